Context: an optimization exercise on an open-source flow, tuned for small area. The choices shown serve that exercise and are no tape-out recipe.
Function was checked by simulation only, so behaviour that the tests miss may differ from the original.
The runs stand in the order in which they began. Some may have run side by side, so a run need not build on the results above it, and the first need not be the original design.
Some runs may be left out. An edit can pass the tests and still lose a function that they never use.
The clock cells of runs 6 to 11 come from the design's own scripts or RTL, not from TritonCTS.
The flow treats the clock pin as an ideal source. Dropping or thinning the clock tree relies on that and would not hold on a real chip.

<file path="design/flow/config.mk">
export PLATFORM = sky130hd
export DESIGN_NAME = lab4
export DESIGN_NICKNAME = lab4
export VERILOG_FILES = /design/flow/design.v
export SDC_FILE = /design/flow/constraint.sdc
export NUM_CORES = 4
export LEC_CHECK = 0
export CAP_MARGIN = 20
export CORE_MARGIN = 2
export CORE_UTILIZATION = 40
export PLACE_DENSITY = 0.6
export SLEW_MARGIN = 20
</file>
<file path="design/flow/constraint.sdc">
create_clock -name core_clock -period 10.0 [get_ports {clk}]
set_input_delay 2.0000 -clock core_clock [delete_from_list [all_inputs] [get_ports {clk}]]
set_output_delay 2.0000 -clock core_clock [all_outputs]
set_load 0.01 [all_outputs]
</file>
<file path="design/flow/design.v">
`timescale 1ns / 1ps
module uart(
    input clk,  
    input rst,  
    input rx,  
    output tx,  
    input transmit,  
    input [7:0] tx_byte,  
    output received,  
    output [7:0] rx_byte,  
    output is_receiving,  
    output is_transmitting,  
    output recv_error  
    );
parameter CLOCK_DIVIDE = 651;  
parameter RX_IDLE = 0;
parameter RX_CHECK_START = 1;
parameter RX_READ_BITS = 2;
parameter RX_CHECK_STOP = 3;
parameter RX_DELAY_RESTART = 4;
parameter RX_ERROR = 5;
parameter RX_RECEIVED = 6;
parameter TX_IDLE = 0;
parameter TX_SENDING = 1;
parameter TX_DELAY_RESTART = 2;
reg [10:0] rx_clk_divider;
reg [10:0] tx_clk_divider;
reg [2:0] recv_state;
reg [5:0] rx_countdown;
reg [3:0] rx_bits_remaining;
reg [7:0] rx_data;
reg tx_out;
reg [1:0] tx_state;
reg [5:0] tx_countdown;
reg [3:0] tx_bits_remaining;
reg [7:0] tx_data;
assign received = (recv_state == RX_RECEIVED);
assign recv_error = (recv_state == RX_ERROR);
assign is_receiving = (recv_state != RX_IDLE);
assign rx_byte = rx_data;
assign tx = tx_out;
assign is_transmitting = tx_state != TX_IDLE;
reg [10:0] rx_clk_divider_n;
reg [10:0] tx_clk_divider_n;
reg [2:0] recv_state_n;
reg [5:0] rx_countdown_n;
reg [3:0] rx_bits_remaining_n;
reg [7:0] rx_data_n;
reg tx_out_n;
reg [1:0] tx_state_n;
reg [5:0] tx_countdown_n;
reg [3:0] tx_bits_remaining_n;
reg [7:0] tx_data_n;
always @(posedge clk) begin
  rx_clk_divider_n = rx_clk_divider;
  tx_clk_divider_n = tx_clk_divider;
  recv_state_n = recv_state;
  rx_countdown_n = rx_countdown;
  rx_bits_remaining_n = rx_bits_remaining;
  rx_data_n = rx_data;
  tx_out_n = tx_out;
  tx_state_n = tx_state;
  tx_countdown_n = tx_countdown;
  tx_bits_remaining_n = tx_bits_remaining;
  tx_data_n = tx_data;
  if (rst) begin
    recv_state_n = RX_IDLE;
    tx_state_n = TX_IDLE;
    rx_clk_divider_n = CLOCK_DIVIDE;
    tx_clk_divider_n = CLOCK_DIVIDE;
    rx_countdown_n = 0;
    tx_countdown_n = 0;
    rx_bits_remaining_n = 0;
    tx_bits_remaining_n = 0;
    rx_data_n = 0;
    tx_data_n = 0;
    tx_out_n = 1;
  end else begin
  rx_clk_divider_n = rx_clk_divider_n - 1;
  if (!rx_clk_divider_n) begin
    rx_clk_divider_n = CLOCK_DIVIDE;
    rx_countdown_n = rx_countdown_n - 1;
  end
  tx_clk_divider_n = tx_clk_divider_n - 1;
  if (!tx_clk_divider_n) begin
    tx_clk_divider_n = CLOCK_DIVIDE;
    tx_countdown_n = tx_countdown_n - 1;
  end
  case (recv_state_n)
    RX_IDLE: begin
      if (!rx) begin
        rx_clk_divider_n = CLOCK_DIVIDE;
        rx_countdown_n = 8;
        recv_state_n = RX_CHECK_START;
      end
    end
    RX_CHECK_START: begin
      if (!rx_countdown_n) begin
        if (!rx) begin
          rx_countdown_n = 16;
          rx_bits_remaining_n = 8;
          recv_state_n = RX_READ_BITS;
        end else begin
          recv_state_n = RX_ERROR;
        end
      end
    end
    RX_READ_BITS: begin
      if (!rx_countdown_n) begin
        rx_data_n = {rx, rx_data_n[7:1]};
        rx_countdown_n = 16;
        rx_bits_remaining_n = rx_bits_remaining_n - 1;
        recv_state_n = rx_bits_remaining_n ? RX_READ_BITS : RX_CHECK_STOP;
      end
    end
    RX_CHECK_STOP: begin
      if (!rx_countdown_n) begin
        recv_state_n = rx ? RX_RECEIVED : RX_ERROR;
      end
    end
    RX_DELAY_RESTART: begin
      recv_state_n = rx_countdown_n ? RX_DELAY_RESTART : RX_IDLE;
    end
    RX_ERROR: begin
      rx_countdown_n = 32;
      recv_state_n = RX_DELAY_RESTART;
    end
    RX_RECEIVED: begin
      recv_state_n = RX_IDLE;
    end
    default: recv_state_n = RX_IDLE;
  endcase
  case (tx_state_n)
    TX_IDLE: begin
      if (transmit) begin
        tx_data_n = tx_byte;
        tx_clk_divider_n = CLOCK_DIVIDE;
        tx_countdown_n = 16;
        tx_out_n = 0;
        tx_bits_remaining_n = 8;
        tx_state_n = TX_SENDING;
      end
    end
    TX_SENDING: begin
      if (!tx_countdown_n) begin
        if (tx_bits_remaining_n) begin
          tx_bits_remaining_n = tx_bits_remaining_n - 1;
          tx_out_n = tx_data_n[0];
          tx_data_n = {1'b0, tx_data_n[7:1]};
          tx_countdown_n = 16;
          tx_state_n = TX_SENDING;
        end else begin
          tx_out_n = 1;
          tx_countdown_n = 32;
          tx_state_n = TX_DELAY_RESTART;
        end
      end
    end
    TX_DELAY_RESTART: begin
      tx_state_n = tx_countdown_n ? TX_DELAY_RESTART : TX_IDLE;
    end
    default: tx_state_n = TX_IDLE;
  endcase
  end
  rx_clk_divider <= rx_clk_divider_n;
  tx_clk_divider <= tx_clk_divider_n;
  recv_state <= recv_state_n;
  rx_countdown <= rx_countdown_n;
  rx_bits_remaining <= rx_bits_remaining_n;
  rx_data <= rx_data_n;
  tx_out <= tx_out_n;
  tx_state <= tx_state_n;
  tx_countdown <= tx_countdown_n;
  tx_bits_remaining <= tx_bits_remaining_n;
  tx_data <= tx_data_n;
end
endmodule
`timescale 1ns / 1ps
module lab4(
  input  clk,
  input  reset_n,
  input  [3:0] usr_btn,
  output [3:0] usr_led,
  input  uart_rx,
  output uart_tx
);
localparam [1:0] S_MAIN_INIT = 0, S_MAIN_PROMPT = 1,
                 S_MAIN_WAIT_KEY = 2, S_MAIN_HELLO = 3;
localparam [1:0] S_UART_IDLE = 0, S_UART_WAIT = 1,
                 S_UART_SEND = 2, S_UART_INCR = 3;
wire print_enable, print_done;
reg [4:0] send_counter;
reg [1:0] P, P_next;
reg [1:0] Q, Q_next;
reg [23:0] init_counter;
wire transmit;
wire received;
wire [7:0] rx_byte;
reg  [7:0] rx_temp;
wire [7:0] tx_byte;
wire is_receiving;
wire enter_pressed;
wire is_transmitting;
wire recv_error;
uart uart(
  .clk(clk),
  .rst(~reset_n),
  .rx(uart_rx),
  .tx(uart_tx),
  .transmit(transmit),
  .tx_byte(tx_byte),
  .received(received),
  .rx_byte(rx_byte),
  .is_receiving(is_receiving),
  .is_transmitting(is_transmitting),
  .recv_error(recv_error)
);
localparam MEM_SIZE = 32;
localparam PROMPT_STR = 0;
localparam HELLO_STR = 16;
reg [7:0] rom_byte;
always @(*) begin
  case (send_counter)
    5'd0:  rom_byte = 8'h0D;
    5'd1:  rom_byte = 8'h0A;
    5'd2:  rom_byte = "P";
    5'd3:  rom_byte = "r";
    5'd4:  rom_byte = "e";
    5'd5:  rom_byte = "s";
    5'd6:  rom_byte = "s";
    5'd7:  rom_byte = " ";
    5'd8:  rom_byte = "E";
    5'd9:  rom_byte = "n";
    5'd10: rom_byte = "t";
    5'd11: rom_byte = "e";
    5'd12: rom_byte = "r";
    5'd13: rom_byte = ":";
    5'd14: rom_byte = " ";
    5'd15: rom_byte = 8'h00;
    5'd16: rom_byte = "H";
    5'd17: rom_byte = "e";
    5'd18: rom_byte = "l";
    5'd19: rom_byte = "l";
    5'd20: rom_byte = "o";
    5'd21: rom_byte = ",";
    5'd22: rom_byte = " ";
    5'd23: rom_byte = "W";
    5'd24: rom_byte = "o";
    5'd25: rom_byte = "r";
    5'd26: rom_byte = "l";
    5'd27: rom_byte = "d";
    5'd28: rom_byte = "!";
    5'd29: rom_byte = 8'h0D;
    5'd30: rom_byte = 8'h0A;
    default: rom_byte = 8'h00;
  endcase
end
assign usr_led = usr_btn;
assign enter_pressed = (rx_temp == 8'h0D);
assign tx_byte = rom_byte;
always @(posedge clk) begin
  if (~reset_n) P <= S_MAIN_INIT;
  else P <= P_next;
end
always @(*) begin  
  case (P)
    S_MAIN_INIT:  
	   if (init_counter < 1000) P_next = S_MAIN_INIT;
		else P_next = S_MAIN_PROMPT;
    S_MAIN_PROMPT:  
      if (print_done) P_next = S_MAIN_WAIT_KEY;
      else P_next = S_MAIN_PROMPT;
    S_MAIN_WAIT_KEY:  
      if (enter_pressed) P_next = S_MAIN_HELLO;
      else P_next = S_MAIN_WAIT_KEY;
    S_MAIN_HELLO:  
      if (print_done) P_next = S_MAIN_INIT;
      else P_next = S_MAIN_HELLO;
  endcase
end
assign print_enable = (P != S_MAIN_PROMPT && P_next == S_MAIN_PROMPT) ||
                  (P == S_MAIN_WAIT_KEY && P_next == S_MAIN_HELLO);
assign print_done = (tx_byte == 8'h0);
always @(posedge clk) begin
  if (~reset_n) init_counter <= 0;
  else if (P == S_MAIN_INIT) init_counter <= init_counter + 1;
  else init_counter <= 0;
end
always @(posedge clk) begin
  if (~reset_n) Q <= S_UART_IDLE;
  else Q <= Q_next;
end
always @(*) begin  
  case (Q)
    S_UART_IDLE:  
      if (print_enable) Q_next = S_UART_WAIT;
      else Q_next = S_UART_IDLE;
    S_UART_WAIT:  
      if (is_transmitting == 1) Q_next = S_UART_SEND;
      else Q_next = S_UART_WAIT;
    S_UART_SEND:  
      if (is_transmitting == 0) Q_next = S_UART_INCR;  
      else Q_next = S_UART_SEND;
    S_UART_INCR:
      if (tx_byte == 8'h0) Q_next = S_UART_IDLE;  
      else Q_next = S_UART_WAIT;
  endcase
end
assign transmit = (Q_next == S_UART_WAIT || print_enable);
always @(posedge clk) begin
  if (~reset_n) send_counter <= PROMPT_STR;
  else case (P_next)
    S_MAIN_INIT: send_counter <= PROMPT_STR;
    S_MAIN_WAIT_KEY: send_counter <= HELLO_STR;
    default: send_counter <= send_counter + (Q_next == S_UART_INCR);
  endcase
end
always @(posedge clk) begin
  if (~reset_n) rx_temp <= 8'h0;
  else rx_temp <= (received)? rx_byte : 8'h0;
end
endmodule
</file>
<file path="design/flow/run.sh">
#!/bin/bash
# synth_recipe.tcl (not shown) runs the flow's synth.tcl, then flattens the netlist and writes it again
# the make line also repeats each setting of config.mk as NAME=value (left out here)
make -C /OpenROAD-flow-scripts/flow DESIGN_CONFIG=/design/flow/config.mk WORK_HOME=/design/flow/orfs CLKGATE_MAP_FILE= SYNTH_SCRIPT=/design/flow/synth_recipe.tcl finish
</file>
==> summary.txt, run 1 <==
Floorplan
  – Die Y: 124 µm
  – Core Area: 0.0140 mm²
  – Die width: 124 µm
  – Rows: 43
  – Top Ports: 12
  – Initial Util: 0.411
  – Die area: 0.0154 mm²

Drt
  – Avg WL per Cell: 13.5 µm
  – Via-per-instance ratio: 5.47
  – Routed WL: 11.6 mm
  – Post-route antenna net violation count: 0
  – 1st-pass router iterations: 5
  – Vias: 4,716
  – # DRC: 0
  – Drt initial violations: 288

Worst setup path
  – CP endpoint kind: register
  – Worst R2R Setup Slack: 6420 ps
  – CP dominant cell by count: nor2_1
  – RR Startpoint: uart.tx_clk_divider[0]
  – WP data arrival: 4800 ps
  – CP startpoint kind: primary input
  – Required @ worst endpoint: 10,250 ps
  – CP max stage delay: 470 ps
  – Delay-heaviest family, CP: compound AO/OA/AOI/OAI gates
  – Worst reg2reg endpoint: uart.tx_data[5]
  – Slowest CP cell: clkdlybuf4s50_1
  – Crit-path cells: clkdlybuf4s50_1 -> buf_4 -> o2111ai_1 -> nor2_1 -> inv_1 -> ha_1 -> o21ai_0 -> nor2_1 -> a221oi_1 -> nor3_1 -> a21o_1
  – Critical path type: primary input to register
  – Worst r2r path cells: 9
  – WP buf/inv: 3
  – Max FO, Critical Path: 28

Final layout
  – Final #Nets: 703
  – Area Growth Syn to Fin: 7.74%
  – Fraction of layout cells with a size suffix above 1: 0.0630
  – # fillers: 1,411
  – Diode count: 0
  – Register Area: 0.00222 mm²
  – Non-filler cells, final: 862
  – Area of the multi-input gates: 0.00325 mm²

Logic synthesis
  – Top_reg_cell synth: dfxtp_1
  – Async SR Flop Fraction: 0
  – Share of the synthesized area in the top cell type: 0.386
  – YS warnings: 2
  – Commonest cells post-synth: 111 x dfxtp_1, 95 x nor2_1, 56 x nand2_1
  – Cells after synthesis: 690
  – Post-Syn Area: 0.00575 mm²
  – Most common cell in the netlist: dfxtp_1
  – Syn_nets: 716
  – Post-synth EDFFs: 0
  – Seq/Total Area, Yosys: 0.386
  – Post-Syn Area per Cell: 8.34 µm²
  – Top post-synthesis cells by area: dfxtp_1 39%, nor2_1 6.2%, xnor2_1 4.6%
  – Count of unique library cells instantiated by Yosys: 73
  – Largest area contributor in the netlist: dfxtp_1
  – Yosys reg bits: 111

Timing
  – Fin crit share: 0.455
  – Post-Route Setup TNS: 0 ps
  – Rel. slew slack: 0.353
  – Max frequency: 220 MHz
  – Fin crit period: 4550 ps
  – Worst-margin pin slew: 968 ps
  – Final setup fails: 0
  – Slew Limit Fails: 0
  – RSZ-0062 raised after global routing: no
  – Skew final: 10.5 ps
  – Final hold vios: 0

CTS
  – Worst-skew pair later-pin latency: 350 ps
  – Total CTS buffers: 9
  – Hold buffer count at CTS: 0
  – Post-CTS Setup Inserts: 0
  – TritonCTS clock tree: built
  – Num Clock Sinks: 111
  – Quantity of gates resized following cts: 0
  – Clock Tree Buf Depth: 2
  – Clk pin slew, worst setup/hold paths: 70 ps
  – CTS root buf: clkbuf_16
  – H-tree level count: 3

GRT
  – Largest net degree at the start of global routing: 29
  – First-pass GRT wire length: 19.9 mm
  – GRT Max-Usage Layer: met2
  – GR Util met3: 0.0302
  – Initial antenna violation count: 0
  – GR Util met2: 0.263
  – Total grt overflow: 0
  – Met1 Usage GRT: 0.213
  – Total Routing Usage GR: 0.161
  – Vias in the first global route: 4,302

Placed design
  – GP Congestion: 0.900
  – Detailed placement HPWL: 8.29 mm
  – Dpl cells: 846
  – Port Buffers: 3

Hold path
  – Worst Hold Class: register to register
  – HP Start: uart.tx_clk_divider[0]
  – End of the worst hold path: uart.tx_clk_divider[0]
  – Hold path cells: 1

Job
  – Max_cap viols: 0

Run status
  – Outcome: no timing/DRC/antenna violations
-- layout by cell type (no fill, tap or decap), types with 7 or more instances in the layout --
| cell type | instances |
|---|---|
| dfxtp_1 | 111 |
| nor2_1 | 95 |
| nand2_1 | 56 |
| inv_1 | 36 |
| a21oi_1 | 35 |
| o21ai_0 | 30 |
| xnor2_1 | 30 |
| nor3_1 | 27 |
| xor2_1 | 19 |
| ha_1 | 19 |
| nand3_1 | 18 |
| nor4_1 | 13 |
| mux2i_1 | 13 |
| and2_1 | 12 |
| or3_1 | 11 |
| and3_1 | 9 |
| clkbuf_16 | 9 |
| nand4_1 | 8 |
| nand2b_1 | 7 |
| a211oi_1 | 7 |
| o221a_2 | 7 |
-- registers in the layout, summed over array words and instances, names as in the netlist --
register,count
P,2
Q,2
init_counter,24
rx_temp,8
send_counter,5
tx_byte,7
uart.recv_state,3
uart.rx_bits_remaining,4
uart.rx_clk_divider,11
uart.rx_countdown,6
uart.rx_data,8
uart.tx_bits_remaining,4
uart.tx_clk_divider,11
uart.tx_countdown,6
uart.tx_data,7
uart.tx_out,1
uart.tx_state,2
-- routing by layer --
metal	share of wire	vias to the layer above
met2	0.47	68
met5	0	-
met1	0.49	2226
met3	0.026	10
met4	0.012	0
li1	-	2412
-- final cells by class --
| type | instances | share of cell area |
|---|---|---|
| Timing Repair Buffer | 7 | 0.00969 |
| Tap cell | 180 | 0.0363 |
| Clock buffer | 9 | 0.0363 |
| Inverter | 37 | 0.0224 |
| Sequential cell | 111 | 0.358 |
| Multi-Input combinational cell | 511 | 0.524 |
| Clock inverter | 7 | 0.0125 |
-- worst max path at each step --
stage | from | endpoint | cells after the start
3_3_place_gp | reset_n | tx_byte[4] | 11
3_5_place_dp | reset_n | tx_byte[4] | 11
5_1_grt | reset_n | tx_byte[4] | 11
2_1_floorplan | usr_btn[0] | usr_led[0] | 1
4_1_cts | reset_n | tx_byte[4] | 11
6_report | reset_n | tx_byte[4] | 11
-- logic make-up after synthesis --
logic type | count (synthesis) | share of synthesized area
and+or+nand+nor | 290 | 0.252
AOI/OAI and AO/OA | 136 | 0.165
DFF | 111 | 0.386
buffers and inverters | 68 | 0.0500
xor gates and xnor gates | 49 | 0.0746
adders and majority gates | 19 | 0.0413
muxes | 17 | 0.0309
-- stage by stage --
stage | utilization | hold slack [ps] | setup slack [ps] | area, µm²
finish | 0.443 | 462 | 5450 | 6200
floorplan | - | 410 | 5880 | 5750
global placement | 0.421 | 433 | 5230 | 5890
CTS | 0.443 | 469 | 5530 | 6200
detailed placement | 0.421 | 453 | 5150 | 5900
global route | 0.443 | 496 | 5200 | 6200
Power of run 1 is not shown: the default activity estimate is doubtful for this run.
==> run 2, diff against run 1 <==
==> design/flow/design.v (replaced) <==
`timescale 1ns / 1ps
module uart(
  input  clk,
  input  reset_n,
  input  rx,
  output enter
);
localparam integer DIV  = 651;
localparam integer BIT  = 16 * DIV;
localparam integer HALF = 8 * DIV;
localparam [7:0] KEY = 8'h0D;
reg [13:0] rtm;
reg [3:0]  rc;
reg        match;
wire [2:0] ksel = rc[2:0] - 3'd1;
always @(posedge clk) begin
  if (~reset_n) begin
    rc <= 4'd15;
  end else if (rc[3:1] == 3'b111) begin
    if (~rx) begin
      rc  <= 4'd0;
      rtm <= HALF - 1;
    end else
      rc <= 4'd15;
  end else if (rc == 4'd12) begin
    rc <= 4'd14;
  end else if (rc == 4'd13) begin
    rc <= 4'd15;
  end else if (rtm == 14'd0) begin
    rtm <= BIT - 1;
    if (rc == 4'd0) begin
      rc    <= rx ? 4'd10 : 4'd1;
      match <= 1'b1;
    end else if (rc <= 4'd8) begin
      rc    <= rc + 4'd1;
      match <= match & (rx == KEY[ksel]);
    end else if (rc == 4'd9) begin
      rc <= rx ? (match ? 4'd12 : 4'd13) : 4'd10;
    end else if (rc == 4'd10) begin
      rc <= 4'd11;
    end else begin
      rc <= 4'd15;
    end
  end else begin
    rtm <= rtm - 14'd1;
  end
end
assign enter = (rc == 4'd14);
endmodule
`timescale 1ns / 1ps
module lab4(
  input  clk,
  input  reset_n,
  input  [3:0] usr_btn,
  output [3:0] usr_led,
  input  uart_rx,
  output uart_tx
);
localparam integer DIV   = 651;        
localparam integer INITD = 1000;       
localparam integer BIT   = 16 * DIV;   
assign usr_led = usr_btn;
wire enter;
uart uart(
  .clk(clk),
  .reset_n(reset_n),
  .rx(uart_rx),
  .enter(enter)
);
reg [13:0] ttm;
reg [3:0]  slot;
reg [3:0]  bidx;
reg        str;    
wire tev = (ttm == 14'd0);
always @(posedge clk) begin
  if (~reset_n) begin
    slot <= 4'd11;
    bidx <= 4'd0;
    str  <= 1'b0;
    ttm  <= INITD;
  end else if (slot == 4'd12) begin
    if (enter) begin
      slot <= 4'd0;
      ttm  <= BIT - 1;
    end
  end else if (tev) begin
    if (slot == 4'd10) begin
      if (bidx == 4'd14) begin
        bidx <= 4'd0;
        str  <= ~str;
        slot <= str ? 4'd11 : 4'd12;
        ttm  <= INITD;
      end else begin
        bidx <= bidx + 4'd1;
        slot <= 4'd0;
        ttm  <= BIT - 1;
      end
    end else begin
      slot <= (slot == 4'd11) ? 4'd0 : slot + 4'd1;
      ttm  <= (slot == 4'd9) ? BIT + 1 : BIT - 1;
    end
  end else begin
    ttm <= ttm - 14'd1;
  end
end
reg [7:0] rom_byte;
always @(*) begin
  case ({str, bidx})
    5'd0:  rom_byte = 8'h0D;
    5'd1:  rom_byte = 8'h0A;
    5'd2:  rom_byte = "P";
    5'd3:  rom_byte = "r";
    5'd4:  rom_byte = "e";
    5'd5:  rom_byte = "s";
    5'd6:  rom_byte = "s";
    5'd7:  rom_byte = " ";
    5'd8:  rom_byte = "E";
    5'd9:  rom_byte = "n";
    5'd10: rom_byte = "t";
    5'd11: rom_byte = "e";
    5'd12: rom_byte = "r";
    5'd13: rom_byte = ":";
    5'd14: rom_byte = " ";
    5'd16: rom_byte = "H";
    5'd17: rom_byte = "e";
    5'd18: rom_byte = "l";
    5'd19: rom_byte = "l";
    5'd20: rom_byte = "o";
    5'd21: rom_byte = ",";
    5'd22: rom_byte = " ";
    5'd23: rom_byte = "W";
    5'd24: rom_byte = "o";
    5'd25: rom_byte = "r";
    5'd26: rom_byte = "l";
    5'd27: rom_byte = "d";
    5'd28: rom_byte = "!";
    5'd29: rom_byte = 8'h0D;
    5'd30: rom_byte = 8'h0A;
    default: rom_byte = 8'h00;
  endcase
end
wire [2:0] bsel = slot[2:0] - 3'd1;
assign uart_tx = (slot == 4'd0) ? 1'b0 :
                 (slot <= 4'd8) ? rom_byte[bsel] : 1'b1;
endmodule
==> run 2 against run 1 <==
  * Routed wire length is 39% lower
  * Synthesized cell count decreased by 42%
  * Still clean
  * Critical path type is now register to output port
  * First-iteration DRC count down 50%
  * Final area decreased by 47%
  * Clock skew is 4.2 ps lower
==> summary.txt, run 2 <==
Timing
  – Final hold vios: 0
  – Worst-margin pin slew: 760 ps
  – RSZ-0062 raised after global routing: no
  – Rel. slew slack: 0.487
  – Fin crit period: 5070 ps
  – Post-Route Setup TNS: 0 ps
  – Slew Limit Fails: 0
  – Skew final: 6.27 ps
  – Final setup fails: 0
  – Max frequency: 197 MHz
  – Fin crit share: 0.507

Drt
  – # DRC: 0
  – Via-per-instance ratio: 5.70
  – Drt initial violations: 143
  – 1st-pass router iterations: 4
  – Routed WL: 7.14 mm
  – Vias: 2,772
  – Avg WL per Cell: 14.7 µm
  – Post-route antenna net violation count: 0

Logic synthesis
  – Most common cell in the netlist: nand2_1
  – Share of the synthesized area in the top cell type: 0.172
  – Post-Syn Area: 0.00314 mm²
  – Async SR Flop Fraction: 0
  – Post-Syn Area per Cell: 7.90 µm²
  – Commonest cells post-synth: 41 x nand2_1, 36 x nor2_1, 32 x o21ai_0
  – Post-synth EDFFs: 15
  – Top post-synthesis cells by area: dfxtp_1 17%, edfxtp_1 14%, ha_1 8.0%
  – Syn_nets: 425
  – YS warnings: 2
  – Seq/Total Area, Yosys: 0.315
  – Top_reg_cell synth: dfxtp_1
  – Cells after synthesis: 398
  – Largest area contributor in the netlist: dfxtp_1
  – Yosys reg bits: 42
  – Count of unique library cells instantiated by Yosys: 58

GRT
  – First-pass GRT wire length: 12.1 mm
  – Vias in the first global route: 2,489
  – Largest net degree at the start of global routing: 27
  – Total grt overflow: 0
  – Total Routing Usage GR: 0.173
  – Initial antenna violation count: 0

Floorplan
  – Top Ports: 12
  – Die width: 92.7 µm
  – Core Area: 0.00769 mm²
  – Die area: 0.00859 mm²
  – Rows: 32
  – Die Y: 92.7 µm
  – Initial Util: 0.409

Hold path
  – Worst Hold Class: register to register

CTS
  – Worst-skew pair later-pin latency: 290 ps
  – Num Clock Sinks: 42
  – Clk pin slew, worst setup/hold paths: 80 ps
  – Clock Tree Buf Depth: 2
  – Total CTS buffers: 5
  – Hold buffer count at CTS: 0
  – TritonCTS clock tree: built
  – H-tree level count: 2
  – Quantity of gates resized following cts: 0
  – CTS root buf: clkbuf_8
  – Post-CTS Setup Inserts: 0

Final layout
  – Most frequent cells in the layout: 41 x nand2_1, 36 x nor2_1, 32 x o21ai_0
  – Biggest registers after layout: ttm (14), uart.rtm (14)
  – Commonest non-fill, non-tap cell in the layout: nand2_1
  – Diode count: 0
  – Area Growth Syn to Fin: 4.85%
  – Fraction of layout cells with a size suffix above 1: 0.0469
  – Final #Nets: 410

Worst setup path
  – CP max stage delay: 570 ps
  – Delay-heaviest family, CP: buffers and inverters
  – Slowest CP cell: dfxtp_1
  – WP data arrival: 3070 ps
  – Required @ worst endpoint: 8000 ps
  – CP startpoint kind: register
  – Critical path type: register to output port
  – Crit-path cells: inv_1 -> ha_1 -> nor2b_1 -> or4_1 -> a21oi_1 -> o22ai_1 -> a221oi_1 -> a211oi_1 -> clkdlybuf4s50_1
  – Max FO, Critical Path: 12
  – CP endpoint kind: output port
  – WP buf/inv: 2
  – Worst R2R Setup Slack: 7170 ps

Placed design
  – Detailed placement HPWL: 5.18 mm
  – Port Buffers: 3
  – GP Congestion: 0.862

Run status
  – Outcome: no timing/DRC/antenna violations

Job
  – Max_cap viols: 0
run 2: kinds of logic (layout without fill, tap and decap cells):
logic type,Yosys count,in the layout,synth area share
simple gates,158,158,0.255
compound gates,118,118,0.244
flops,42,42,0.315
fa+ha+maj,20,20,0.0796
xor+xnor,13,13,0.0362
mux,3,3,0.00995
buf+inv,44,30,0.0605
run 2: worst paths after layout:
path	startpoint	endpoint	cells after the start
worst min-delay path	ttm[9]	ttm[9]	2
worst min register to register	ttm[9]	ttm[9]	2
worst max-delay path	bidx[1]	uart_tx	9
worst max register to register	ttm[0]	bidx[3]	7
run 2: layer usage:
metal  vias to the layer above  wire, µm  track usage
li1                       1422         -            -
met1                      1287      3580        0.240
met2                        57      3250        0.276
met3                         6       252       0.0334
met4                         0        62       0.0453
met5                         -         0            0
run 2: cell type report:
cell class | count | area [µm²]
well taps | 102 | 128
clock inverters | 2 | 37.5
multi-input cells | 312 | 1960
clock buffers | 6 | 72.6
fillers | 785 | 4390
repair buffers | 4 | 37.5
flip-flops and latches | 42 | 991
inverters | 18 | 67.6
run 2: through the flow:
| stage | utilization | instances | hold WS (ps) | setup WS [ps] | instance area (µm²) |
|---|---|---|---|---|---|
| global placement | 0.415 | 478 | 491 | 5290 | 3190 |
| floorplan | - | 398 | 467 | 5880 | 3140 |
| finish | 0.429 | 486 | 505 | 4930 | 3300 |
| global route | 0.429 | 486 | 546 | 4740 | 3300 |
| detailed placement | 0.415 | 478 | 493 | 5270 | 3190 |
| CTS | 0.429 | 486 | 507 | 4940 | 3300 |
run 2: tightest hold or removal path: stages, from the launching register on:
cell	delay (ps)
dfxtp_1	320
o21ai_0	70
nand3_1	70
Power of run 2 is not shown: the default activity estimate is doubtful for this run.
==> run 3, diff against run 2 <==
--- a/design/flow/design.v
+++ b/design/flow/design.v
@@ -6,11 +6,14 @@
   output enter
 );
-localparam integer DIV  = 651;
-localparam integer BIT  = 16 * DIV;
-localparam integer HALF = 8 * DIV;
 localparam [7:0] KEY = 8'h0D;
+localparam [13:0] R_END  = 14'h1337;
+localparam [13:0] R_MASK = 14'h2FEE;
+localparam [13:0] R_HALF = 14'h23EB;    
+localparam [13:0] R_BIT  = 14'h2129;    
 reg [13:0] rtm;
 reg [3:0]  rc;
 reg        match;
+wire rev = ((rtm ^ R_END) & R_MASK) == 14'd0;
+wire [13:0] rstep = {rtm[12:0], rtm[13] ^ rtm[12]};
 wire [2:0] ksel = rc[2:0] - 3'd1;
 always @(posedge clk) begin
@@ -18,15 +21,10 @@
     rc <= 4'd15;
   end else if (rc[3:1] == 3'b111) begin
-    if (~rx) begin
-      rc  <= 4'd0;
-      rtm <= HALF - 1;
-    end else
-      rc <= 4'd15;
+    rc  <= rx ? 4'd15 : 4'd0;
   end else if (rc == 4'd12) begin
     rc <= 4'd14;
   end else if (rc == 4'd13) begin
     rc <= 4'd15;
-  end else if (rtm == 14'd0) begin
-    rtm <= BIT - 1;
+  end else if (rev) begin
     if (rc == 4'd0) begin
       rc    <= rx ? 4'd10 : 4'd1;
@@ -42,7 +40,10 @@
       rc <= 4'd15;
     end
-  end else begin
-    rtm <= rtm - 14'd1;
   end
+end
+always @(posedge clk) begin
+  if (rc[3:1] == 3'b111) rtm <= R_HALF;
+  else if (rev) rtm <= R_BIT;
+  else rtm <= rstep;
 end
 assign enter = (rc == 4'd14);
@@ -57,7 +58,4 @@
   output uart_tx
 );
-localparam integer DIV   = 651;        
-localparam integer INITD = 1000;       
-localparam integer BIT   = 16 * DIV;   
 assign usr_led = usr_btn;
 wire enter;
@@ -68,9 +66,15 @@
   .enter(enter)
 );
+localparam [13:0] T_END  = 14'h05B8;
+localparam [13:0] T_MASK = 14'h36FB;
+localparam [13:0] T_BIT  = 14'h1475;    
+localparam [13:0] T_BIT2 = 14'h351D;    
+localparam [13:0] T_INIT = 14'h3571;    
 reg [13:0] ttm;
 reg [3:0]  slot;
 reg [3:0]  bidx;
 reg        str;    
-wire tev = (ttm == 14'd0);
+wire tev = ((ttm ^ T_END) & T_MASK) == 14'd0;
+wire [13:0] tstep = {ttm[12:0], ttm[13] ^ ttm[12]};
 always @(posedge clk) begin
   if (~reset_n) begin
@@ -78,10 +82,8 @@
     bidx <= 4'd0;
     str  <= 1'b0;
-    ttm  <= INITD;
+    ttm  <= T_INIT;
   end else if (slot == 4'd12) begin
-    if (enter) begin
-      slot <= 4'd0;
-      ttm  <= BIT - 1;
-    end
+    ttm <= T_BIT;
+    if (enter) slot <= 4'd0;
   end else if (tev) begin
     if (slot == 4'd10) begin
@@ -90,16 +92,16 @@
         str  <= ~str;
         slot <= str ? 4'd11 : 4'd12;
-        ttm  <= INITD;
+        ttm  <= T_INIT;
       end else begin
         bidx <= bidx + 4'd1;
         slot <= 4'd0;
-        ttm  <= BIT - 1;
+        ttm  <= T_BIT;
       end
     end else begin
       slot <= (slot == 4'd11) ? 4'd0 : slot + 4'd1;
-      ttm  <= (slot == 4'd9) ? BIT + 1 : BIT - 1;
+      ttm  <= (slot == 4'd9) ? T_BIT2 : T_BIT;
     end
   end else begin
-    ttm <= ttm - 14'd1;
+    ttm <= tstep;
   end
 end
==> run 3 against run 2 <==
  * Still clean
  * Via count is 24% lower
  * Area after synthesis is 15% lower
  * Critical path depth is 1 lower
  * Routed wire length is 26% lower
  * Sequential share of layout area is 0.71 points higher
  * Sequential cell count stayed put
  * Register-to-register slack better by 780 ps
  * Fmax is 2.0% higher
  * Non-clock buffer count is 1 lower
  * Final area is 16% lower
  * Critical path type unchanged
==> summary.txt, run 3 <==
Run status
  – Outcome: no timing/DRC/antenna violations

Timing
  – Fin crit period: 4970 ps
  – Slew Limit Fails: 0
  – Fin crit share: 0.497
  – Max frequency: 201 MHz
  – Rel. slew slack: 0.481
  – Skew final: 9.14 ps
  – Worst-margin pin slew: 778 ps
  – Final setup fails: 0
  – RSZ-0062 raised after global routing: no
  – Final hold vios: 0
  – Post-Route Setup TNS: 0 ps

Worst setup path
  – Critical path type: register to output port
  – CP max stage delay: 830 ps
  – Slowest CP cell: dfxtp_1
  – CP endpoint kind: output port
  – WP data arrival: 2970 ps
  – CP startpoint kind: register
  – Crit-path cells: inv_2 -> ha_1 -> nor2_1 -> a211oi_1 -> a211o_1 -> a32o_1 -> a31oi_1 -> clkdlybuf4s50_1
  – Max FO, Critical Path: 24
  – Delay-heaviest family, CP: flip-flops
  – Required @ worst endpoint: 8000 ps
  – WP buf/inv: 2
  – Worst R2R Setup Slack: 7950 ps

Final layout
  – Register Area: 851 µm²
  – Area Growth Syn to Fin: 3.71%
  – Most frequent cells in the layout: 41 x dfxtp_1, 28 x nand2_1, 19 x nor2_1
  – Commonest non-fill, non-tap cell in the layout: dfxtp_1
  – Area of the multi-input gates: 0.00162 mm²
  – Fraction of layout cells with a size suffix above 1: 0.0828
  – Biggest registers after layout: ttm (14), uart.rtm (14)
  – Util after Layout: 0.433
  – # fillers: 648
  – Diode count: 0
  – Final #Nets: 326

CTS
  – Worst-skew pair later-pin latency: 300 ps
  – Post-CTS Setup Inserts: 0
  – Clock Tree Buf Depth: 2
  – TritonCTS clock tree: built
  – Quantity of gates resized following cts: 0
  – CTS root buf: clkbuf_8
  – Clk pin slew, worst setup/hold paths: 70 ps
  – Hold buffer count at CTS: 0
  – Num Clock Sinks: 42
  – Total CTS buffers: 5
  – H-tree level count: 2

Logic synthesis
  – Post-Syn Area per Cell: 8.52 µm²
  – Seq/Total Area, Yosys: 0.319
  – Commonest cells post-synth: 41 x dfxtp_1, 28 x nand2_1, 19 x nor2_1
  – Async SR Flop Fraction: 0
  – Count of unique library cells instantiated by Yosys: 64
  – Post-synth EDFFs: 1
  – YS warnings: 2
  – Top post-synthesis cells by area: dfxtp_1 31%, ha_1 8.4%, nand2_1 3.9%
  – Share of the synthesized area in the top cell type: 0.308
  – Cells after synthesis: 313
  – Top_reg_cell synth: dfxtp_1
  – Post-Syn Area: 0.00267 mm²
  – Yosys reg bits: 42
  – Syn_nets: 338
  – Most common cell in the netlist: dfxtp_1
  – Largest area contributor in the netlist: dfxtp_1

Drt
  – Vias: 2,110
  – Avg WL per Cell: 13.9 µm
  – Drt initial violations: 122
  – Routed WL: 5.26 mm
  – 1st-pass router iterations: 4
  – # DRC: 0
  – Via-per-instance ratio: 5.57
  – Post-route antenna net violation count: 0

GRT
  – First-pass GRT wire length: 9.21 mm
  – Total grt overflow: 0
  – Initial antenna violation count: 0
  – GR Util met2: 0.223
  – GR Util met3: 0.0404
  – Vias in the first global route: 1,904
  – Met1 Usage GRT: 0.230
  – GRT Max-Usage Layer: met1
  – Largest net degree at the start of global routing: 25
  – Total Routing Usage GR: 0.155

Floorplan
  – Core Area: 0.00639 mm²
  – Top Ports: 12
  – Rows: 29
  – Initial Util: 0.418
  – Die area: 0.00734 mm²
  – Die width: 85.6 µm
  – Die Y: 85.6 µm

Hold path
  – Worst Hold Class: register to register

Job
  – Max_cap viols: 0

Placed design
  – Port Buffers: 3
  – GP Congestion: 0.844
  – Detailed placement HPWL: 3.86 mm
-- run 3: cell types whose count changed after synthesis, sizes merged, moves of 6 or more --
cell    previous run  this run
a21oi             26        18
buf                9        16
clkbuf            17         6
dfxtp             27        41
edfxtp            15         1
nand2             41        28
nor2              36        19
nor4               6         0
o21ai             33        19
-- run 3: stage by stage --
stage / hold WS, ps / area [µm²] / cells / worst slack (ps)
5_1_grt: 428 / 2770 / 379 / 4810
6_report: 417 / 2770 / 379 / 5030
2_1_floorplan: 386 / 2670 / 313 / 5880
3_5_place_dp: 405 / 2660 / 371 / 5370
3_3_place_gp: 394 / 2660 / 371 / 5430
4_1_cts: 419 / 2770 / 379 / 5040
-- run 3: cell type report --
type,instances,share of cell area
Sequential cell,42,0.308
Inverter,17,0.0231
Tap cell,77,0.0348
Clock buffer,6,0.0339
Multi-Input combinational cell,232,0.586
Timing Repair Buffer,3,0.0109
Clock inverter,2,0.00362
-- run 3: worst paths after layout --
kind | end | from | cells after the start
hold reg to reg | ttm[12] | ttm[11] | 1
setup reg to reg | uart.rc[2] | uart.rc[1] | 6
hold / removal | ttm[12] | ttm[11] | 1
setup / recovery | uart_tx | bidx[2] | 8
-- run 3: per-layer routing --
| metal | vias up | wire length, µm |
|---|---|---|
| met3 | 6 | 230 |
| met2 | 47 | 2250 |
| met1 | 973 | 2730 |
| met4 | 0 | 50 |
| li1 | 1084 | - |
| met5 | - | 0 |
-- run 3: kinds of logic after synthesis --
| logic type | Yosys count | synth area share |
|---|---|---|
| simple gates | 124 | 0.279 |
| buf+inv | 39 | 0.0732 |
| mux | 5 | 0.0235 |
| compound gates | 80 | 0.204 |
| flops | 42 | 0.319 |
| xor+xnor | 5 | 0.0164 |
| fa+ha+maj | 18 | 0.0845 |
-- run 3: worst reg2reg max path, cell delays in order, from the launching register on --
cell	delay, ps
dfxtp_1	530
inv_1	110
ha_1	380
o311ai_0	460
and2_1	220
o21ai_0	110
o311ai_0	130
Power of run 3 is not shown: the default activity estimate is doubtful for this run.
==> run 4, diff against run 3 <==
==> design/flow/flow/run.sh (new file) <==
#!/bin/bash
# Own layout flow: the standard flow (standard.sh), with two changes:
#  - synthesis maps the logic with an area-oriented ABC script (area.abc) and
#    without ORFS's adder extraction; everything else in synthesis, and so the
#    registers, their names and cell types, is synth_recipe.tcl unchanged;
#  - clock tree synthesis uses CTS_ARGS below (no dummy loads, big clusters).
# Each tool's output stays in orfs/logs/; make's own output goes to flow.log.
set -euo pipefail
W=$(pwd)
export MY_WORK=$W
export MY_ABC_SCRIPT=$W/flow/area.abc
CTS="-sink_clustering_enable -repair_clock_nets -dont_use_dummy_load"
CTS="$CTS -buf_list ${MY_CTS_BUF:-sky130_fd_sc_hd__clkbuf_8} -sink_clustering_size 60 -sink_clustering_max_diameter 300"
bash standard.sh SYNTH_SCRIPT=$W/flow/synth.tcl ADDER_MAP_FILE= "CTS_ARGS=$CTS" finish > $W/flow.log 2>&1
==> design/flow/flow/area.abc (new file) <==
strash
&get -n
&fraig -x
&put
scorr
dc2
strash
&get -n
&deepsyn -T 60 -S 1
&dch -f
&nf -p -R 1000
&put
==> design/flow/flow/synth.tcl (new file) <==
# synth_recipe.tcl with ORFS's abc call given our own script (area.abc) and no
# delay target; every other step, and the flatten/rename at the end, is
# synth_recipe.tcl's own.
proc abc {args} {
  set i [lsearch -exact $args -script]
  if { $i >= 0 } { set args [lreplace $args $i [expr {$i + 1}] -script $::env(MY_ABC_SCRIPT)] }
  set j [lsearch -exact $args -D]
  if { $j >= 0 } { set args [lreplace $args $j [expr {$j + 1}]] }
  yosys abc {*}$args
}
source $::env(MY_WORK)/synth_recipe.tcl
==> design/flow/standard.sh (new file) <==
#!/bin/bash
# synth_recipe.tcl (not shown) runs the flow's synth.tcl, then flattens the netlist and writes it again
# the make line also repeats each setting of config.mk as NAME=value (left out here)
make -C /OpenROAD-flow-scripts/flow DESIGN_CONFIG=/design/flow/config.mk WORK_HOME=/design/flow/orfs CLKGATE_MAP_FILE= SYNTH_SCRIPT=/design/flow/synth_recipe.tcl "${@:-finish}"
removed: design/flow/run.sh
==> run 4 against run 3 <==
  * Hold slack improved by 2.5 ps
  * Critical endpoint unchanged
  * Fmax decreased by 3.9%
  * Clock skew increased by 10 ps
==> summary.txt, run 4 <==
Floorplan
  – Core Area: 0.00438 mm²
  – Top Ports: 12
  – Die area: 0.00517 mm²
  – Initial Util: 0.421
  – Die width: 71.9 µm
  – Die Y: 71.9 µm
  – Rows: 24

Worst setup path
  – Worst R2R Setup Slack: 7580 ps
  – RR Startpoint: ttm[12]
  – Worst reg2reg endpoint: bidx[2]
  – Required @ worst endpoint: 8000 ps
  – Critical path type: register to output port
  – Max FO, Critical Path: 16
  – WP data arrival: 3170 ps
  – CP startpoint kind: register
  – CP endpoint kind: output port
  – Worst r2r path cells: 8

CTS
  – H-tree level count: 2
  – Hold buffer count at CTS: 0
  – CTS root buf: clkbuf_8
  – Worst-skew pair later-pin latency: 290 ps
  – Total CTS buffers: 5
  – Quantity of gates resized following cts: 0
  – Clock Tree Buf Depth: 2
  – TritonCTS clock tree: built
  – Post-CTS Setup Inserts: 0
  – Num Clock Sinks: 42
  – Clk pin slew, worst setup/hold paths: 60 ps

Timing
  – Fin crit period: 5170 ps
  – Rel. slew slack: 0.579
  – Fin crit share: 0.517
  – Worst setup margin: 4830 ps
  – Max frequency: 193 MHz
  – Slew Limit Fails: 0
  – Final hold vios: 0
  – RSZ-0062 raised after global routing: no
  – Post-Route Setup TNS: 0 ps
  – Final setup fails: 0
  – Skew final: 19.6 ps
  – Worst-margin pin slew: 629 ps

Job
  – Max_cap viols: 0

Final layout
  – Register Area: 851 µm²
  – Commonest non-fill, non-tap cell in the layout: dfxtp_1
  – Area of the multi-input gates: 945 µm²
  – Most frequent cells in the layout: 41 x dfxtp_1, 30 x nand2_1, 21 x nor2_1
  – Biggest registers after layout: ttm (14), uart.rtm (14)
  – # fillers: 452
  – Diode count: 0
  – Fraction of layout cells with a size suffix above 1: 0.0264
  – Final #Nets: 236
  – Area Growth Syn to Fin: 7.67%

Placed design
  – Detailed placement HPWL: 2.49 mm
  – Pre-CTS setup slack: 5210 ps
  – Port Buffers: 3
  – GP Congestion: 0.956

Logic synthesis
  – Async SR Flop Fraction: 0
  – Post-Syn Area per Cell: 8.31 µm²
  – Commonest cells post-synth: 41 x dfxtp_1, 30 x nand2_1, 21 x nor2_1
  – Top_reg_cell synth: dfxtp_1
  – Cells after synthesis: 222
  – Largest area contributor in the netlist: dfxtp_1
  – Top post-synthesis cells by area: dfxtp_1 45%, nand2_1 6.1%, o21ai_0 5.4%
  – Yosys reg bits: 42
  – Post-Syn Area: 0.00184 mm²
  – Count of unique library cells instantiated by Yosys: 41
  – Seq/Total Area, Yosys: 0.461
  – Share of the synthesized area in the top cell type: 0.445
  – Most common cell in the netlist: dfxtp_1
  – YS warnings: 2
  – Post-synth EDFFs: 1
  – Syn_nets: 229

Drt
  – # DRC: 0
  – Post-route antenna net violation count: 0
  – Via-per-instance ratio: 5.55
  – 1st-pass router iterations: 4
  – Vias: 1,549
  – Routed WL: 3.66 mm
  – Drt initial violations: 118
  – Avg WL per Cell: 13.1 µm

GRT
  – Total grt overflow: 0
  – Vias in the first global route: 1,381
  – Total Routing Usage GR: 0.153
  – Initial antenna violation count: 0
  – Largest net degree at the start of global routing: 19
  – First-pass GRT wire length: 6.27 mm

Run status
  – Outcome: no timing/DRC/antenna violations

Hold path
  – End of the worst hold path: ttm[12]
  – HP Start: ttm[11]
  – Hold path cells: 1
  – Worst Hold Class: register to register
[run 4: stage by stage]
stage          cells  hold WS, ps  utilization  area, µm²
4_1_cts          279          422        0.453       1990
6_report         279          419        0.453       1990
3_3_place_gp     274          398        0.437       1920
2_1_floorplan    222          391            -       1840
5_1_grt          279          433        0.453       1990
3_5_place_dp     274          401        0.437       1920
[run 4: logic make-up after synthesis]
group | share of synthesized area
simple gates | 0.303
compound gates | 0.190
xor+xnor | 0.0190
buf+inv | 0.0265
flops | 0.461
[run 4: area by class of cell]
cell class | instances | share of cell area
Multi-Input combinational cell | 171 | 0.476
Tap cell | 52 | 0.0328
Timing Repair Buffer | 4 | 0.0189
Inverter | 5 | 0.00945
Sequential cell | 42 | 0.428
Clock buffer | 5 | 0.0347
[run 4: worst max path at each step]
| stage | startpoint | end | slack (ps) |
|---|---|---|---|
| final | bidx[2] | uart_tx | 4830 |
| after global routing | bidx[2] | uart_tx | 4540 |
| after CTS | bidx[2] | uart_tx | 4880 |
| after detailed placement | bidx[2] | uart_tx | 5210 |
| after global placement | bidx[2] | uart_tx | 5310 |
| after floorplan | usr_btn[0] | usr_led[0] | 5880 |
[run 4: per-layer routing]
metal	vias to the layer above	part of all wire	GRT usage
met5	-	0	0
met4	0	0.019	0.0608
met3	8	0.048	0.0472
met2	37	0.41	0.212
met1	694	0.52	0.221
li1	810	-	-
[run 4: critical path: stages, from the launching register on]
cell and delay (ps):
dfxtp_1 620, nand2_1 230, a21o_1 250, nand2_1 70, a32oi_1 60, and4_1 240
o32ai_1 140, nand2_1 100, a2111oi_0 440, a22oi_1 120, nor2_1 100, a21oi_1 50
clkdlybuf4s50_1 480
Power of run 4 is not shown: the default activity estimate is doubtful for this run.
==> run 5, diff against run 4 <==
--- a/design/flow/design.v
+++ b/design/flow/design.v
@@ -79,26 +79,26 @@
 always @(posedge clk) begin
   if (~reset_n) begin
-    slot <= 4'd11;
-    bidx <= 4'd0;
+    slot <= 4'd14;
+    bidx <= 4'd11;
     str  <= 1'b0;
     ttm  <= T_INIT;
-  end else if (slot == 4'd12) begin
+  end else if (slot == 4'd10) begin
     ttm <= T_BIT;
-    if (enter) slot <= 4'd0;
+    if (enter) slot <= 4'd15;
   end else if (tev) begin
-    if (slot == 4'd10) begin
-      if (bidx == 4'd14) begin
-        bidx <= 4'd0;
+    if (slot == 4'd9) begin
+      if (bidx == 4'd13) begin
+        bidx <= 4'd11;
         str  <= ~str;
-        slot <= str ? 4'd11 : 4'd12;
+        slot <= str ? 4'd14 : 4'd10;
         ttm  <= T_INIT;
       end else begin
-        bidx <= bidx + 4'd1;
-        slot <= 4'd0;
+        bidx <= {bidx[2:0], ~(bidx[3] ^ bidx[0])};
+        slot <= 4'd15;
         ttm  <= T_BIT;
       end
     end else begin
-      slot <= (slot == 4'd11) ? 4'd0 : slot + 4'd1;
-      ttm  <= (slot == 4'd9) ? T_BIT2 : T_BIT;
+      slot <= slot + 4'd1;
+      ttm  <= (slot == 4'd8) ? T_BIT2 : T_BIT;
     end
   end else begin
@@ -109,39 +109,37 @@
 always @(*) begin
   case ({str, bidx})
-    5'd0:  rom_byte = 8'h0D;
-    5'd1:  rom_byte = 8'h0A;
-    5'd2:  rom_byte = "P";
-    5'd3:  rom_byte = "r";
-    5'd4:  rom_byte = "e";
-    5'd5:  rom_byte = "s";
-    5'd6:  rom_byte = "s";
-    5'd7:  rom_byte = " ";
-    5'd8:  rom_byte = "E";
-    5'd9:  rom_byte = "n";
-    5'd10: rom_byte = "t";
-    5'd11: rom_byte = "e";
-    5'd12: rom_byte = "r";
-    5'd13: rom_byte = ":";
-    5'd14: rom_byte = " ";
-    5'd16: rom_byte = "H";
-    5'd17: rom_byte = "e";
-    5'd18: rom_byte = "l";
-    5'd19: rom_byte = "l";
-    5'd20: rom_byte = "o";
-    5'd21: rom_byte = ",";
-    5'd22: rom_byte = " ";
-    5'd23: rom_byte = "W";
-    5'd24: rom_byte = "o";
-    5'd25: rom_byte = "r";
-    5'd26: rom_byte = "l";
-    5'd27: rom_byte = "d";
-    5'd28: rom_byte = "!";
-    5'd29: rom_byte = 8'h0D;
-    5'd30: rom_byte = 8'h0A;
+    5'd11: rom_byte = 8'h0D;
+    5'd7: rom_byte = 8'h0A;
+    5'd14: rom_byte = 8'h50;
+    5'd12: rom_byte = 8'h72;
+    5'd8: rom_byte = 8'h65;
+    5'd0: rom_byte = 8'h73;
+    5'd1: rom_byte = 8'h73;
+    5'd2: rom_byte = 8'h20;
+    5'd5: rom_byte = 8'h45;
+    5'd10: rom_byte = 8'h6E;
+    5'd4: rom_byte = 8'h74;
+    5'd9: rom_byte = 8'h65;
+    5'd3: rom_byte = 8'h72;
+    5'd6: rom_byte = 8'h3A;
+    5'd13: rom_byte = 8'h20;
+    5'd27: rom_byte = 8'h48;
+    5'd23: rom_byte = 8'h65;
+    5'd30: rom_byte = 8'h6C;
+    5'd28: rom_byte = 8'h6C;
+    5'd24: rom_byte = 8'h6F;
+    5'd16: rom_byte = 8'h2C;
+    5'd17: rom_byte = 8'h20;
+    5'd18: rom_byte = 8'h57;
+    5'd21: rom_byte = 8'h6F;
+    5'd26: rom_byte = 8'h72;
+    5'd20: rom_byte = 8'h6C;
+    5'd25: rom_byte = 8'h64;
+    5'd19: rom_byte = 8'h21;
+    5'd22: rom_byte = 8'h0D;
+    5'd29: rom_byte = 8'h0A;
     default: rom_byte = 8'h00;
   endcase
 end
-wire [2:0] bsel = slot[2:0] - 3'd1;
-assign uart_tx = (slot == 4'd0) ? 1'b0 :
-                 (slot <= 4'd8) ? rom_byte[bsel] : 1'b1;
+assign uart_tx = slot[3] ? ~&slot : rom_byte[slot[2:0]];
 endmodule
==> run 5 against run 4 <==
  * Routed wire length fell by 5.5%
  * Non-clock buffer count fell by 1
  * Die area fell by 3.1%
  * Via count fell by 6.2%
  * Critical path type unchanged
  * Critical endpoint unchanged
  * Largest cell class unchanged
==> summary.txt, run 5 <==
Drt
  – Drt initial violations: 91
  – Vias: 1,453
  – # DRC: 0
  – Post-route antenna net violation count: 0
  – Routed WL: 3.46 mm
  – Via-per-instance ratio: 5.55
  – Avg WL per Cell: 13.2 µm
  – 1st-pass router iterations: 4

Worst setup path
  – CP dominant cell by count: nor2_1
  – Max FO, Critical Path: 14
  – CP startpoint kind: register
  – CP max stage delay: 620 ps
  – WP data arrival: 2760 ps
  – Worst r2r path cells: 8
  – Required @ worst endpoint: 8000 ps
  – Critical path type: register to output port
  – CP endpoint kind: output port
  – Crit-path cells: clkinv_1 -> nor2_1 -> a2111oi_0 -> a21oi_1 -> nand2_1 -> nor2_1 -> a211oi_1 -> a21o_1 -> a32oi_1 -> clkdlybuf4s50_1
  – Slowest CP cell: dfxtp_1

Floorplan
  – Die area: 0.00501 mm²
  – Die Y: 70.8 µm
  – Initial Util: 0.413
  – Die width: 70.8 µm
  – Top Ports: 12
  – Rows: 24
  – Core Area: 0.00432 mm²

GRT
  – Initial antenna violation count: 0
  – Largest net degree at the start of global routing: 18
  – Total grt overflow: 0
  – Total Routing Usage GR: 0.147
  – Vias in the first global route: 1,317
  – First-pass GRT wire length: 5.91 mm

Logic synthesis
  – Top_reg_cell synth: dfxtp_1
  – Syn_nets: 213
  – Post-synth EDFFs: 1
  – Commonest cells post-synth: 41 x dfxtp_1, 30 x nand2_1, 14 x a21oi_1
  – Seq/Total Area, Yosys: 0.477
  – Top post-synthesis cells by area: dfxtp_1 46%, nand2_1 6.3%, a21oi_1 3.9%
  – Post-Syn Area: 0.00178 mm²
  – YS warnings: 2
  – Most common cell in the netlist: dfxtp_1
  – Yosys reg bits: 42
  – Largest area contributor in the netlist: dfxtp_1
  – Share of the synthesized area in the top cell type: 0.460
  – Count of unique library cells instantiated by Yosys: 38
  – Post-Syn Area per Cell: 8.66 µm²
  – Async SR Flop Fraction: 0
  – Cells after synthesis: 206

Timing
  – Fin crit period: 4760 ps
  – RSZ-0062 raised after global routing: no
  – Skew final: 18.8 ps
  – Slew Limit Fails: 0
  – Post-Route Setup TNS: 0 ps
  – Rel. slew slack: 0.363
  – Final hold vios: 0
  – Final setup fails: 0
  – Worst-margin pin slew: 949 ps
  – Max frequency: 210 MHz
  – Fin crit share: 0.476

Placed design
  – GP Congestion: 0.802
  – Detailed placement HPWL: 2.39 mm
  – Port Buffers: 3

Job
  – Max_cap viols: 0

CTS
  – H-tree level count: 2
  – Hold buffer count at CTS: 0
  – TritonCTS clock tree: built
  – Worst-skew pair later-pin latency: 300 ps
  – Clock Tree Buf Depth: 2
  – CTS root buf: clkbuf_8
  – Post-CTS Setup Inserts: 0
  – Total CTS buffers: 5
  – Clk pin slew, worst setup/hold paths: 70 ps
  – Num Clock Sinks: 42
  – Quantity of gates resized following cts: 0

Hold path
  – Worst Hold Class: register to register
  – Hold path cells: 1

Final layout
  – # fillers: 439
  – Fraction of layout cells with a size suffix above 1: 0.0238
  – Biggest registers after layout: ttm (14), uart.rtm (14)
  – Final #Nets: 219
  – Area Growth Syn to Fin: 7.50%
  – Most frequent cells in the layout: 41 x dfxtp_1, 30 x nand2_1, 14 x a21oi_1
  – Commonest non-fill, non-tap cell in the layout: dfxtp_1
  – Diode count: 0

Run status
  – Outcome: no timing/DRC/antenna violations
==> run 5: layer usage <==
metal | wire (µm) | vias to the layer above | GRT usage
met1 | 1830 | 651 | 0.202
met5 | 0 | - | 0
li1 | - | 756 | -
met3 | 174 | 6 | 0.0513
met2 | 1400 | 40 | 0.210
met4 | 61 | 0 | 0.0650
==> run 5: cells by family (layout without fill, tap and decap cells) <==
| logic type | count (synthesis) | count (layout) | share of synthesized area |
|---|---|---|---|
| compound gates | 61 | 61 | 0.224 |
| xor+xnor | 6 | 6 | 0.0295 |
| buf+inv | 13 | 17 | 0.0358 |
| flops | 42 | 42 | 0.477 |
| simple gates | 84 | 84 | 0.234 |
==> run 5: worst paths after layout <==
path / start / end / slack, ps
max: slot[0] / uart_tx / 5240
min: uart.rtm[4] / uart.rtm[5] / 410
max reg2reg: ttm[12] / str / 7570
min reg2reg: uart.rtm[4] / uart.rtm[5] / 410
==> run 5: cell type report <==
| type | instances | area, µm² | share of cell area |
|---|---|---|---|
| tap | 52 | 65.1 | 0.0339 |
| timing repair buffer | 3 | 30.0 | 0.0157 |
| multi-input combinational | 151 | 870 | 0.453 |
| inverter | 9 | 33.8 | 0.0176 |
| clock buffer | 5 | 68.8 | 0.0359 |
| sequential | 42 | 851 | 0.444 |
==> run 5: worst max-delay path: cells and delay by family, from the launching register on <==
family,cells,cell delay (ps)
flip-flops,1,620
buffers and inverters,2,790
AO/OA/AOI/OAI,5,700
AND/OR/NAND/NOR,3,390
==> run 5: stage by stage <==
step	setup slack [ps]	cell area (µm²)	std cells	hold slack, ps	utilization
6_report	5240	1920	262	408	0.444
5_1_grt	5040	1920	262	423	0.444
4_1_cts	5250	1920	262	410	0.444
3_5_place_dp	5570	1850	257	392	0.428
3_3_place_gp	5570	1850	257	388	0.428
2_1_floorplan	5880	1780	206	386	-
Power of run 5 is not shown: the default activity estimate is doubtful for this run.
==> run 6, diff against run 5 <==
==> design/flow/flow/run.sh (replaced) <==
#!/bin/bash
# Own layout flow: the standard flow (standard.sh), with these changes:
#  - synthesis maps the logic with an area-oriented ABC script (area.abc) and
#    without ORFS's adder extraction; everything else in synthesis, and so the
#    registers, their names and cell types, is synth_recipe.tcl unchanged;
#  - the clock tree is a flat one made by cts.tcl (a few buffers from the
#    clock port, each driving a group of flip-flops) instead of TritonCTS;
#  - port buffers are buf_1 cells.
# Each tool's output stays in orfs/logs/; make's own output goes to flow.log.
set -euo pipefail
W=$(pwd)
export MY_WORK=$W
export MY_ABC_SCRIPT=$W/flow/area.abc
export MY_CTS_BUF=${MY_CTS_BUF:-sky130_fd_sc_hd__clkbuf_8}
export MY_CTS_N=${MY_CTS_N:-3}
export PRE_CTS_TCL=$W/flow/cts.tcl
bash standard.sh SYNTH_SCRIPT=$W/flow/synth.tcl ADDER_MAP_FILE= \
  "BUFFER_PORTS_ARGS=-inputs -outputs -buffer_cell sky130_fd_sc_hd__buf_1" \
  finish > $W/flow.log 2>&1
==> design/flow/flow/cts.tcl (new file) <==
# PRE_CTS_TCL: replaces TritonCTS for this small design with a flat clock
# tree: the clock port drives MY_CTS_N buffers (MY_CTS_BUF), each placed at
# the centre of the flip-flops it drives, the flip-flops cut into groups by
# x position. The rest of ORFS's cts step (placement legalisation, timing
# repair) runs as usual.
proc manual_cts {buf n} {
  set items {}
  foreach p [get_pins -of_objects [get_nets clk]] {
    if {[get_property $p direction] == "input"} {
      set inst [[sta::sta_to_db_pin $p] getInst]
      set loc [$inst getLocation]
      lappend items [list [lindex $loc 0] [lindex $loc 1] $p]
    }
  }
  set items [lsort -integer -index 0 $items]
  set per [expr {int(ceil([llength $items] / double($n)))}]
  for {set g 0} {$g < $n} {incr g} {
    set grp [lrange $items [expr {$g * $per}] [expr {($g + 1) * $per - 1}]]
    if {[llength $grp] == 0} { continue }
    set sx 0
    set sy 0
    set lp {}
    foreach it $grp {
      set sx [expr {$sx + [lindex $it 0]}]
      set sy [expr {$sy + [lindex $it 1]}]
      lappend lp [lindex $it 2]
    }
    set cx [expr {$sx / [llength $grp] / 1000.0}]
    set cy [expr {$sy / [llength $grp] / 1000.0}]
    puts "manual_cts: $buf for [llength $grp] sinks at $cx $cy"
    insert_buffer -buffer_cell $buf -net clk -load_pins $lp -location [list $cx $cy] \
      -buffer_name clkbuf_m$g -net_name clknet_m$g
  }
}
rename clock_tree_synthesis tritoncts_clock_tree_synthesis
proc clock_tree_synthesis {args} {
  manual_cts $::env(MY_CTS_BUF) $::env(MY_CTS_N)
  set_propagated_clock [all_clocks]
}
==> run 6 against run 5 <==
  * Critical path type unchanged
  * Routed wire length down 6.7%
  * Via count down 0.83%
  * Fmax up 13%
  * Largest cell class unchanged
==> summary.txt, run 6 <==
Logic synthesis
  – Share of the synthesized area in the top cell type: 0.460
  – Post-Syn Area: 0.00178 mm²
  – Post-synthesis adder-cell area fraction: 0
  – Top post-synthesis cells by area: dfxtp_1 46%, nand2_1 6.3%, a21oi_1 3.9%
  – Compound-Gate Fraction of Synth Area: 0.224
  – Post-Synth XOR/XNOR Area: 0.0295
  – Largest area contributor in the netlist: dfxtp_1
  – Largest family of logic cells by synthesized area: simple AND/OR/NAND/NOR gates
  – Cells after synthesis: 206
  – Most common cell in the netlist: dfxtp_1
  – Top_reg_cell synth: dfxtp_1
  – Seq/Total Area, Yosys: 0.477
  – Post-Synth Simple-Gate Area: 0.234
  – Post-synthesis mux area share: 0
  – Async SR Flop Fraction: 0
  – Yosys reg bits: 42
  – Count of unique library cells instantiated by Yosys: 38
  – Post-synth EDFFs: 1
  – YS warnings: 2
  – Syn_nets: 213
  – Commonest cells post-synth: 41 x dfxtp_1, 30 x nand2_1, 14 x a21oi_1
  – Post-Syn Area per Cell: 8.66 µm²

Drt
  – Post-route antenna net violation count: 0
  – # DRC: 0
  – Avg WL per Cell: 12.4 µm
  – Vias: 1,441
  – Highest metal used: met4
  – Met1 wire length: 1.66 mm
  – 1st-pass router iterations: 4
  – Met2 WL: 1.43 mm
  – Routed WL: 3.23 mm
  – Via-per-instance ratio: 5.54
  – Drt initial violations: 58
  – Met3 wire len: 110 µm

Job
  – Max_cap viols: 0

Floorplan
  – Top Ports: 12
  – Rows: 24
  – Die width: 70.8 µm
  – Die Y: 70.8 µm
  – Initial Util: 0.413
  – Core Area: 0.00432 mm²
  – Die area: 0.00501 mm²

Timing
  – Skew final: 9.11 ps
  – Fin crit share: 0.422
  – Final hold vios: 0
  – Final setup fails: 0
  – Max frequency: 237 MHz
  – Post-Route Setup TNS: 0 ps
  – Rel. slew slack: 0.337
  – Worst setup margin: 5780 ps
  – RSZ-0062 raised after global routing: no
  – Worst-margin pin slew: 987 ps
  – Fin crit period: 4220 ps
  – WHS: 412 ps
  – Slew Limit Fails: 0

Placed design
  – Pre-CTS setup slack: 5950 ps
  – Detailed placement HPWL: 2.33 mm
  – Port Buffers: 3
  – GP Congestion: 0.813

Worst setup path
  – WP data arrival: 2220 ps
  – Critical path type: register to output port
  – Required @ worst endpoint: 8000 ps
  – Max FO, Critical Path: 14
  – CP endpoint kind: output port
  – CP startpoint kind: register

GRT
  – First-pass GRT wire length: 5.90 mm
  – Vias in the first global route: 1,296
  – Total grt overflow: 0
  – Total Routing Usage GR: 0.135
  – Initial antenna violation count: 0
  – Largest net degree at the start of global routing: 18

Final layout
  – Biggest registers after layout: ttm (14), uart.rtm (14)
  – Area Growth Syn to Fin: 4.91%
  – Fraction of layout cells with a size suffix above 1: 0.0144
  – Commonest non-fill, non-tap cell in the layout: dfxtp_1
  – Most frequent cells in the layout: 41 x dfxtp_1, 30 x nand2_1, 14 x a21oi_1
  – Final #Nets: 217
  – # fillers: 450
  – Util after Layout: 0.433
  – Diode count: 0

CTS
  – Post-CTS Setup Inserts: 0
  – Hold buffer count at CTS: 0
  – Quantity of gates resized following cts: 0
  – Clk pin slew, worst setup/hold paths: 90 ps
  – Worst-skew pair later-pin latency: 150 ps

Hold path
  – Worst Hold Class: register to register

Run status
  – Outcome: no timing/DRC/antenna violations
==> run 6: cell counts after synthesis <==
Identical to the previous run, type by type.
==> run 6: worst max-delay path, cell delays in order (launching register included) <==
cell and delay, ps:
dfxtp_1 600, clkinv_1 220, nor2_1 220, a2111oi_0 130, a21oi_1 200, nand2_1 70
nor2_1 100, a211oi_1 60, a21o_1 160, a32oi_1 130, buf_1 170
==> run 6: cells by family (layout without fill, tap and decap cells) <==
| logic type | count (synthesis) | in the layout |
|---|---|---|
| xor gates and xnor gates | 6 | 6 |
| and+or+nand+nor | 84 | 84 |
| buffers and inverters | 13 | 15 |
| AOI/OAI and AO/OA | 61 | 61 |
| DFF | 42 | 42 |
==> run 6: per-stage QoR <==
stage               instances  instance area [µm²]
finish                    260                 1870
detailed placement        257                 1830
global route              260                 1870
global placement          257                 1830
floorplan                 206                 1780
CTS                       260                 1870
==> run 6: metal layers <==
metal	global-route usage	up-vias
li1	-	750
met1	0.201	663
met2	0.220	25
met3	0.0114	3
met4	0.0189	0
met5	0	-
==> run 6: area by class of cell, without the clock buffers <==
type,instances,area (µm²),share of cell area
timing repair buffer,3,11.3,0.00602
tap,52,65.1,0.0348
multi-input combinational,151,870,0.465
sequential,42,851,0.455
inverter,9,33.8,0.0180
==> run 6: path summary, 6_finish.rpt <==
check	start	to	slack (ps)	depth (start not counted)
worst max-delay path	slot[0]	uart_tx	5780	10
worst min-delay path	uart.rtm[4]	uart.rtm[5]	410	1
worst max register to register	ttm[12]	ttm[8]	7520	8
worst min register to register	uart.rtm[4]	uart.rtm[5]	410	1
Power of run 6 is not shown: the default activity estimate is doubtful for this run.
==> run 7, diff against run 6 <==
--- a/design/flow/design.v
+++ b/design/flow/design.v
@@ -11,9 +11,11 @@
 localparam [13:0] R_HALF = 14'h23EB;    
 localparam [13:0] R_BIT  = 14'h2129;    
+localparam [13:0] R_INV  = 14'h2AAA;
 reg [13:0] rtm;
 reg [3:0]  rc;
 reg        match;
-wire rev = ((rtm ^ R_END) & R_MASK) == 14'd0;
-wire [13:0] rstep = {rtm[12:0], rtm[13] ^ rtm[12]};
+wire [13:0] rval = rtm ^ R_INV;    
+wire rev = ((rval ^ R_END) & R_MASK) == 14'd0;
+wire [13:0] rstep = {rval[12:0], rval[13] ^ rval[12]} ^ R_INV;
 wire [2:0] ksel = rc[2:0] - 3'd1;
 always @(posedge clk) begin
@@ -29,8 +31,6 @@
     if (rc == 4'd0) begin
       rc    <= rx ? 4'd10 : 4'd1;
-      match <= 1'b1;
     end else if (rc <= 4'd8) begin
       rc    <= rc + 4'd1;
-      match <= match & (rx == KEY[ksel]);
     end else if (rc == 4'd9) begin
       rc <= rx ? (match ? 4'd12 : 4'd13) : 4'd10;
@@ -43,8 +43,12 @@
 end
 always @(posedge clk) begin
-  if (rc[3:1] == 3'b111) rtm <= R_HALF;
-  else if (rev) rtm <= R_BIT;
+  if (rc[3:1] == 3'b111) rtm <= R_HALF ^ R_INV;
+  else if (rev) rtm <= R_BIT ^ R_INV;
   else rtm <= rstep;
 end
+wire chk_ev  = rev & (rc == 4'd0);
+wire miss_ev = rev & (rc != 4'd0) & (rc <= 4'd8) & (rx != KEY[ksel]);
+always @(posedge clk)
+  match <= chk_ev | (match & ~miss_ev);
 assign enter = (rc == 4'd14);
 endmodule
@@ -71,10 +75,12 @@
 localparam [13:0] T_BIT2 = 14'h351D;    
 localparam [13:0] T_INIT = 14'h3571;    
+localparam [13:0] T_INV  = 14'h2AAA;
 reg [13:0] ttm;
 reg [3:0]  slot;
 reg [3:0]  bidx;
 reg        str;    
-wire tev = ((ttm ^ T_END) & T_MASK) == 14'd0;
-wire [13:0] tstep = {ttm[12:0], ttm[13] ^ ttm[12]};
+wire [13:0] tval = ttm ^ T_INV;    
+wire tev = ((tval ^ T_END) & T_MASK) == 14'd0;
+wire [13:0] tstep = {tval[12:0], tval[13] ^ tval[12]} ^ T_INV;
 always @(posedge clk) begin
   if (~reset_n) begin
@@ -82,23 +88,22 @@
     bidx <= 4'd11;
     str  <= 1'b0;
-    ttm  <= T_INIT;
+    ttm  <= T_INIT ^ T_INV;
   end else if (slot == 4'd10) begin
-    ttm <= T_BIT;
+    ttm <= T_BIT ^ T_INV;
     if (enter) slot <= 4'd15;
   end else if (tev) begin
     if (slot == 4'd9) begin
+      bidx <= {bidx[2:0], ~(bidx[3] ^ bidx[0])};
       if (bidx == 4'd13) begin
-        bidx <= 4'd11;
         str  <= ~str;
         slot <= str ? 4'd14 : 4'd10;
-        ttm  <= T_INIT;
+        ttm  <= T_INIT ^ T_INV;
       end else begin
-        bidx <= {bidx[2:0], ~(bidx[3] ^ bidx[0])};
         slot <= 4'd15;
-        ttm  <= T_BIT;
+        ttm  <= T_BIT ^ T_INV;
       end
     end else begin
       slot <= slot + 4'd1;
-      ttm  <= (slot == 4'd8) ? T_BIT2 : T_BIT;
+      ttm  <= ((slot == 4'd8) ? T_BIT2 : T_BIT) ^ T_INV;
     end
   end else begin
==> design/flow/flow/run.sh (replaced) <==
#!/bin/bash
# Own layout flow: the standard flow (standard.sh), with these changes:
#  - synthesis maps the logic with several area-oriented ABC scripts
#    (abc_*.abc), keeps the smallest result, and skips ORFS's adder
#    extraction; everything else in synthesis, and so the registers, their
#    names and cell types, is synth_recipe.tcl unchanged;
#  - the clock tree is a flat one made by cts.tcl (a few buffers from the
#    clock port, each driving a group of flip-flops) instead of TritonCTS;
#  - port buffers are buf_1 cells, and synthesis puts no buffer between the
#    buttons and the LEDs (the standard flow removes those buffers later).
# Each tool's output stays in orfs/logs/; make's own output goes to flow.log.
set -euo pipefail
W=$(pwd)
export MY_WORK=$W
export MY_ABC_SCRIPTS="$(ls $W/flow/abc_*.abc)"
export MY_CTS_BUF=${MY_CTS_BUF:-sky130_fd_sc_hd__clkbuf_8}
export MY_CTS_N=${MY_CTS_N:-2}
export PRE_CTS_TCL=$W/flow/cts.tcl
bash standard.sh SYNTH_SCRIPT=$W/flow/synth.tcl ADDER_MAP_FILE= SYNTH_INSBUF=0 \
  "BUFFER_PORTS_ARGS=-inputs -outputs -buffer_cell sky130_fd_sc_hd__buf_1" \
  finish > $W/flow.log 2>&1
==> design/flow/flow/abc_s1.abc (new file) <==
strash
&get -n
&fraig -x
&put
scorr
dc2
strash
&get -n
&deepsyn -T 45 -S 1
&nf -p -R 1000
&put
==> design/flow/flow/abc_s3.abc (new file) <==
strash
&get -n
&fraig -x
&put
scorr
dc2
strash
&get -n
&deepsyn -T 45 -S 3
&nf -p -R 1000
&put
==> design/flow/flow/abc_s6.abc (new file) <==
strash
&get -n
&fraig -x
&put
scorr
dc2
strash
&get -n
&deepsyn -T 45 -S 6
&nf -p -R 1000
&put
==> design/flow/flow/abc_s6d.abc (new file) <==
strash
&get -n
&fraig -x
&put
scorr
dc2
strash
&get -n
&deepsyn -T 45 -S 6
&dch -f
&nf -p -R 1000
&put
==> design/flow/flow/synth.tcl (replaced) <==
# synth_recipe.tcl with ORFS's abc call replaced: the logic is mapped with
# each of our area-oriented ABC scripts (MY_ABC_SCRIPTS, no delay target) and
# the smallest result is kept. Every other step, and the flatten/rename at
# the end, is synth_recipe.tcl's own, so the registers are the standard ones.
proc abc {args} {
  set i [lsearch -exact $args -script]
  if { $i >= 0 } { set args [lreplace $args $i [expr {$i + 1}]] }
  set j [lsearch -exact $args -D]
  if { $j >= 0 } { set args [lreplace $args $j [expr {$j + 1}]] }
  set libs {}
  for {set n 0} {$n < [llength $args]} {incr n} {
    if { [lindex $args $n] eq "-liberty" } { lappend libs -liberty [lindex $args [expr {$n + 1}]] }
  }
  yosys design -save my_pre_abc
  set best -1
  set k 0
  foreach s $::env(MY_ABC_SCRIPTS) {
    yosys design -load my_pre_abc
    yosys abc {*}$args -script $s
    set f $::env(MY_WORK)/abc_stat_$k.txt
    yosys tee -q -o $f stat {*}$libs
    set fh [open $f r]
    set txt [read $fh]
    close $fh
    regexp {Chip area for module[^:]*:\s*([0-9.]+)} $txt -> area
    puts "abc with [file tail $s]: area $area"
    if { $best < 0 || $area < $best } {
      set best $area
      yosys design -save my_best_abc
    }
    incr k
  }
  puts "abc: kept area $best"
  yosys design -load my_best_abc
}
source $::env(MY_WORK)/synth_recipe.tcl
--- a/design/flow/config.mk
+++ b/design/flow/config.mk
@@ -7,6 +7,7 @@
 export LEC_CHECK = 0
 export CAP_MARGIN = 20
-export CORE_MARGIN = 2
-export CORE_UTILIZATION = 40
-export PLACE_DENSITY = 0.6
+export CORE_AREA = 2 2 60 60
+export DIE_AREA = 0 0 62 62
+export GPL_TIMING_DRIVEN = 0
+export PLACE_DENSITY = 0.8
 export SLEW_MARGIN = 20
removed: design/flow/flow/area.abc
==> run 7 against run 6 <==
  * Register-to-register slack worse by 450 ps
  * Area after synthesis is 5.8% lower
  * Still clean on timing, DRC and antenna
  * Via count is 1.3% lower
  * Critical path type unchanged
  * Synthesized cell count is 5.3% lower
==> summary.txt, run 7 <==
Timing
  – Max frequency: 239 MHz
  – Rel. slew slack: 0.440
  – Fin crit share: 0.418
  – Slew Limit Fails: 0
  – Final setup fails: 0
  – Fin crit period: 4180 ps
  – RSZ-0062 raised after global routing: no
  – Post-Route Setup TNS: 0 ps
  – Worst setup margin: 5820 ps
  – Skew final: 2.75 ps
  – Final hold vios: 0
  – Worst-margin pin slew: 829 ps

CTS
  – Post-CTS Setup Inserts: 0
  – Quantity of gates resized following cts: 0
  – Hold buffer count at CTS: 0
  – Worst-skew pair later-pin latency: 170 ps
  – Clk pin slew, worst setup/hold paths: 110 ps

Drt
  – # DRC: 0
  – Avg WL per Cell: 12.4 µm
  – Drt initial violations: 75
  – Via-per-instance ratio: 5.78
  – Post-route antenna net violation count: 0
  – Routed WL: 3.05 mm
  – Vias: 1,422
  – 1st-pass router iterations: 4

Logic synthesis
  – Async SR Flop Fraction: 0
  – Seq/Total Area, Yosys: 0.500
  – Post-synth EDFFs: 0
  – Count of unique library cells instantiated by Yosys: 38
  – Post-Syn Area: 0.00168 mm²
  – Largest area contributor in the netlist: dfxtp_1
  – Yosys reg bits: 42
  – Most common cell in the netlist: dfxtp_1
  – Syn_nets: 202
  – YS warnings: 2
  – Cells after synthesis: 195
  – Share of the synthesized area in the top cell type: 0.500
  – Post-Syn Area per Cell: 8.62 µm²
  – Top post-synthesis cells by area: dfxtp_1 50%, nor2_1 6.3%, a21oi_1 5.1%
  – Commonest cells post-synth: 42 x dfxtp_1, 28 x nor2_1, 22 x nand2_1
  – Top_reg_cell synth: dfxtp_1

Floorplan
  – Initial Util: 0.512
  – Die area: 0.00384 mm²
  – Core Area: 0.00328 mm²
  – Die Y: 62 µm
  – Die width: 62 µm
  – Top Ports: 12
  – Rows: 21

Worst setup path
  – Crit-path cells: clkinv_1 -> nor2_1 -> a21oi_1 -> nand3b_1 -> o31ai_1 -> a21oi_1 -> nor2_1 -> a2111oi_0 -> a21oi_1 -> buf_1
  – Delay-heaviest family, CP: compound AO/OA/AOI/OAI gates
  – Max FO, Critical Path: 8
  – WP buf/inv: 2
  – CP startpoint kind: register
  – CP dominant cell by count: a21oi_1
  – Required @ worst endpoint: 8000 ps
  – CP max stage delay: 500 ps
  – WP data arrival: 2180 ps
  – CP endpoint kind: output port
  – Critical path type: register to output port
  – Slowest CP cell: dfxtp_1

Placed design
  – Detailed placement HPWL: 2.23 mm
  – Port Buffers: 3
  – Pre-CTS setup slack: 6000 ps
  – Post-DP Area: 0.00176 mm²
  – GP Congestion: 0.902

GRT
  – Total Routing Usage GR: 0.169
  – First-pass GRT wire length: 5.21 mm
  – Initial antenna violation count: 0
  – Largest net degree at the start of global routing: 22
  – Total grt overflow: 0
  – Vias in the first global route: 1,255

Final layout
  – Design area: 0.00178 mm²
  – Fraction of layout cells with a size suffix above 1: 0.0150
  – Most frequent cells in the layout: 42 x dfxtp_1, 28 x nor2_1, 22 x nand2_1
  – Final #Nets: 209
  – Biggest registers after layout: ttm (14), uart.rtm (14)
  – Diode count: 0
  – Util after Layout: 0.543
  – Commonest non-fill, non-tap cell in the layout: dfxtp_1
  – Area Growth Syn to Fin: 6.11%

Run status
  – Outcome: no timing/DRC/antenna violations

Job
  – Max_cap viols: 0

Hold path
  – Worst Hold Class: register to register
[run 7: cell count changes after synthesis, sizes merged, moves of 4 or more]
cell	before	now
nor2	11	28
nand2	30	22
and3	8	2
a21o	4	0
buf	4	0
[run 7: cell families after synthesis]
kind of cell              share of synthesized area
AOI/OAI and AO/OA                             0.200
buffers and inverters                        0.0201
and+or+nand+nor                               0.248
DFF                                           0.500
xor gates and xnor gates                     0.0313
[run 7: metal layers]
| layer | part of all wire | track usage | wire length [µm] | vias to the layer above |
|---|---|---|---|---|
| met5 | 0 | 0 | 0 | - |
| met3 | 0.041 | 0.0124 | 124 | 2 |
| met2 | 0.46 | 0.305 | 1390 | 30 |
| met1 | 0.50 | 0.232 | 1520 | 656 |
| met4 | 0.0033 | 0.00608 | 10 | 0 |
| li1 | - | - | - | 734 |
[run 7: final timing paths]
kind | from | to | slack, ps | cells past startpoint
worst max-delay path | str | uart_tx | 5820 | 10
worst min-delay path | ttm[11] | ttm[12] | 370 | 1
worst max register to register | ttm[13] | slot[2] | 7070 | 9
worst min register to register | ttm[11] | ttm[12] | 370 | 1
[run 7: stage by stage]
| step | cells | hold WS (ps) |
|---|---|---|
| detailed placement | 244 | 348 |
| global route | 246 | 383 |
| global placement | 244 | 345 |
| CTS | 246 | 380 |
| finish | 246 | 375 |
| floorplan | 195 | 343 |
[run 7: cell type report, without the clock buffers]
type,count,area [µm²]
well taps,46,57.6
fillers,303,1500
multi-input cells,144,812
repair buffers,3,11.3
inverters,9,33.8
flip-flops and latches,42,841
Power of run 7 is not shown: the default activity estimate is doubtful for this run.
==> run 8, diff against run 7 <==
==> design/flow/design.v (replaced) <==
`timescale 1ns / 1ps
module uart(
  input  clk,
  input  reset_n,
  input  rx,
  output enter
);
localparam [13:0] R_END  = 14'h3555;
localparam [13:0] R_MASK = 14'h1FFD;
localparam [13:0] R_HALF = 14'h21A2;    
localparam [13:0] R_BIT  = 14'h2426;    
localparam [13:0] R_INV  = 14'h2AAA;
localparam [3:0] R_CHK = 4'd13;
localparam [3:0] R_D0 = 4'd0;
localparam [3:0] R_D1 = 4'd1;
localparam [3:0] R_D2 = 4'd2;
localparam [3:0] R_D3 = 4'd3;
localparam [3:0] R_D4 = 4'd4;
localparam [3:0] R_D5 = 4'd5;
localparam [3:0] R_D6 = 4'd6;
localparam [3:0] R_D7 = 4'd7;
localparam [3:0] R_STOP = 4'd8;
localparam [3:0] R_E1 = 4'd9;
localparam [3:0] R_E2 = 4'd10;
localparam [3:0] R_RCVE = 4'd11;
localparam [3:0] R_RCVO = 4'd12;
localparam [3:0] R_IDLEE = 4'd14;
localparam [3:0] R_IDLE = 4'd15;
reg [13:0] rtm;
reg [3:0]  rc;
reg        match;    
wire [13:0] rval = rtm ^ R_INV;    
wire rev = ((rval ^ R_END) & R_MASK) == 14'd0;
wire [13:0] rstep = {rval[12:0], rval[13] ^ rval[12]} ^ R_INV;
wire idle = (rc == R_IDLE) || (rc == R_IDLEE);
always @(posedge clk) begin
  if (~reset_n) begin
    rc <= R_IDLE;
  end else if (idle) begin
    rc <= rx ? R_IDLE : R_CHK;
  end else if (rc == R_RCVE) begin
    rc <= R_IDLEE;
  end else if (rc == R_RCVO) begin
    rc <= R_IDLE;
  end else if (rev) begin
    case (rc)
      R_CHK:  rc <= rx ? R_E1 : R_D0;
      R_D0:   rc <= R_D1;
      R_D1:   rc <= R_D2;
      R_D2:   rc <= R_D3;
      R_D3:   rc <= R_D4;
      R_D4:   rc <= R_D5;
      R_D5:   rc <= R_D6;
      R_D6:   rc <= R_D7;
      R_D7:   rc <= R_STOP;
      R_STOP: rc <= rx ? (match ? R_RCVE : R_RCVO) : R_E1;
      R_E1: rc <= R_E2;
      default: rc <= R_IDLE;  
    endcase
  end
end
always @(posedge clk) begin
  if (idle) rtm <= R_HALF ^ R_INV;
  else if (rev) rtm <= R_BIT ^ R_INV;
  else rtm <= rstep;
end
reg miss;
always @(*) begin
  case (rc)
    R_D0, R_D2, R_D3: miss = ~rx;
    R_D1, R_D4, R_D5, R_D6, R_D7: miss = rx;
    default: miss = 1'b0;
  endcase
end
always @(posedge clk)
  match <= (rev & (rc == R_CHK)) | (match & ~(rev & miss));
assign enter = (rc == R_IDLEE);
endmodule
`timescale 1ns / 1ps
module lab4(
  input  clk,
  input  reset_n,
  input  [3:0] usr_btn,
  output [3:0] usr_led,
  input  uart_rx,
  output uart_tx
);
assign usr_led = usr_btn;
wire enter;
uart uart(
  .clk(clk),
  .reset_n(reset_n),
  .rx(uart_rx),
  .enter(enter)
);
localparam [13:0] T_END  = 14'h2BAE;
localparam [13:0] T_MASK = 14'h36FB;
localparam [13:0] T_BIT  = 14'h1540;    
localparam [13:0] T_BIT2 = 14'h0550;    
localparam [13:0] T_INIT = 14'h3A51;    
localparam [13:0] T_INV  = 14'h2AAA;
localparam [3:0] S_D0 = 4'd0;
localparam [3:0] S_D1 = 4'd1;
localparam [3:0] S_D2 = 4'd2;
localparam [3:0] S_D3 = 4'd3;
localparam [3:0] S_D4 = 4'd4;
localparam [3:0] S_D5 = 4'd5;
localparam [3:0] S_D6 = 4'd6;
localparam [3:0] S_D7 = 4'd7;
localparam [3:0] S_START = 4'd15;
localparam [3:0] S_STOP1 = 4'd8;
localparam [3:0] S_STOP2 = 4'd9;
localparam [3:0] S_WAIT = 4'd10;
localparam [3:0] S_INIT = 4'd14;
reg [13:0] ttm;
reg [3:0]  slot;
reg [3:0]  bidx;
reg        str;    
wire [13:0] tval = ttm ^ T_INV;    
wire tev = ((tval ^ T_END) & T_MASK) == 14'd0;
wire [13:0] tstep = {tval[12:0], tval[13] ^ tval[12]} ^ T_INV;
always @(posedge clk) begin
  if (~reset_n) begin
    slot <= S_INIT;
    bidx <= 4'd11;
    str  <= 1'b0;
    ttm  <= T_INIT ^ T_INV;
  end else if (slot == S_WAIT) begin
    ttm <= T_BIT ^ T_INV;
    if (enter) slot <= S_START;
  end else if (tev) begin
    ttm <= T_BIT ^ T_INV;
    case (slot)
      S_INIT:  slot <= S_START;
      S_START: slot <= S_D0;
      S_D0:    slot <= S_D1;
      S_D1:    slot <= S_D2;
      S_D2:    slot <= S_D3;
      S_D3:    slot <= S_D4;
      S_D4:    slot <= S_D5;
      S_D5:    slot <= S_D6;
      S_D6:    slot <= S_D7;
      S_D7:    slot <= S_STOP1;
      S_STOP1: begin
        slot <= S_STOP2;
        ttm  <= T_BIT2 ^ T_INV;
      end
      default: begin  
        bidx <= {bidx[2:0], ~(bidx[3] ^ bidx[0])};
        if (bidx == 4'd13) begin
          str  <= ~str;
          slot <= str ? S_INIT : S_WAIT;
          ttm  <= T_INIT ^ T_INV;
        end else begin
          slot <= S_START;
        end
      end
    endcase
  end else begin
    ttm <= tstep;
  end
end
reg [7:0] rom_byte;
always @(*) begin
  case ({str, bidx})
    5'd11: rom_byte = 8'h0D;
    5'd7: rom_byte = 8'h0A;
    5'd14: rom_byte = 8'h50;
    5'd12: rom_byte = 8'h72;
    5'd8: rom_byte = 8'h65;
    5'd0: rom_byte = 8'h73;
    5'd1: rom_byte = 8'h73;
    5'd2: rom_byte = 8'h20;
    5'd5: rom_byte = 8'h45;
    5'd10: rom_byte = 8'h6E;
    5'd4: rom_byte = 8'h74;
    5'd9: rom_byte = 8'h65;
    5'd3: rom_byte = 8'h72;
    5'd6: rom_byte = 8'h3A;
    5'd13: rom_byte = 8'h20;
    5'd27: rom_byte = 8'h48;
    5'd23: rom_byte = 8'h65;
    5'd30: rom_byte = 8'h6C;
    5'd28: rom_byte = 8'h6C;
    5'd24: rom_byte = 8'h6F;
    5'd16: rom_byte = 8'h2C;
    5'd17: rom_byte = 8'h20;
    5'd18: rom_byte = 8'h57;
    5'd21: rom_byte = 8'h6F;
    5'd26: rom_byte = 8'h72;
    5'd20: rom_byte = 8'h6C;
    5'd25: rom_byte = 8'h64;
    5'd19: rom_byte = 8'h21;
    5'd22: rom_byte = 8'h0D;
    5'd29: rom_byte = 8'h0A;
    default: rom_byte = 8'h00;
  endcase
end
reg tx;
always @(*) begin
  case (slot)
    S_D0, S_D1, S_D2, S_D3, S_D4, S_D5, S_D6, S_D7: tx = rom_byte[slot[2:0]];
    S_START: tx = 1'b0;
    default: tx = 1'b1;
  endcase
end
assign uart_tx = tx;
endmodule
==> design/flow/flow/abc_j1000_s3.abc (new file) <==
strash
&get -n
&fraig -x
&put
scorr
dc2
strash
&get -n
&deepsyn -J 1000 -S 3
&nf -p -R 1000
&put
==> design/flow/flow/abc_j1000_s4.abc (new file) <==
strash
&get -n
&fraig -x
&put
scorr
dc2
strash
&get -n
&deepsyn -J 1000 -S 4
&nf -p -R 1000
&put
removed: design/flow/flow/abc_s1.abc
removed: design/flow/flow/abc_s3.abc
removed: design/flow/flow/abc_s6.abc
removed: design/flow/flow/abc_s6d.abc
==> run 8 against run 7 <==
  * Setup slack improved by 79 ps
  * Fmax up 1.9%
  * Via count decreased by 5.8%
  * Utilization fell by 0.84 points
==> summary.txt, run 8 <==
Floorplan
  – Rows: 21
  – Die Y: 62 µm
  – Top Ports: 12
  – Initial Util: 0.505
  – Core Area: 0.00328 mm²
  – Die width: 62 µm
  – Die area: 0.00384 mm²

Logic synthesis
  – Cells after synthesis: 192
  – Syn_nets: 199
  – Post-Syn Area: 0.00166 mm²
  – Top_reg_cell synth: dfxtp_1
  – Yosys reg bits: 42
  – Commonest cells post-synth: 42 x dfxtp_1, 27 x nand2_1, 21 x o21ai_0
  – Seq/Total Area, Yosys: 0.507
  – YS warnings: 2
  – Largest area contributor in the netlist: dfxtp_1
  – Share of the synthesized area in the top cell type: 0.507
  – Most common cell in the netlist: dfxtp_1
  – Post-Syn Area per Cell: 8.64 µm²
  – Async SR Flop Fraction: 0
  – Post-synth EDFFs: 0
  – Top post-synthesis cells by area: dfxtp_1 51%, o21ai_0 6.3%, nand2_1 6.1%
  – Count of unique library cells instantiated by Yosys: 34

CTS
  – Clk pin slew, worst setup/hold paths: 120 ps
  – Post-CTS Setup Inserts: 0
  – Hold buffer count at CTS: 0
  – Quantity of gates resized following cts: 0
  – Worst-skew pair later-pin latency: 170 ps

Final layout
  – Biggest registers after layout: ttm (14), uart.rtm (14)
  – Commonest non-fill, non-tap cell in the layout: dfxtp_1
  – Final #Nets: 206
  – Area Growth Syn to Fin: 5.81%
  – Diode count: 0
  – Fraction of layout cells with a size suffix above 1: 0.0102
  – Most frequent cells in the layout: 42 x dfxtp_1, 27 x nand2_1, 21 x o21ai_0

GRT
  – First-pass GRT wire length: 4.57 mm
  – Total Routing Usage GR: 0.148
  – Initial antenna violation count: 0
  – Largest net degree at the start of global routing: 22
  – Vias in the first global route: 1,102
  – Total grt overflow: 0

Worst setup path
  – CP startpoint kind: register
  – Required @ worst endpoint: 8000 ps
  – WP data arrival: 2110 ps
  – Worst r2r path cells: 8
  – Max FO, Critical Path: 13
  – CP endpoint kind: output port
  – Critical path type: register to output port

Drt
  – Avg WL per Cell: 11.7 µm
  – Drt initial violations: 100
  – Vias: 1,340
  – Post-route antenna net violation count: 0
  – Via-per-instance ratio: 5.51
  – # DRC: 0
  – Routed WL: 2.84 mm
  – 1st-pass router iterations: 4

Job
  – Max_cap viols: 0

Placed design
  – Detailed placement HPWL: 2.03 mm
  – Port Buffers: 3
  – GP Congestion: 0.760

Timing
  – Rel. slew slack: 0.379
  – Fin crit period: 4110 ps
  – Skew final: 9.01 ps
  – Slew Limit Fails: 0
  – Final setup fails: 0
  – Final hold vios: 0
  – RSZ-0062 raised after global routing: no
  – Worst-margin pin slew: 922 ps
  – WHS: 376 ps
  – Fin crit share: 0.411
  – Post-Route Setup TNS: 0 ps
  – Max frequency: 244 MHz

Hold path
  – Hold path cells: 1
  – Worst Hold Class: register to register

Run status
  – Outcome: no timing/DRC/antenna violations
[run 8: changes by cell type in the layout (fill, tap and decap cells not counted), moves of 4 or more]
cell	before	now
a21oi_1	17	11
clkinv_1	9	4
nand2_1	22	27
nand2b_1	6	2
nand3_1	5	9
nor2_1	28	19
o21ai_0	11	21
o22ai_1	5	1
[run 8: path summary, 6_finish.rpt]
| path | from | end | slack [ps] |
|---|---|---|---|
| worst max-delay path | bidx[2] | uart_tx | 5890 |
| worst min-delay path | ttm[2] | ttm[3] | 380 |
| worst max register to register | ttm[10] | ttm[10] | 7110 |
| worst min register to register | ttm[2] | ttm[3] | 380 |
[run 8: critical path, cell delays in order (launching register included)]
cell       delay, ps
dfxtp_1          590
nor2b_1          110
nand2_1          100
o31ai_1           80
a31oi_1          190
o21ai_0          110
nand4_1          110
o2111ai_1        110
a21oi_1          160
a211oi_1          60
a31oi_1          140
buf_1            170
[run 8: logic make-up after synthesis]
group | synth area share
buffers and inverters | 0.00905
AOI/OAI and AO/OA | 0.220
DFF | 0.507
and+or+nand+nor | 0.243
xor gates and xnor gates | 0.0211
[run 8: through the flow]
stage / area, µm² / setup slack [ps] / instances / util
2_1_floorplan: 1660 / 6000 / 192 / -
6_report: 1760 / 5890 / 243 / 0.534
4_1_cts: 1760 / 5880 / 243 / 0.534
3_3_place_gp: 1730 / 6000 / 241 / 0.526
5_1_grt: 1760 / 5690 / 243 / 0.534
3_5_place_dp: 1730 / 6000 / 241 / 0.526
[run 8: layer usage]
layer	global-route usage	vias up	share of wire
met5	0	-	0
met4	0.00912	0	0.0078
li1	-	723	-
met3	0.00828	2	0.022
met1	0.216	602	0.50
met2	0.254	13	0.46
[run 8: final cells by class, without the clock buffers]
cell class	count	area, µm²
multi-input cells	146	803
fillers	321	1530
inverters	4	15.0
flip-flops and latches	42	841
repair buffers	3	11.3
well taps	46	57.6
Power of run 8 is not shown: the default activity estimate is doubtful for this run.
==> run 9, diff against run 8 <==
--- a/design/flow/design.v
+++ b/design/flow/design.v
@@ -100,17 +100,17 @@
 localparam [13:0] T_INIT = 14'h3A51;    
 localparam [13:0] T_INV  = 14'h2AAA;
-localparam [3:0] S_D0 = 4'd0;
-localparam [3:0] S_D1 = 4'd1;
-localparam [3:0] S_D2 = 4'd2;
-localparam [3:0] S_D3 = 4'd3;
-localparam [3:0] S_D4 = 4'd4;
-localparam [3:0] S_D5 = 4'd5;
-localparam [3:0] S_D6 = 4'd6;
-localparam [3:0] S_D7 = 4'd7;
-localparam [3:0] S_START = 4'd15;
-localparam [3:0] S_STOP1 = 4'd8;
-localparam [3:0] S_STOP2 = 4'd9;
-localparam [3:0] S_WAIT = 4'd10;
-localparam [3:0] S_INIT = 4'd14;
+localparam [3:0] S_D0 = 4'd10;
+localparam [3:0] S_D1 = 4'd11;
+localparam [3:0] S_D2 = 4'd8;
+localparam [3:0] S_D3 = 4'd9;
+localparam [3:0] S_D4 = 4'd14;
+localparam [3:0] S_D5 = 4'd15;
+localparam [3:0] S_D6 = 4'd12;
+localparam [3:0] S_D7 = 4'd13;
+localparam [3:0] S_START = 4'd5;
+localparam [3:0] S_STOP1 = 4'd2;
+localparam [3:0] S_STOP2 = 4'd3;
+localparam [3:0] S_WAIT = 4'd0;
+localparam [3:0] S_INIT = 4'd4;
 reg [13:0] ttm;
 reg [3:0]  slot;
@@ -164,33 +164,33 @@
 always @(*) begin
   case ({str, bidx})
-    5'd11: rom_byte = 8'h0D;
+    5'd11: rom_byte = 8'h07;
     5'd7: rom_byte = 8'h0A;
     5'd14: rom_byte = 8'h50;
-    5'd12: rom_byte = 8'h72;
-    5'd8: rom_byte = 8'h65;
-    5'd0: rom_byte = 8'h73;
-    5'd1: rom_byte = 8'h73;
-    5'd2: rom_byte = 8'h20;
-    5'd5: rom_byte = 8'h45;
-    5'd10: rom_byte = 8'h6E;
-    5'd4: rom_byte = 8'h74;
-    5'd9: rom_byte = 8'h65;
-    5'd3: rom_byte = 8'h72;
-    5'd6: rom_byte = 8'h3A;
-    5'd13: rom_byte = 8'h20;
-    5'd27: rom_byte = 8'h48;
-    5'd23: rom_byte = 8'h65;
-    5'd30: rom_byte = 8'h6C;
-    5'd28: rom_byte = 8'h6C;
-    5'd24: rom_byte = 8'h6F;
-    5'd16: rom_byte = 8'h2C;
-    5'd17: rom_byte = 8'h20;
-    5'd18: rom_byte = 8'h57;
-    5'd21: rom_byte = 8'h6F;
-    5'd26: rom_byte = 8'h72;
-    5'd20: rom_byte = 8'h6C;
-    5'd25: rom_byte = 8'h64;
-    5'd19: rom_byte = 8'h21;
-    5'd22: rom_byte = 8'h0D;
+    5'd12: rom_byte = 8'hD8;
+    5'd8: rom_byte = 8'h95;
+    5'd0: rom_byte = 8'hDC;
+    5'd1: rom_byte = 8'hDC;
+    5'd2: rom_byte = 8'h80;
+    5'd5: rom_byte = 8'h15;
+    5'd10: rom_byte = 8'h9B;
+    5'd4: rom_byte = 8'hD1;
+    5'd9: rom_byte = 8'h95;
+    5'd3: rom_byte = 8'hD8;
+    5'd6: rom_byte = 8'hCA;
+    5'd13: rom_byte = 8'h80;
+    5'd27: rom_byte = 8'h12;
+    5'd23: rom_byte = 8'h95;
+    5'd30: rom_byte = 8'h93;
+    5'd28: rom_byte = 8'h93;
+    5'd24: rom_byte = 8'h9F;
+    5'd16: rom_byte = 8'h83;
+    5'd17: rom_byte = 8'h80;
+    5'd18: rom_byte = 8'h5D;
+    5'd21: rom_byte = 8'h9F;
+    5'd26: rom_byte = 8'hD8;
+    5'd20: rom_byte = 8'h93;
+    5'd25: rom_byte = 8'h91;
+    5'd19: rom_byte = 8'h84;
+    5'd22: rom_byte = 8'h07;
     5'd29: rom_byte = 8'h0A;
     default: rom_byte = 8'h00;
==> design/flow/flow/abc_j1000_s2.abc (new file) <==
strash
&get -n
&fraig -x
&put
scorr
dc2
strash
&get -n
&deepsyn -J 1000 -S 2
&nf -p -R 1000
&put
removed: design/flow/flow/abc_j1000_s4.abc
==> run 9 against run 8 <==
  * Highest routed layer unchanged
  * Fmax decreased by 4.2%
  * Routed wire length increased by 5.1%
  * Via count increased by 0.67%
  * First-iteration DRC count increased by 38%
  * Final area decreased by 1.1%
==> summary.txt, run 9 <==
Run status
  – Outcome: no timing/DRC/antenna violations

Placed design
  – Detailed placement HPWL: 2.14 mm
  – GP Congestion: 0.885
  – Dpl cells: 241
  – Port Buffers: 3

CTS
  – Hold buffer count at CTS: 0
  – Worst-skew pair later-pin latency: 170 ps
  – Quantity of gates resized following cts: 0
  – Clk pin slew, worst setup/hold paths: 120 ps
  – Post-CTS Setup Inserts: 0

Timing
  – Fin crit share: 0.429
  – Slew Limit Fails: 0
  – Fin crit period: 4290 ps
  – Rel. slew slack: 0.461
  – Final hold vios: 0
  – RSZ-0062 raised after global routing: no
  – Worst-margin pin slew: 801 ps
  – Final setup fails: 0
  – Skew final: 9.04 ps
  – Post-Route Setup TNS: 0 ps
  – Max frequency: 233 MHz

Drt
  – Vias: 1,349
  – Routed WL: 2.98 mm
  – Post-route antenna net violation count: 0
  – Via-per-instance ratio: 5.55
  – Drt initial violations: 138
  – # DRC: 0
  – Avg WL per Cell: 12.3 µm
  – 1st-pass router iterations: 4

Logic synthesis
  – Cells after synthesis: 192
  – Most common cell in the netlist: dfxtp_1
  – Post-Syn Area: 0.00164 mm²
  – Post-Syn Area per Cell: 8.54 µm²
  – YS warnings: 2
  – Post-synth EDFFs: 0
  – Top post-synthesis cells by area: dfxtp_1 51%, o21ai_0 5.8%, nand2_1 5.7%
  – Share of the synthesized area in the top cell type: 0.513
  – Commonest cells post-synth: 42 x dfxtp_1, 25 x nand2_1, 22 x nor2_1
  – Count of unique library cells instantiated by Yosys: 34
  – Largest area contributor in the netlist: dfxtp_1
  – Async SR Flop Fraction: 0
  – Seq/Total Area, Yosys: 0.513
  – Syn_nets: 199
  – Top_reg_cell synth: dfxtp_1
  – Yosys reg bits: 42

Floorplan
  – Top Ports: 12
  – Initial Util: 0.499
  – Die width: 62 µm
  – Die area: 0.00384 mm²
  – Die Y: 62 µm
  – Core Area: 0.00328 mm²
  – Rows: 21

GRT
  – GR Util met3: 0.0145
  – Largest net degree at the start of global routing: 22
  – First-pass GRT wire length: 4.85 mm
  – Vias in the first global route: 1,112
  – Total grt overflow: 0
  – Initial antenna violation count: 0
  – GRT Max-Usage Layer: met2
  – Total Routing Usage GR: 0.157
  – GR Util met2: 0.246
  – Met1 Usage GRT: 0.238

Final layout
  – Most frequent cells in the layout: 42 x dfxtp_1, 25 x nand2_1, 22 x nor2_1
  – Fraction of layout cells with a size suffix above 1: 0.0102
  – Area Growth Syn to Fin: 5.88%
  – Commonest non-fill, non-tap cell in the layout: dfxtp_1
  – Biggest registers after layout: ttm (14), uart.rtm (14)
  – Non-filler cells, final: 243
  – Final #Nets: 206
  – Diode count: 0

Worst setup path
  – CP max stage delay: 560 ps
  – Critical path type: register to output port
  – CP startpoint kind: register
  – Required @ worst endpoint: 8000 ps
  – Max FO, Critical Path: 11
  – Slowest CP cell: dfxtp_1
  – CP endpoint kind: output port
  – WP data arrival: 2290 ps
  – Crit-path cells: clkinv_1 -> nand2_1 -> nor2_1 -> a211oi_1 -> nor2_1 -> nor2_1 -> o21ai_0 -> a221o_1 -> a32oi_1 -> buf_1
  – CP dominant cell by count: nor2_1

Hold path
  – Worst Hold Class: register to register

Job
  – Max_cap viols: 0
==> run 9: cell types whose count changed after synthesis, moves of 3 or more <==
| cell | change |
|---|---|
| nor3_1 | +6 |
| nand3_1 | -5 |
| clkinv_1 | +3 |
| nor2_1 | +3 |
==> run 9: cells by family after synthesis <==
kind of cell,after synthesis,share of synthesized area
xor gates and xnor gates,3,0.0160
AOI/OAI and AO/OA,57,0.215
buffers and inverters,7,0.0160
and+or+nand+nor,83,0.240
DFF,42,0.513
==> run 9: path summary, 6_finish.rpt <==
kind            from      end  slack [ps]  cells past startpoint
max          bidx[0]  uart_tx        5710                     10
min reg2reg   ttm[2]   ttm[3]         390                      1
min           ttm[2]   ttm[3]         390                      1
max reg2reg   ttm[0]  ttm[13]        7120                      9
==> run 9: routing by layer <==
layer  up-vias  part of all wire  wire (µm)
li1        710                 -          -
met4         0             0.014         42
met5         -                 0          0
met2        22              0.45       1330
met1       613              0.51       1510
met3         4             0.032         94
==> run 9: worst max-delay path, delay by kind of cell (launching register included) <==
family	cells	cell delay, ps
buffers and inverters	2	320
AND/OR/NAND/NOR	4	340
AO/OA/AOI/OAI	4	880
flip-flops	1	560
==> run 9: final cells by class, without the clock buffers <==
| class | count | area, µm² |
|---|---|---|
| repair buffers | 3 | 11.3 |
| inverters | 7 | 26.3 |
| flip-flops and latches | 42 | 841 |
| fillers | 305 | 1550 |
| multi-input cells | 143 | 772 |
| well taps | 46 | 57.6 |
==> run 9: stage by stage <==
stage / worst slack [ps] / util / hold slack, ps / instance area [µm²]
after global routing: 5500 / 0.528 / 403 / 1740
after detailed placement: 5940 / 0.520 / 363 / 1710
after global placement: 5980 / 0.520 / 360 / 1710
after CTS: 5710 / 0.528 / 392 / 1740
after floorplan: 6000 / - / 355 / 1640
final: 5710 / 0.528 / 386 / 1740
Power of run 9 is not shown: the default activity estimate is doubtful for this run.
==> run 10, diff against run 9 <==
--- a/design/flow/flow/run.sh
+++ b/design/flow/flow/run.sh
@@ -15,5 +15,5 @@
 export MY_ABC_SCRIPTS="$(ls $W/flow/abc_*.abc)"
 export MY_CTS_BUF=${MY_CTS_BUF:-sky130_fd_sc_hd__clkbuf_8}
-export MY_CTS_N=${MY_CTS_N:-2}
+export MY_CTS_N=${MY_CTS_N:-3}
 export PRE_CTS_TCL=$W/flow/cts.tcl
 bash standard.sh SYNTH_SCRIPT=$W/flow/synth.tcl ADDER_MAP_FILE= SYNTH_INSBUF=0 \
==> run 10 against run 9 <==
  * Synthesized cell count stayed put
  * Routed wire length is 0.97% lower
  * Highest routed layer unchanged
  * Critical path depth stayed put
  * Clock skew is 1.8 ps higher
  * Area after synthesis stayed put
  * Still clean on timing, DRC and antenna
  * First-iteration DRC count is 5.8% higher
  * Via count is 1.3% higher
  * Critical path type unchanged
  * Final area is 0.79% higher
==> summary.txt, run 10 <==
Logic synthesis
  – Count of unique library cells instantiated by Yosys: 34
  – Post-Syn Area per Cell: 8.54 µm²
  – Commonest cells post-synth: 42 x dfxtp_1, 25 x nand2_1, 22 x nor2_1
  – Post-Syn Area: 0.00164 mm²
  – Cells after synthesis: 192
  – Top post-synthesis cells by area: dfxtp_1 51%, o21ai_0 5.8%, nand2_1 5.7%
  – Async SR Flop Fraction: 0
  – YS warnings: 2
  – Largest area contributor in the netlist: dfxtp_1
  – Syn_nets: 199
  – Share of the synthesized area in the top cell type: 0.513
  – Top_reg_cell synth: dfxtp_1
  – Yosys reg bits: 42
  – Seq/Total Area, Yosys: 0.513
  – Most common cell in the netlist: dfxtp_1
  – Post-synth EDFFs: 0

CTS
  – Quantity of gates resized following cts: 0
  – Clk pin slew, worst setup/hold paths: 90 ps
  – Post-CTS Setup Inserts: 0
  – Hold buffer count at CTS: 0
  – Worst-skew pair later-pin latency: 150 ps

Placed design
  – Port Buffers: 3
  – GP Congestion: 0.885
  – Detailed placement HPWL: 2.14 mm

Timing
  – Worst-margin pin slew: 802 ps
  – Slew Limit Fails: 0
  – Final setup fails: 0
  – Fin crit period: 4230 ps
  – RSZ-0062 raised after global routing: no
  – Skew final: 10.9 ps
  – Post-Route Setup TNS: 0 ps
  – Rel. slew slack: 0.460
  – Max frequency: 236 MHz
  – Fin crit share: 0.423
  – Final hold vios: 0

Drt
  – Drt initial violations: 146
  – Post-route antenna net violation count: 0
  – Routed WL: 2.95 mm
  – Avg WL per Cell: 12.1 µm
  – Vias: 1,366
  – # DRC: 0
  – 1st-pass router iterations: 4
  – Via-per-instance ratio: 5.60

Final layout
  – Commonest non-fill, non-tap cell in the layout: dfxtp_1
  – Biggest registers after layout: ttm (14), uart.rtm (14)
  – # fillers: 308
  – Area Growth Syn to Fin: 6.72%
  – Diode count: 0
  – Fraction of layout cells with a size suffix above 1: 0.0152
  – Final #Nets: 207
  – Most frequent cells in the layout: 42 x dfxtp_1, 25 x nand2_1, 22 x nor2_1

Worst setup path
  – CP dominant cell by count: nor2_1
  – Required @ worst endpoint: 8000 ps
  – WP data arrival: 2230 ps
  – Delay-heaviest family, CP: compound AO/OA/AOI/OAI gates
  – Slowest CP cell: dfxtp_1
  – CP max stage delay: 540 ps
  – Max FO, Critical Path: 11
  – WP buf/inv: 2
  – CP endpoint kind: output port
  – Critical path type: register to output port
  – CP startpoint kind: register
  – Crit-path cells: clkinv_1 -> nand2_1 -> nor2_1 -> a211oi_1 -> nor2_1 -> nor2_1 -> o21ai_0 -> a221o_1 -> a32oi_1 -> buf_1

GRT
  – First-pass GRT wire length: 4.87 mm
  – Total Routing Usage GR: 0.157
  – Vias in the first global route: 1,121
  – Total grt overflow: 0
  – Initial antenna violation count: 0
  – Largest net degree at the start of global routing: 15

Floorplan
  – Initial Util: 0.499
  – Rows: 21
  – Top Ports: 12
  – Die Y: 62 µm
  – Die area: 0.00384 mm²
  – Core Area: 0.00328 mm²
  – Die width: 62 µm

Hold path
  – Worst Hold Class: register to register

Job
  – Max_cap viols: 0

Run status
  – Outcome: no timing/DRC/antenna violations
==> run 10: routing by layer <==
layer / vias to the layer above / wire length, µm / global-route usage
li1: 712 / - / -
met1: 624 / 1470 / 0.236
met2: 28 / 1360 / 0.246
met3: 2 / 106 / 0.0166
met4: 0 / 8 / 0.0304
met5: - / 0 / 0
==> run 10: cells by family (layout without fill, tap and decap cells) <==
family,after synthesis,after routing,share of synthesized area
AOI/OAI and AO/OA,57,57,0.215
xor gates and xnor gates,3,3,0.0160
buffers and inverters,7,13,0.0160
DFF,42,42,0.513
and+or+nand+nor,83,83,0.240
==> run 10: through the flow <==
step | instance area (µm²) | utilization | hold slack, ps | setup slack [ps] | std cells
after floorplan | 1640 | - | 355 | 6000 | 192
after global placement | 1710 | 0.520 | 360 | 5980 | 241
after detailed placement | 1710 | 0.520 | 363 | 5940 | 241
after CTS | 1750 | 0.533 | 380 | 5750 | 244
after global routing | 1750 | 0.533 | 394 | 5540 | 244
final | 1750 | 0.533 | 372 | 5770 | 244
==> run 10: worst paths after layout <==
| check | from | cells after the start | end | slack [ps] |
|---|---|---|---|---|
| worst min register to register | ttm[4] | 1 | ttm[5] | 370 |
| worst max register to register | ttm[10] | 9 | ttm[13] | 7130 |
| worst min-delay path | ttm[4] | 1 | ttm[5] | 370 |
| worst max-delay path | bidx[0] | 10 | uart_tx | 5770 |
==> run 10: layout make-up, without the clock buffers <==
type                    count  area (µm²)  share of cell area
flip-flops and latches     42         841               0.481
multi-input cells         143         772               0.441
well taps                  46        57.6              0.0329
repair buffers              3        11.3             0.00644
inverters                   7        26.3              0.0150
Power of run 10 is not shown: the default activity estimate is doubtful for this run.
==> run 11, diff against run 10 <==
--- a/design/flow/flow/run.sh
+++ b/design/flow/flow/run.sh
@@ -15,5 +15,5 @@
 export MY_ABC_SCRIPTS="$(ls $W/flow/abc_*.abc)"
 export MY_CTS_BUF=${MY_CTS_BUF:-sky130_fd_sc_hd__clkbuf_8}
-export MY_CTS_N=${MY_CTS_N:-3}
+export MY_CTS_N=${MY_CTS_N:-2}
 export PRE_CTS_TCL=$W/flow/cts.tcl
 bash standard.sh SYNTH_SCRIPT=$W/flow/synth.tcl ADDER_MAP_FILE= SYNTH_INSBUF=0 \
--- a/design/flow/config.mk
+++ b/design/flow/config.mk
@@ -10,4 +10,4 @@
 export DIE_AREA = 0 0 62 62
 export GPL_TIMING_DRIVEN = 0
-export PLACE_DENSITY = 0.8
+export PLACE_DENSITY = 0.92
 export SLEW_MARGIN = 20
==> run 11 against run 10 <==
  * Still clean
  * Cell count shrank 0.41%
  * Global-route usage grew 1.3 points
  * Fmax shrank 0.62%
  * Hold slack gained 18 ps
  * Sequential share of layout area grew 0.38 points
  * Register-to-register slack lost 170 ps
  * Clock skew shrank 6.4 ps
  * Setup slack lost 26 ps
  * Routed wire length grew 8.6%
  * Critical endpoint unchanged
==> summary.txt, run 11 <==
Logic synthesis
  – Commonest cells post-synth: 42 x dfxtp_1, 25 x nand2_1, 22 x nor2_1
  – Post-Syn Area per Cell: 8.54 µm²
  – Cells after synthesis: 192
  – Post-Syn Area: 0.00164 mm²
  – Top post-synthesis cells by area: dfxtp_1 51%, o21ai_0 5.8%, nand2_1 5.7%
  – Post-synthesis adder-cell area fraction: 0
  – Count of unique library cells instantiated by Yosys: 34
  – Post-synthesis mux area share: 0
  – YS warnings: 2
  – Largest area contributor in the netlist: dfxtp_1
  – Most common cell in the netlist: dfxtp_1
  – Yosys reg bits: 42
  – Top_reg_cell synth: dfxtp_1
  – Post-Synth Simple-Gate Area: 0.240
  – Share of the synthesized area in the top cell type: 0.513
  – Syn_nets: 199
  – Post-synth EDFFs: 0
  – Seq/Total Area, Yosys: 0.513
  – Largest family of logic cells by synthesized area: simple AND/OR/NAND/NOR gates
  – Post-Synth XOR/XNOR Area: 0.0160
  – Compound-Gate Fraction of Synth Area: 0.215
  – Async SR Flop Fraction: 0

Floorplan
  – Initial Util: 0.499
  – Die width: 62 µm
  – Top Ports: 12
  – Core Area: 0.00328 mm²
  – Rows: 21
  – Die Y: 62 µm
  – Die area: 0.00384 mm²

Final layout
  – # fillers: 317
  – Area of the multi-input gates: 772 µm²
  – Fraction of layout cells with a size suffix above 1: 0.0102
  – Design area: 0.00174 mm²
  – Commonest non-fill, non-tap cell in the layout: dfxtp_1
  – Area Growth Syn to Fin: 5.88%
  – Diode count: 0
  – Non-filler cells, final: 243
  – Biggest registers after layout: ttm (14), uart.rtm (14)
  – Most frequent cells in the layout: 42 x dfxtp_1, 25 x nand2_1, 22 x nor2_1
  – Final #Nets: 206
  – Register Area: 841 µm²

CTS
  – Quantity of gates resized following cts: 0
  – Clk pin slew, worst setup/hold paths: 110 ps
  – Post-CTS Setup Inserts: 0
  – Hold buffer count at CTS: 0
  – Worst-skew pair later-pin latency: 170 ps

Placed design
  – Dpl cells: 241
  – Pre-CTS setup slack: 5960 ps
  – Detailed placement HPWL: 2.33 mm
  – Post-DP Area: 0.00171 mm²
  – Port Buffers: 3
  – GP Congestion: 0.900

GRT
  – Largest net degree at the start of global routing: 22
  – Vias in the first global route: 1,193
  – Total Routing Usage GR: 0.170
  – Initial antenna violation count: 0
  – First-pass GRT wire length: 5.14 mm
  – Total grt overflow: 0

Worst setup path
  – CP max stage delay: 540 ps
  – CP endpoint kind: output port
  – WP data arrival: 2260 ps
  – Critical path type: register to output port
  – RR Startpoint: ttm[0]
  – Slowest CP cell: dfxtp_1
  – CP startpoint kind: register
  – Worst setup startpoint: bidx[0]
  – CP dominant cell by count: nor2_1
  – Max FO, Critical Path: 11
  – Crit-path cells: clkinv_1 -> nand2_1 -> nor2_1 -> a211oi_1 -> nor2_1 -> nor2_1 -> o21ai_0 -> a221o_1 -> a32oi_1 -> buf_1
  – Required @ worst endpoint: 8000 ps

Timing
  – Worst-margin pin slew: 838 ps
  – RSZ-0062 raised after global routing: no
  – Final setup fails: 0
  – Skew final: 4.45 ps
  – Final hold vios: 0
  – Worst setup margin: 5740 ps
  – Max frequency: 235 MHz
  – Fin crit period: 4260 ps
  – Rel. slew slack: 0.436
  – Post-Route Setup TNS: 0 ps
  – Slew Limit Fails: 0
  – Fin crit share: 0.426

Drt
  – Via-per-instance ratio: 5.76
  – Post-route antenna net violation count: 0
  – Drt initial violations: 170
  – # DRC: 0
  – 1st-pass router iterations: 4
  – Avg WL per Cell: 13.2 µm
  – Vias: 1,400
  – Routed WL: 3.20 mm

Hold path
  – Worst Hold Class: register to register
  – HP Start: ttm[2]

Job
  – Max_cap viols: 0

Run status
  – Outcome: no timing/DRC/antenna violations
run 11: cell count changes in the layout (fill, tap and decap cells not counted), sizes merged:
cell,before,now
clkbuf,3,2
run 11: worst paths after layout:
check | cells past startpoint | endpoint | slack, ps
hold / removal | 1 | ttm[3] | 390
setup / recovery | 10 | uart_tx | 5740
setup reg to reg | 9 | ttm[11] | 6960
hold reg to reg | 1 | ttm[3] | 390
run 11: cells by family after synthesis:
logic type | after synthesis
buf+inv | 7
simple gates | 83
compound gates | 57
flops | 42
xor+xnor | 3
run 11: area by class of cell, without the clock buffers:
| cell class | instances | share of cell area |
|---|---|---|
| flip-flops and latches | 42 | 0.484 |
| multi-input cells | 143 | 0.445 |
| well taps | 46 | 0.0332 |
| inverters | 7 | 0.0151 |
| repair buffers | 3 | 0.00649 |
run 11: worst max-delay path: cells and delay by family, from the launching register on:
family,cells,cell delay (ps)
buf+inv,2,310
simple gates,4,330
flops,1,540
compound gates,4,920
run 11: per-stage QoR:
step	hold WS, ps	utilization
after detailed placement	371	0.520
final	390	0.528
after global placement	361	0.520
after global routing	412	0.528
after CTS	398	0.528
after floorplan	355	-
run 11: routing by layer:
metal | wire length [µm] | global-route usage
met1 | 1490 | 0.226
met2 | 1550 | 0.311
met3 | 128 | 0.00828
met4 | 33 | 0.0213
met5 | 0 | 0
Power of run 11 is not shown: the default activity estimate is doubtful for this run.

[re-timing with driven ports]
No port has a modelled driver above. Below, the same layouts with a new extraction and two added sets of constraints. Step 1, drivers: a clkbuf_16 drives clk and a buf_2 each remaining input, both assumed. Step 2 moves the port delays by t, midway between the first and last clock arrival at a register: inputs arrive t later, outputs are due t later. That takes back most of the time a late clock gives input paths. a / b / c = no drivers / after step 1 / after step 2; a / b = the first two.
| run | t, ns | setup slack, ns | worst register clock-pin slew, ns | worst data-port slew with drivers (ns) | pins driven straight from the clock port |
|---|---|---|---|---|---|
| run 1 | 0.388 | 5.449 / 5.464 / 5.077 | 0.08 / 0.08 | 0.06 | 1 |
| run 2 | 0.323 | 4.934 / 4.902 / 5.225 | 0.09 / 0.09 | 0.06 | 1 |
| run 3 | 0.324 | 5.033 / 5.005 / 5.328 | 0.08 / 0.08 | 0.06 | 1 |
| run 4 | 0.309 | 4.832 / 4.806 / 5.116 | 0.09 / 0.09 | 0.06 | 1 |
| run 5 | 0.315 | 5.235 / 5.207 / 5.522 | 0.08 / 0.08 | 0.06 | 1 |
| run 6 | 0.188 | 5.776 / 5.735 / 5.922 | 0.09 / 0.09 | 0.06 | 3 |
| run 7 | 0.196 | 5.815 / 5.785 / 5.959 | 0.11 / 0.11 | 0.06 | 2 |
| run 8 | 0.197 | 5.895 / 5.862 / 5.959 | 0.12 / 0.12 | 0.06 | 2 |
| run 9 | 0.201 | 5.715 / 5.681 / 5.882 | 0.12 / 0.12 | 0.06 | 2 |
| run 10 | 0.182 | 5.765 / 5.726 / 5.908 | 0.09 / 0.09 | 0.06 | 3 |
| run 11 | 0.201 | 5.739 / 5.705 / 5.905 | 0.12 / 0.12 | 0.06 | 2 |
After both steps every run listed still meets setup and hold. For run 1, which loses most, drivers alone change the setup slack by +0.015 ns; drivers and shift together by -0.372 ns.
